Source: an optimization exercise on an open RTL-to-GDS flow (aim: small area and a short achievable clock period). Production flows keep margins and buffers that such runs may drop.
RTL that was checked went through simulation tests only; none was proved equivalent to the original.
Order is by start time. A run may have started before the one above it ended, and the first run may already hold edits.
Some runs may be left out. An edit can pass the tests and still lose a function that they never use.
No functional check of the RTL was part of run 3.

## flow/design.v

```verilog
`timescale 1ns / 1ps
module Metastable_Remover(
    input signal_in,
    output signal_out,
    input clk
    );
    parameter BARLEN=4;  
    reg [BARLEN-1:0] barieer; 
    always @(posedge clk) begin
        barieer<={signal_in,barieer[BARLEN-1:1]};
    end
    assign signal_out=barieer[0];
endmodule
`timescale 1ns / 1ps
module Bounce_Remover(
    si,
    so,
    clk,
    rst
    );
    input  wire si;
    output reg so;
    input  wire clk;
    input  wire rst;
    parameter WAITBW=4;  
    reg si0;
    always @(posedge clk) si0<=rst ? 1'b0 : si;
    wire si_rise, si_fall;
    assign si_rise = (~si0)&si;
    assign si_fall  = si0&(~si);
    reg [WAITBW-1:0] waitcount;
    wire [WAITBW-1:0] all0;
    assign all0=0;
    always @(posedge clk) 
    if (rst) begin
        so<=0;
        waitcount<=0;
    end else if (waitcount>0) begin
        waitcount<=waitcount-1;
    end else if (si_rise) begin
        so<=1;
        waitcount<=~all0;
    end else if (si_fall) begin
        so<=0;
        waitcount<=~all0;
    end 
endmodule
`timescale 1ns / 1ps
module Period_Measurer(si, so, init, clk, rst);
   input  wire si;
   output reg  so;
   input  wire init;
   input  wire clk;
   input  wire rst;
   localparam [2:0] S_IDLE = 3'd0, S_ACC = 3'd1, S_LAST = 3'd2, S_PRE = 3'd3, S_RUN = 3'd4;
   localparam [25:0] DIVIDEND = 26'd50000000;
   reg si0;
   always @(posedge clk) si0 <= rst ? 1'b0 : si;
   wire rise = ~si0 & si;
   wire fall = si0 & ~si;
   reg [2:0]  st;
   reg [31:0] sh, sl;
   reg [15:0] k;
   reg [19:0] r, q;
   reg [5:0]  n;
   reg [2:0]  ds;    
   wire last_fall = (st == S_ACC) & fall & (k == 16'd4095);
   wire lo_half   = (ds == 3'd3);
   wire busy      = (ds == 3'd1) | lo_half;
   wire div1      = (n < 6'd22);
   wire addst     = (n == 6'd22);
   wire [19:0] dvs = div1 ? (lo_half ? sl[31:12] : sh[31:12]) : q;
   wire dbit = div1 ? DIVIDEND[5'd21 - n[4:0]] : DIVIDEND[6'd38 - n];
   wire [20:0] trial = {r, dbit};
   wire [21:0] diff  = {1'b0, trial} - {2'b0, dvs};
   wire qb = ~diff[21];
   wire [19:0] rn = qb ? diff[19:0] : trial[19:0];
   always @(posedge clk) begin
      if (st == S_IDLE) begin
         ds <= 3'd0;
      end else if (ds == 3'd0) begin
         if (last_fall) begin
            ds <= 3'd1;
            n  <= 6'd0;
            r  <= 20'd11;
         end
      end else if (ds == 3'd2) begin
         if (st == S_PRE || st == S_RUN) begin
            ds <= 3'd3;
            n  <= 6'd0;
            r  <= 20'd11;
         end
      end else if (busy) begin
         n <= n + 6'd1;
         if (n == 6'd38) ds <= ds + 3'd1;
         if (addst) begin
            q <= q + 20'd1000;
            r <= 20'd762;
         end else begin
            r <= rn;
            if (div1) q <= {q[18:0], qb};
         end
      end
   end
   wire div2step = busy & ~div1 & ~addst;
   always @(posedge clk) begin
      if (st == S_IDLE) begin
         sh <= {31'd0, rise};
         sl <= 32'd0;
      end else begin
         if (st == S_ACC && si)
            sh <= sh + 32'd1;
         else if (div2step && !lo_half)
            sh[15:0] <= {sh[14:0], qb};
         if ((st == S_ACC || st == S_LAST) && !si)
            sl <= sl + 32'd1;
         else if (div2step && lo_half)
            sl[15:0] <= {sl[14:0], qb};
      end
   end
   wire hit = so ? ((ds >= 3'd2) & (k == sh[15:0])) : ((ds == 3'd4) & (k == sl[15:0]));
   always @(posedge clk) begin
      if (init | rst) st <= S_IDLE;
      else case (st)
         S_IDLE: if (rise) st <= S_ACC;
         S_ACC:  if (last_fall) st <= S_LAST;
         S_LAST: if (rise) st <= S_PRE;
         S_PRE:  if (k == 16'd0) st <= S_RUN;
         default: ;
      endcase
      if (rst) so <= 1'b0;
      else if (st == S_PRE) so <= (k == 16'd0);
      else if (st == S_RUN) so <= so ^ hit;
      else so <= 1'b0;
      case (st)
         S_IDLE: k <= 16'd0;
         S_ACC:  if (rise) k <= k + 16'd1;
         S_LAST: if (rise) k <= 16'hFFF6;
         S_PRE:  k <= k + 16'd1;
         default: k <= hit ? 16'd1 : k + 16'd1;
      endcase
   end
endmodule
`timescale 1ns / 1ps
`timescale 1ns / 1ps
module lock3(
        input CLK,
        input rst,
        input c1,
        input c2,
        input c3,
        input init,
        output Bounce_Remover_outc1,
        output Bounce_Remover_outc2,
        output Bounce_Remover_outc3,
        output so1,
        output so2,
        output so3
    );
    wire Metastable_Remover_outc1;
    wire Metastable_Remover_outc2;
    wire Metastable_Remover_outc3;
    Metastable_Remover Metastable_Remover_Sensor1(.signal_in(c1), .signal_out(Metastable_Remover_outc1), .clk(CLK));
    Bounce_Remover Bounce_Remover_Sensor1(.si(Metastable_Remover_outc1), .so(Bounce_Remover_outc1), .clk(CLK), .rst(rst));
    Period_Measurer Period_Measurer1(.si(Bounce_Remover_outc1), .so(so1), .init(init), .clk(CLK), .rst(rst));
    Metastable_Remover Metastable_Remover_Sensor2(.signal_in(c2), .signal_out(Metastable_Remover_outc2), .clk(CLK));
    Bounce_Remover Bounce_Remover_Sensor2(.si(Metastable_Remover_outc2), .so(Bounce_Remover_outc2), .clk(CLK), .rst(rst));
    Period_Measurer Period_Measurer2(.si(Bounce_Remover_outc2), .so(so2), .init(init), .clk(CLK), .rst(rst));
    Metastable_Remover Metastable_Remover_Sensor3(.signal_in(c3), .signal_out(Metastable_Remover_outc3), .clk(CLK));
    Bounce_Remover Bounce_Remover_Sensor3(.si(Metastable_Remover_outc3), .so(Bounce_Remover_outc3), .clk(CLK), .rst(rst));
    Period_Measurer Period_Measurer3(.si(Bounce_Remover_outc3), .so(so3), .init(init), .clk(CLK), .rst(rst));
endmodule
```

## flow/run.sh

```bash
#!/bin/bash
# synth_recipe.tcl (not shown) runs the flow's synth.tcl, then flattens the netlist and writes it again
# the make line also repeats each setting of config.mk as NAME=value (left out here)
make -C /OpenROAD-flow-scripts/flow DESIGN_CONFIG=/design/flow/config.mk WORK_HOME=/design/flow/orfs CLKGATE_MAP_FILE= SYNTH_SCRIPT=/design/flow/synth_recipe.tcl finish
```

## flow/config.mk

```make
export PLATFORM = sky130hd
export DESIGN_NAME = lock3
export DESIGN_NICKNAME = lock3
export VERILOG_FILES = /design/flow/design.v
export SDC_FILE = /design/flow/constraint.sdc
export NUM_CORES = 8
export LEC_CHECK = 0
export CAP_MARGIN = 20
export CORE_MARGIN = 2
export CORE_UTILIZATION = 50
export PLACE_DENSITY = 0.6
export SLEW_MARGIN = 20
```

## flow/constraint.sdc

```tcl
create_clock -name core_clock -period 110.0 [get_ports {CLK}]
set_input_delay 22.0000 -clock core_clock [delete_from_list [all_inputs] [get_ports {CLK}]]
set_output_delay 22.0000 -clock core_clock [all_outputs]
set_load 0.01 [all_outputs]
```

==> results of run 1 <==
[routing by layer]
layer,wire [microns],global-route usage,share of wire,vias to the layer above
met5,0,0,0,-
met4,1760,0.0765,0.026,0
met3,2940,0.0307,0.044,118
met2,31900,0.396,0.47,521
met1,30700,0.305,0.46,11135
li1,-,-,-,11664
[logic make-up (layout without fill, tap and decap cells)]
kind of cell             count (synthesis)  count (layout)
multiplexers                           116             116
AO/OA/AOI/OAI                          744             744
AND/OR/NAND/NOR                       1311            1311
flip-flops                             432             432
XOR/XNOR                               290             290
buffers and inverters                  283             211
adder cells (fa/ha/maj)                114             114
[state kept, by name (all words and copies together), names as in the netlist, 16 cells and up]
name	flops
Period_Measurer1.sl	32
Period_Measurer3.sl	32
Period_Measurer1.sh	32
Period_Measurer1.q	20
Period_Measurer2.sl	32
Period_Measurer3.sh	32
Period_Measurer2.sh	32
Period_Measurer1.r	20
Period_Measurer1.k	16
Period_Measurer2.k	16
Period_Measurer3.q	20
Period_Measurer2.q	20
Period_Measurer2.r	20
Period_Measurer3.k	16
Period_Measurer3.r	20
[layout make-up]
type | instances | area, sq um | area share
Inverter | 79 | 297 | 0.00989
Tap cell | 748 | 936 | 0.0312
Clock inverter | 32 | 357 | 0.0119
Multi-Input combinational cell | 2575 | 16100 | 0.538
Sequential cell | 432 | 10500 | 0.351
Timing Repair Buffer | 37 | 325 | 0.0108
Clock buffer | 63 | 1400 | 0.0468
[cell usage after synthesis (11+ instances only)]
library cell  count
a211oi_1         52
a21o_1           21
a21oi_1         284
a311oi_1         13
a31o_2           15
a31oi_1          27
and2_1           24
and3_1           72
and4_1           15
buf_1            15
buf_2            26
clkbuf_1        157
dfxtp_1         243
edfxtp_1        189
ha_1            111
inv_1            78
mux2i_1         110
nand2_1         302
nand2b_1         18
nand3_1         168
nand4_1          61
nor2_1          401
nor2b_1          29
nor3_1           79
nor3b_1          11
nor4_1           38
o211ai_1         18
o21a_1           20
o21ai_0         171
o22ai_1          21
or3_1            35
xnor2_1         129
xor2_1          161
[worst paths after layout]
path / startpoint / depth (start not counted) / slack, ns / to
hold reg to reg: Metastable_Remover_Sensor1.barieer[3]$_DFF_P_ / 0 / 0.33 / Metastable_Remover_Sensor1.barieer[2]$_DFF_P_
setup / recovery: Bounce_Remover_Sensor2.so$_SDFFE_PP0P_ / 1 / 86.20 / Bounce_Remover_outc2
hold / removal: Metastable_Remover_Sensor1.barieer[3]$_DFF_P_ / 0 / 0.33 / Metastable_Remover_Sensor1.barieer[2]$_DFF_P_
setup reg to reg: Period_Measurer3.n[4]$_SDFFCE_PN0P_ / 15 / 104.95 / Period_Measurer3.r[0]$_SDFFCE_PN1P_
[stage by stage]
step	worst slack (ns)	instance area, sq um
after floorplan	87.25	27700
after global placement	86.76	28200
after detailed placement	86.73	28200
after CTS	86.15	30000
after global routing	86.10	30000
final	86.20	30000
[worst register-to-register path, stage by stage (launching register included)]
cell and delay (ns):
edfxtp_1 0.57, a21o_1 0.21, a31o_2 0.74, nand2_1 0.14
o21ai_0 0.15, o21ai_0 0.13, a32oi_1 0.30, ha_1 0.24
nor2b_1 0.07, o31a_1 0.30, o211ai_2 0.26, o2111ai_2 0.16
and3_4 0.22, a31oi_4 0.86, mux2_2 0.42, o21ai_0 0.13
==> metrics.yaml, run 1 <==
status:
  outcome: "complete, no violations"
yosys:
  synth_top_area_share: 0.205
  synth_top_family_by_area: "simple AND/OR/NAND/NOR gates"
  synth_area_leaders: "edfxtp_1 (20%), dfxtp_1 (18%), nor2_1 (5.4%), a21oi_1 (5.1%), xor2_1 (5.1%)"
  synth_cells: 3290
  synth_compound_area_frac: 0.165
  yosys.area.top_type: "edfxtp_1"
  ys_seq_area_frac: 0.380
  yosysWarnings: 3
  synthArstFlopShare: 0
  synth-adder-area-share: 0.0523
  synth-xor-area-share: 0.0916
  synth-edff-count: 189
  syn-num-nets: 3410
  synth-simple-area-share: 0.228
  ys_types: 93
  synth.cell_area_sq_um: 27700
  yosys_register_bits: 432
  muxShareOfSynthArea: 0.0422
  syn_avg_cell_area_sq_um: 8.42
  ys_dominant_reg_cell: "dfxtp_1"
routing:
  ant_nets: 0
  first_iter_violations: 1641
  drt-total-wl_microns: 67300
  drc_errors: 0
  wl_per_cell_microns: 17.0
  num_vias: 23438
  vias_per_cell: 5.91
  dr.pass1.iters: 7
timing:
  worstMarginPinSlew_ns: 1.07
  grt_setup_unrepaired: "false"
  fmax_mhz: 42.0
  max_slew_margin: 0.290
  hold_viol_final: 0
  report.final.slew_viol_count: 0
  skew_ns: 0.0255
  fin_crit_sh: 0.216
  whs_ns: 0.325
  fin_tns_setup_ns: 0
  period_minus_slack_ns: 23.80
  setup_viol: 0
place:
  dp.cells: 3870
  dp_hpwl_microns: 47200
  portBuffers: 11
  gp_congestion: 0.897
floorplanning:
  io_pins: 12
  start_util: 0.504
  fp.dieW_microns: 239
  die_h_microns: 239
  dieArea_sq_um: 57300
  row_count: 86
  coreArea_sq_um: 55000
clock_network:
  cts.path.max_buffers: 3
  clock_sinks: 432
  cts_tree: "yes"
  htree_levels: 2
  clk_latency_ns: 0.61
  cts-root-buf: "clkbuf_16"
  ctsHoldBuffers: 0
  numCtsBuffers: 51
  cts_setup_buffers: 0
  cts_resized: 0
  clk_pin_slew_ns: 0.06
critical_path:
  arrival_ns: 1.80
  cp_max_fo: 11
  cp_cell_sequence: "clkdlybuf4s50_1"
  slowest_stage: "clkdlybuf4s50_1"
  max_stage_delay_ns: 0.62
  cp.required_ns: 88.00
  endpoint_kind: "output port"
  worstSetupPathType: "register to output port"
  crit_buf_inv: 1
  startpoint_type: "register"
  critPathTopFamily: "buffers and inverters"
global_routing:
  grt_pass1_wl_microns: 111000
  grt_start_max_net_pins: 68
  overflow: 0
  antenna_found_initial: 0
  first_global_vias: 22223
  grt_usage: 0.233
layout:
  final_cell_mix: "nor2_1 (400), nand2_1 (302), a21oi_1 (282), dfxtp_1 (243), edfxtp_1 (189)"
  fin_util: 0.545
  layout.nets: 3296
  nFillCells: 5082
  diodes: 0
  stdcell_count: 3966
  drive_above_1_share: 0.0578
  final_common_cell: "nor2_1"
  synthToLayoutAreaGrowth_pct: 8.22
flow_run:
  cap_violations: 0
worst_hold_path:
  worstHoldPathType: "register to register"
Power of run 1 is not shown: the default activity estimate is doubtful for this run.
==> inputs of run 2 (changes only) <==
==> flow/design.v (replaced) <==
`timescale 1ns / 1ps
module Metastable_Remover(
    input signal_in,
    output signal_out,
    input clk
    );
    parameter BARLEN=4;  
    reg [BARLEN-1:0] barieer; 
    always @(posedge clk) begin
        barieer<={signal_in,barieer[BARLEN-1:1]};
    end
    assign signal_out=barieer[0];
endmodule
`timescale 1ns / 1ps
module Bounce_Remover(
    si,
    so,
    clk,
    rst
    );
    input  wire si;
    output reg so;
    input  wire clk;
    input  wire rst;
    parameter WAITBW=4;  
    reg si0;
    always @(posedge clk) si0<=rst ? 1'b0 : si;
    wire si_rise, si_fall;
    assign si_rise = (~si0)&si;
    assign si_fall  = si0&(~si);
    reg [WAITBW-1:0] waitcount;
    wire [WAITBW-1:0] all0;
    assign all0=0;
    always @(posedge clk) 
    if (rst) begin
        so<=0;
        waitcount<=0;
    end else if (waitcount>0) begin
        waitcount<=waitcount-1;
    end else if (si_rise) begin
        so<=1;
        waitcount<=~all0;
    end else if (si_fall) begin
        so<=0;
        waitcount<=~all0;
    end 
endmodule
`timescale 1ns / 1ps
module Period_Measurer(si, so, init, clk, rst, ph, pl, hrdy, lrdy, qb, hsh, lsh, hfin, lfin);
   input  wire si;
   output reg  so;
   input  wire init;
   input  wire clk;
   input  wire rst;
   output wire [19:0] ph, pl;
   output wire hrdy, lrdy;
   input  wire [1:0] qb;
   input  wire hsh, lsh, hfin, lfin;
   localparam [2:0] S_IDLE = 3'd0, S_ACC = 3'd1, S_LAST = 3'd2, S_PRE = 3'd3, S_RUN = 3'd4;
   reg si0;
   always @(posedge clk) si0 <= rst ? 1'b0 : si;
   wire rise = ~si0 & si;
   wire fall = si0 & ~si;
   reg [2:0]  st;
   reg [31:0] sh, sl;
   reg [15:0] k;
   reg hdone, ldone;
   wire last_fall = (st == S_ACC) & fall & (k == 16'd4095);
   wire locked = (st == S_PRE) | (st == S_RUN);
   assign ph = sh[31:12];
   assign pl = sl[31:12];
   assign hrdy = (locked | (st == S_LAST)) & ~hdone;
   assign lrdy = locked & ~ldone;
   always @(posedge clk) begin
      if (st == S_IDLE) begin
         hdone <= 1'b0;
         ldone <= 1'b0;
      end else begin
         if (hfin) hdone <= 1'b1;
         if (lfin) ldone <= 1'b1;
      end
   end
   always @(posedge clk) begin
      if (st == S_IDLE) begin
         sh <= {31'd0, rise};
         sl <= 32'd0;
      end else begin
         if (st == S_ACC && si)
            sh <= sh + 32'd1;
         else if (hsh)
            sh[15:0] <= {sh[13:0], qb};
         if ((st == S_ACC || st == S_LAST) && !si)
            sl <= sl + 32'd1;
         else if (lsh)
            sl[15:0] <= {sl[13:0], qb};
      end
   end
   wire hit = so ? (hdone & (k == sh[15:0])) : (ldone & (k == sl[15:0]));
   always @(posedge clk) begin
      if (init | rst) st <= S_IDLE;
      else case (st)
         S_IDLE: if (rise) st <= S_ACC;
         S_ACC:  if (last_fall) st <= S_LAST;
         S_LAST: if (rise) st <= S_PRE;
         S_PRE:  if (k == 16'd0) st <= S_RUN;
         default: ;
      endcase
      if (rst) so <= 1'b0;
      else if (st == S_PRE) so <= (k == 16'd0);
      else if (st == S_RUN) so <= so ^ hit;
      else so <= 1'b0;
      case (st)
         S_IDLE: k <= 16'd0;
         S_ACC:  if (rise) k <= k + 16'd1;
         S_LAST: if (rise) k <= 16'hFFF6;
         S_PRE:  k <= k + 16'd1;
         default: k <= hit ? 16'd1 : k + 16'd1;
      endcase
   end
endmodule
module Divider(clk, abort, ph1, pl1, ph2, pl2, ph3, pl3, hrdy, lrdy, qb, hsh, lsh, hfin, lfin);
   input  wire clk, abort;
   input  wire [19:0] ph1, pl1, ph2, pl2, ph3, pl3;
   input  wire [2:0] hrdy, lrdy;
   output wire [1:0] qb;
   output wire [2:0] hsh, lsh, hfin, lfin;
   localparam [25:0] DIVIDEND = 26'd50000000;
   reg busy;
   reg [1:0] ch;
   reg half;           
   reg [4:0] n;
   reg [19:0] r, q;
   wire [2:0] cur = busy ? (3'd1 << ch) : 3'd0;
   wire [2:0] hreq = hrdy & ~(half ? 3'd0 : cur);
   wire [2:0] lreq = lrdy & ~(half ? cur : 3'd0);
   wire last = busy & (n == 5'd18);
   wire div1 = (n < 5'd11);
   reg [19:0] p;
   always @(*) begin
      case ({half, ch})
         3'b000: p = ph1;
         3'b001: p = ph2;
         3'b010: p = ph3;
         3'b100: p = pl1;
         3'b101: p = pl2;
         default: p = pl3;
      endcase
   end
   wire [19:0] dvs = div1 ? p : q + 20'd1000;
   wire [5:0] bi = div1 ? (6'd21 - {n, 1'b0}) : (6'd37 - {n, 1'b0});
   wire b0 = DIVIDEND[bi];
   wire b1 = DIVIDEND[bi - 6'd1];
   wire [20:0] t0 = {r, b0};
   wire [21:0] d0 = {1'b0, t0} - {2'b0, dvs};
   wire q0 = ~d0[21];
   wire [19:0] r0 = q0 ? d0[19:0] : t0[19:0];
   wire [20:0] t1 = {r0, b1};
   wire [21:0] d1 = {1'b0, t1} - {2'b0, dvs};
   wire q1 = ~d1[21];
   wire [19:0] r1 = q1 ? d1[19:0] : t1[19:0];
   assign qb = {q0, q1};
   wire wr2 = busy & ~div1;
   assign hsh  = (wr2 & ~half) ? cur : 3'd0;
   assign lsh  = (wr2 &  half) ? cur : 3'd0;
   assign hfin = (last & ~half) ? cur : 3'd0;
   assign lfin = (last &  half) ? cur : 3'd0;
   wire start = ~busy | last;
   always @(posedge clk) begin
      if (abort) begin
         busy <= 1'b0;
      end else if (start && (hreq != 3'd0 || lreq != 3'd0)) begin
         busy <= 1'b1;
         n <= 5'd0;
         r <= 20'd11;
         if (hreq[0])      begin half <= 1'b0; ch <= 2'd0; end
         else if (hreq[1]) begin half <= 1'b0; ch <= 2'd1; end
         else if (hreq[2]) begin half <= 1'b0; ch <= 2'd2; end
         else if (lreq[0]) begin half <= 1'b1; ch <= 2'd0; end
         else if (lreq[1]) begin half <= 1'b1; ch <= 2'd1; end
         else              begin half <= 1'b1; ch <= 2'd2; end
      end else if (last) begin
         busy <= 1'b0;
      end else if (busy) begin
         n <= n + 5'd1;
         if (n == 5'd10) r <= 20'd762;
         else r <= r1;
         if (div1) q <= {q[17:0], q0, q1};
      end
   end
endmodule
`timescale 1ns / 1ps
`timescale 1ns / 1ps
module lock3(
        input CLK,
        input rst,
        input c1,
        input c2,
        input c3,
        input init,
        output Bounce_Remover_outc1,
        output Bounce_Remover_outc2,
        output Bounce_Remover_outc3,
        output so1,
        output so2,
        output so3
    );
    wire Metastable_Remover_outc1;
    wire Metastable_Remover_outc2;
    wire Metastable_Remover_outc3;
    wire [19:0] ph1, pl1, ph2, pl2, ph3, pl3;
    wire [2:0] hrdy, lrdy, hsh, lsh, hfin, lfin;
    wire [1:0] qb;
    Metastable_Remover Metastable_Remover_Sensor1(.signal_in(c1), .signal_out(Metastable_Remover_outc1), .clk(CLK));
    Bounce_Remover Bounce_Remover_Sensor1(.si(Metastable_Remover_outc1), .so(Bounce_Remover_outc1), .clk(CLK), .rst(rst));
    Period_Measurer Period_Measurer1(.si(Bounce_Remover_outc1), .so(so1), .init(init), .clk(CLK), .rst(rst),
        .ph(ph1), .pl(pl1), .hrdy(hrdy[0]), .lrdy(lrdy[0]), .qb(qb), .hsh(hsh[0]), .lsh(lsh[0]), .hfin(hfin[0]), .lfin(lfin[0]));
    Metastable_Remover Metastable_Remover_Sensor2(.signal_in(c2), .signal_out(Metastable_Remover_outc2), .clk(CLK));
    Bounce_Remover Bounce_Remover_Sensor2(.si(Metastable_Remover_outc2), .so(Bounce_Remover_outc2), .clk(CLK), .rst(rst));
    Period_Measurer Period_Measurer2(.si(Bounce_Remover_outc2), .so(so2), .init(init), .clk(CLK), .rst(rst),
        .ph(ph2), .pl(pl2), .hrdy(hrdy[1]), .lrdy(lrdy[1]), .qb(qb), .hsh(hsh[1]), .lsh(lsh[1]), .hfin(hfin[1]), .lfin(lfin[1]));
    Metastable_Remover Metastable_Remover_Sensor3(.signal_in(c3), .signal_out(Metastable_Remover_outc3), .clk(CLK));
    Bounce_Remover Bounce_Remover_Sensor3(.si(Metastable_Remover_outc3), .so(Bounce_Remover_outc3), .clk(CLK), .rst(rst));
    Period_Measurer Period_Measurer3(.si(Bounce_Remover_outc3), .so(so3), .init(init), .clk(CLK), .rst(rst),
        .ph(ph3), .pl(pl3), .hrdy(hrdy[2]), .lrdy(lrdy[2]), .qb(qb), .hsh(hsh[2]), .lsh(lsh[2]), .hfin(hfin[2]), .lfin(lfin[2]));
    Divider Divider0(.clk(CLK), .abort(init | rst),
        .ph1(ph1), .pl1(pl1), .ph2(ph2), .pl2(pl2), .ph3(ph3), .pl3(pl3),
        .hrdy(hrdy), .lrdy(lrdy), .qb(qb), .hsh(hsh), .lsh(lsh), .hfin(hfin), .lfin(lfin));
endmodule
==> run 2 against run 1 <==
Global-route usage is 3.8 points higher. Maximum frequency is 0.47% lower. Via count is 20% lower. Critical path type is now primary input to register. Highest routed layer unchanged.
==> metrics.yaml, run 2 <==
layout:
  final_common_cell: "nor2_1"
  final_cell_mix: "nor2_1 (306), dfxtp_1 (241), nand2_1 (230), a21oi_1 (197), o21ai_0 (163)"
  drive_above_1_share: 0.0652  # +0.00736
  synthToLayoutAreaGrowth_pct: 7.57
  nFillCells: 3933  # -23%
  layout.nets: 2560  # -22%
  diodes: 0  # unchanged
status:
  outcome: "complete, no violations"
place:
  gp_congestion: 0.915  # +1.9%
  dp_hpwl_microns: 43800  # -7.1%
  portBuffers: 11  # unchanged
floorplanning:
  start_util: 0.507  # +0.00333
  die_h_microns: 211  # -12%
  fp.dieW_microns: 211  # -12%
  dieArea_sq_um: 44300  # -23%
  row_count: 75  # -13%
  coreArea_sq_um: 42000  # -24%
  io_pins: 12  # unchanged
yosys:
  yosysWarnings: 4  # +1
  yosys.area.top_type: "dfxtp_1"
  ys_seq_area_frac: 0.366  # -0.0147
  synth.most_common_cell: "nor2_1"
  ys_dominant_reg_cell: "dfxtp_1"
  synth_compound_area_frac: 0.173  # +0.00778
  synth_top_area_share: 0.226  # +0.0214
  yosys_register_bits: 340  # -21%
  synth.cell_area_sq_um: 21300  # -23%
  synthArstFlopShare: 0  # unchanged
  synth-adder-area-share: 0.0406  # -0.0117
  synth_cells: 2576  # -22%
  syn_avg_cell_area_sq_um: 8.28  # -1.7%
  muxShareOfSynthArea: 0.0250  # -0.0172
  synth_area_leaders: "dfxtp_1 (23%), edfxtp_1 (14%), xnor2_1 (5.6%), nor2_1 (5.4%), xor2_1 (5.2%)"
  syn-num-nets: 2650  # -22%
  synth-edff-count: 99  # -48%
  synth-xor-area-share: 0.108  # +0.0168
  ys_types: 101  # +8.6%
  synth-simple-area-share: 0.245  # +0.0166
  ys_top_cells_by_count: "nor2_1 (307), dfxtp_1 (241), nand2_1 (230)"
  synth_top_family_by_area: "simple AND/OR/NAND/NOR gates"
worst_hold_path:
  worstHoldPathType: "register to register"
routing:
  drt-total-wl_microns: 60000  # -11%
  ant_nets: 0  # unchanged
  top_layer: "met4"
  vias_per_cell: 6.16  # +4.3%
  first_iter_violations: 1772  # +8.0%
  met2WireLength_microns: 26900  # -16%
  wl_met3_microns: 4270  # +45%
  dr.pass1.iters: 6  # -1
  drc_errors: 0  # unchanged
  drt-met1-wl_microns: 27500  # -10%
  num_vias: 18839  # -20%
  wl_per_cell_microns: 19.6  # +16%
global_routing:
  antenna_found_initial: 1  # +1
  overflow: 0  # unchanged
  grt_usage: 0.271  # +0.0383
  first_global_vias: 17682  # -20%
  grt_start_max_net_pins: 63  # -7.4%
  grt_pass1_wl_microns: 96800  # -13%
critical_path:
  startpoint_type: "primary input"
  cp_max_fo: 20  # +9
  endpoint_kind: "register"
  worstSetupPathType: "primary input to register"
  cp.required_ns: 110.25  # +22.25 ns
  arrival_ns: 24.16  # +22.36 ns
clock_network:
  htree_levels: 2  # unchanged
  numCtsBuffers: 41  # -20%
  ctsHoldBuffers: 0  # unchanged
  clk_pin_slew_ns: 0.06  # about the same
  cts.path.max_buffers: 3  # unchanged
  clk_latency_ns: 0.57  # -0.04 ns
  clock_sinks: 340  # -21%
  cts-root-buf: "clkbuf_16"
  cts_resized: 0  # unchanged
  cts_tree: "yes"
  cts_setup_buffers: 0  # unchanged
timing:
  max_slew_margin: 0.313  # +0.0234
  grt_setup_unrepaired: "false"
  fin_tns_setup_ns: 0  # unchanged
  fin_crit_sh: 0.217  # +0.00103
  hold_viol_final: 0  # unchanged
  setup_viol: 0  # unchanged
  fmax_mhz: 41.8  # -0.47%
  report.final.slew_viol_count: 0  # unchanged
  worstMarginPinSlew_ns: 1.03  # -0.0389 ns
  period_minus_slack_ns: 23.91  # +0.113 ns
  skew_ns: 0.0166  # -0.00893 ns
flow_run:
  cap_violations: 0  # unchanged
==> run 2: changes by cell type in the layout (fill, tap and decap cells not counted), moves of 23 or more <==
cell,before,now
edfxtp_1,189,99
a211oi_1,50,27
nand3_1,168,135
a21oi_1,282,197
nand2_1,302,230
ha_1,111,66
mux2i_1,110,15
inv_1,78,52
nor2_1,400,306
xor2_1,161,127
nor3_1,75,51
==> run 2: worst paths after layout <==
path	start	to	slack, ns	cells after the start
worst max-delay path	rst	Divider0.q[12]$_DFFE_PP_	86.09	5
worst max register to register	Divider0.ch[0]$_SDFFCE_PP0P_	Divider0.r[15]$_SDFFCE_PP0P_	101.55	24
worst min-delay path	Metastable_Remover_Sensor3.barieer[2]$_DFF_P_	Metastable_Remover_Sensor3.barieer[1]$_DFF_P_	0.33	0
worst min register to register	Metastable_Remover_Sensor3.barieer[2]$_DFF_P_	Metastable_Remover_Sensor3.barieer[1]$_DFF_P_	0.33	0
==> run 2: per-layer routing <==
layer / GRT usage / vias to the layer above
met5: 0 / -
met4: 0.0794 / 0
met3: 0.0408 / 98
met2: 0.426 / 663
met1: 0.386 / 8996
li1: - / 9082
==> run 2: area by class of cell <==
type | count | area [sq um] | area share
clock buffer | 60 | 1220 | 0.0532
clock inverter | 14 | 133 | 0.00578
inverter | 54 | 203 | 0.00883
multi-input combinational | 2016 | 12600 | 0.551
sequential | 340 | 7800 | 0.340
tap | 539 | 674 | 0.0294
timing repair buffer | 33 | 275 | 0.0120
==> run 2: cell families after synthesis <==
logic type / Yosys count
simple gates: 1051
xor+xnor: 264
buf+inv: 220
fa+ha+maj: 68
mux: 40
compound gates: 593
flops: 340
==> run 2: critical path: stages <==
cell	delay, ns
clkdlybuf4s50_1	0.76
buf_4	0.38
or2_2	0.48
nor3b_2	0.21
buf_4	0.30
==> run 2: through the flow <==
stage | std cells | utilization | hold WS, ns | cell area (sq um) | setup WS [ns]
after floorplan | 2576 | - | 0.310 | 21300 | 85.72
after global placement | 2982 | 0.514 | 0.312 | 21600 | 85.57
after detailed placement | 2982 | 0.514 | 0.312 | 21600 | 85.53
after CTS | 3056 | 0.546 | 0.329 | 22900 | 86.14
after global routing | 3056 | 0.546 | 0.342 | 22900 | 85.97
final | 3056 | 0.546 | 0.325 | 22900 | 86.09
Power of run 2 is not shown: the default activity estimate is doubtful for this run.
==> inputs of run 3 (changes only) <==
--- a/flow/design.v
+++ b/flow/design.v
@@ -65,14 +65,19 @@
    reg [31:0] sh, sl;
    reg [15:0] k;
    reg hdone, ldone;
-   wire last_fall = (st == S_ACC) & fall & (k == 16'd4095);
-   wire locked = (st == S_PRE) | (st == S_RUN);
+   wire idle = (st == S_IDLE);
+   wire acc  = (st == S_ACC);
+   wire lst  = (st == S_LAST);
+   wire pre  = (st == S_PRE);
+   wire run  = (st == S_RUN);
+   wire last_fall = acc & fall & (k[11:0] == 12'hFFF);
+   wire locked = pre | run;
    assign ph = sh[31:12];
    assign pl = sl[31:12];
-   assign hrdy = (locked | (st == S_LAST)) & ~hdone;
+   assign hrdy = (locked | lst) & ~hdone;
    assign lrdy = locked & ~ldone;
    always @(posedge clk) begin
-      if (st == S_IDLE) begin
+      if (idle) begin
          hdone <= 1'b0;
          ldone <= 1'b0;
       end else begin
@@ -80,42 +85,49 @@
          if (lfin) ldone <= 1'b1;
       end
    end
-   always @(posedge clk) begin
-      if (st == S_IDLE) begin
+   function [11:0] lfsr_next(input [11:0] s);
+      lfsr_next = {s[10:0], s[11] ^ s[5] ^ s[3] ^ s[0] ^ (s[10:0] == 11'd0)};
+   endfunction
+   wire hinc = acc & si;
+   wire linc = (acc | lst) & ~si;
+   wire hwrap = (sh[11:0] == 12'h800);
+   wire lwrap = (sl[11:0] == 12'h800);
+   always @(posedge clk) begin
+      if (idle) begin
          sh <= {31'd0, rise};
          sl <= 32'd0;
       end else begin
-         if (st == S_ACC && si)
-            sh <= sh + 32'd1;
-         else if (hsh)
+         if (hinc) begin
+            sh[11:0] <= lfsr_next(sh[11:0]);
+            if (hwrap) sh[31:12] <= sh[31:12] + 20'd1;
+         end else if (hsh)
             sh[15:0] <= {sh[13:0], qb};
-         if ((st == S_ACC || st == S_LAST) && !si)
-            sl <= sl + 32'd1;
-         else if (lsh)
+         if (linc) begin
+            sl[11:0] <= lfsr_next(sl[11:0]);
+            if (lwrap) sl[31:12] <= sl[31:12] + 20'd1;
+         end else if (lsh)
             sl[15:0] <= {sl[13:0], qb};
       end
    end
-   wire hit = so ? (hdone & (k == sh[15:0])) : (ldone & (k == sl[15:0]));
+   wire [15:0] dsel = so ? sh[15:0] : sl[15:0];
+   wire hit = (so ? hdone : ldone) & (k == dsel);
+   wire go = pre & k[3] & k[1];
    always @(posedge clk) begin
       if (init | rst) st <= S_IDLE;
       else case (st)
          S_IDLE: if (rise) st <= S_ACC;
          S_ACC:  if (last_fall) st <= S_LAST;
          S_LAST: if (rise) st <= S_PRE;
-         S_PRE:  if (k == 16'd0) st <= S_RUN;
+         S_PRE:  if (go) st <= S_RUN;
          default: ;
       endcase
       if (rst) so <= 1'b0;
-      else if (st == S_PRE) so <= (k == 16'd0);
-      else if (st == S_RUN) so <= so ^ hit;
+      else if (pre) so <= go;
+      else if (run) so <= so ^ hit;
       else so <= 1'b0;
-      case (st)
-         S_IDLE: k <= 16'd0;
-         S_ACC:  if (rise) k <= k + 16'd1;
-         S_LAST: if (rise) k <= 16'hFFF6;
-         S_PRE:  k <= k + 16'd1;
-         default: k <= hit ? 16'd1 : k + 16'd1;
-      endcase
+      if (idle) k <= 16'd0;
+      else if (go | (run & hit)) k <= 16'd1;
+      else if (((acc | lst) & rise) | locked) k <= k + 16'd1;
    end
 endmodule
 module Divider(clk, abort, ph1, pl1, ph2, pl2, ph3, pl3, hrdy, lrdy, qb, hsh, lsh, hfin, lfin);
@@ -124,32 +136,43 @@
    input  wire [2:0] hrdy, lrdy;
    output wire [1:0] qb;
    output wire [2:0] hsh, lsh, hfin, lfin;
-   localparam [25:0] DIVIDEND = 26'd50000000;
    reg busy;
    reg [1:0] ch;
    reg half;           
    reg [4:0] n;
    reg [19:0] r, q;
-   wire [2:0] cur = busy ? (3'd1 << ch) : 3'd0;
-   wire [2:0] hreq = hrdy & ~(half ? 3'd0 : cur);
-   wire [2:0] lreq = lrdy & ~(half ? cur : 3'd0);
+   wire [2:0] cur = busy ? {ch == 2'd2, ch == 2'd1, ch == 2'd0} : 3'd0;
+   wire [2:0] hcur = half ? 3'd0 : cur;
+   wire [2:0] lcur = half ? cur : 3'd0;
+   wire [2:0] hreq = hrdy & ~hcur;
+   wire [2:0] lreq = lrdy & ~lcur;
    wire last = busy & (n == 5'd18);
    wire div1 = (n < 5'd11);
-   reg [19:0] p;
+   wire [19:0] p = ({20{hcur[0]}} & ph1) | ({20{hcur[1]}} & ph2) | ({20{hcur[2]}} & ph3) |
+                   ({20{lcur[0]}} & pl1) | ({20{lcur[1]}} & pl2) | ({20{lcur[2]}} & pl3);
+   wire [19:0] dvs = div1 ? p : q + 20'd1000;
+   reg b0, b1;
    always @(*) begin
-      case ({half, ch})
-         3'b000: p = ph1;
-         3'b001: p = ph2;
-         3'b010: p = ph3;
-         3'b100: p = pl1;
-         3'b101: p = pl2;
-         default: p = pl3;
+      case (n)
+         5'd0:  {b0, b1} = 2'b11;
+         5'd1:  {b0, b1} = 2'b10;
+         5'd2:  {b0, b1} = 2'b10;
+         5'd3:  {b0, b1} = 2'b11;
+         5'd4:  {b0, b1} = 2'b11;
+         5'd5:  {b0, b1} = 2'b00;
+         5'd6:  {b0, b1} = 2'b00;
+         5'd7:  {b0, b1} = 2'b10;
+         5'd8:  {b0, b1} = 2'b00;
+         5'd9:  {b0, b1} = 2'b00;
+         5'd10: {b0, b1} = 2'b00;
+         5'd11: {b0, b1} = 2'b11;
+         5'd12: {b0, b1} = 2'b11;
+         5'd13: {b0, b1} = 2'b00;
+         5'd14: {b0, b1} = 2'b00;
+         5'd15: {b0, b1} = 2'b10;
+         default: {b0, b1} = 2'b00;
       endcase
    end
-   wire [19:0] dvs = div1 ? p : q + 20'd1000;
-   wire [5:0] bi = div1 ? (6'd21 - {n, 1'b0}) : (6'd37 - {n, 1'b0});
-   wire b0 = DIVIDEND[bi];
-   wire b1 = DIVIDEND[bi - 6'd1];
    wire [20:0] t0 = {r, b0};
    wire [21:0] d0 = {1'b0, t0} - {2'b0, dvs};
    wire q0 = ~d0[21];
@@ -159,33 +182,28 @@
    wire q1 = ~d1[21];
    wire [19:0] r1 = q1 ? d1[19:0] : t1[19:0];
    assign qb = {q0, q1};
-   wire wr2 = busy & ~div1;
-   assign hsh  = (wr2 & ~half) ? cur : 3'd0;
-   assign lsh  = (wr2 &  half) ? cur : 3'd0;
-   assign hfin = (last & ~half) ? cur : 3'd0;
-   assign lfin = (last &  half) ? cur : 3'd0;
-   wire start = ~busy | last;
-   always @(posedge clk) begin
-      if (abort) begin
-         busy <= 1'b0;
-      end else if (start && (hreq != 3'd0 || lreq != 3'd0)) begin
-         busy <= 1'b1;
-         n <= 5'd0;
-         r <= 20'd11;
+   wire wr2 = ~div1;
+   assign hsh  = wr2 ? hcur : 3'd0;
+   assign lsh  = wr2 ? lcur : 3'd0;
+   assign hfin = (n == 5'd18) ? hcur : 3'd0;
+   assign lfin = (n == 5'd18) ? lcur : 3'd0;
+   wire any = (hreq != 3'd0) | (lreq != 3'd0);
+   wire start = (~busy | last) & any;
+   always @(posedge clk) begin
+      if (abort) busy <= 1'b0;
+      else if (start) busy <= 1'b1;
+      else if (last) busy <= 1'b0;
+      if (start) begin
          if (hreq[0])      begin half <= 1'b0; ch <= 2'd0; end
          else if (hreq[1]) begin half <= 1'b0; ch <= 2'd1; end
          else if (hreq[2]) begin half <= 1'b0; ch <= 2'd2; end
          else if (lreq[0]) begin half <= 1'b1; ch <= 2'd0; end
          else if (lreq[1]) begin half <= 1'b1; ch <= 2'd1; end
          else              begin half <= 1'b1; ch <= 2'd2; end
-      end else if (last) begin
-         busy <= 1'b0;
-      end else if (busy) begin
-         n <= n + 5'd1;
-         if (n == 5'd10) r <= 20'd762;
-         else r <= r1;
-         if (div1) q <= {q[17:0], q0, q1};
       end
+      n <= start ? 5'd0 : n + 5'd1;
+      r <= start ? 20'd11 : (n == 5'd10) ? 20'd762 : r1;
+      if (busy & div1) q <= {q[17:0], q0, q1};
    end
 endmodule
 `timescale 1ns / 1ps
--- a/flow/config.mk
+++ b/flow/config.mk
@@ -7,6 +7,7 @@
 export LEC_CHECK = 0
 export CAP_MARGIN = 20
 export CORE_MARGIN = 2
-export CORE_UTILIZATION = 50
-export PLACE_DENSITY = 0.6
+export CORE_UTILIZATION = 70
+export CTS_BUF_LIST = sky130_fd_sc_hd__clkbuf_4 sky130_fd_sc_hd__clkbuf_8
+export PLACE_DENSITY = 0.8
 export SLEW_MARGIN = 20
==> run 3 against run 2 <==
Still clean. Sequential cell count grew 2. Non-clock buffer count is the same. Wire length shrank 20%. Critical path depth shrank 4. Global-route usage grew 6.0 points. Core utilization grew 23 points. Synthesized area shrank 9.3%.
==> metrics.yaml, run 3 <==
yosys:
  synth.most_common_cell: "nor2_1"
  ys_seq_area_frac: 0.367  # +0.00184
  synth_top_area_share: 0.327  # +0.101
  ys_top_cells_by_count: "nor2_1 (333), dfxtp_1 (316), nand2_1 (157)"
  ys_types: 71  # -30%
  synthArstFlopShare: 0  # unchanged
  synth_area_leaders: "dfxtp_1 (33%), mux2i_1 (6.7%), nor2_1 (6.5%), xor2_1 (6.0%), xnor2_1 (5.5%)"
  synth.cell_area_sq_um: 19300  # -9.3%
  yosys.area.top_type: "dfxtp_1"
  synth-edff-count: 26  # -74%
  syn-num-nets: 2360  # -11%
  yosys_register_bits: 342  # +0.59%
  syn_avg_cell_area_sq_um: 8.45  # +2.0%
  yosysWarnings: 4  # unchanged
  synth_cells: 2290  # -11%
  ys_dominant_reg_cell: "dfxtp_1"
clock_network:
  cts_tree: "yes"
  htree_levels: 2  # unchanged
  ctsHoldBuffers: 0  # unchanged
  clk_pin_slew_ns: 0.07  # about the same
  cts-root-buf: "clkbuf_8"
  numCtsBuffers: 56  # +37%
  cts_resized: 0  # unchanged
  clock_sinks: 342  # +0.59%
  clk_latency_ns: 0.60  # +0.03 ns
  cts_setup_buffers: 0  # unchanged
  cts.path.max_buffers: 3  # unchanged
routing:
  first_iter_violations: 1658  # -6.4%
  num_vias: 16749  # -11%
  vias_per_cell: 6.33  # +2.7%
  wl_per_cell_microns: 18.2  # -7.4%
  dr.pass1.iters: 6  # unchanged
  drc_errors: 0  # unchanged
  drt-total-wl_microns: 48100  # -20%
  ant_nets: 0  # unchanged
place:
  portBuffers: 11  # unchanged
  gp_congestion: 0.872  # -4.7%
  dp_hpwl_microns: 33600  # -23%
timing:
  max_slew_margin: 0.312  # -0.00109
  skew_ns: 0.0199  # +0.00339 ns
  fin_tns_setup_ns: 0  # unchanged
  period_minus_slack_ns: 24.33  # +0.418 ns
  worstMarginPinSlew_ns: 1.03  # +0.00403 ns
  fmax_mhz: 41.1  # -1.7%
  report.final.slew_viol_count: 0  # unchanged
  setup_viol: 0  # unchanged
  hold_viol_final: 0  # unchanged
  fin_crit_sh: 0.221  # +0.00380
  grt_setup_unrepaired: "false"
floorplanning:
  fp.dieW_microns: 170  # -19%
  start_util: 0.716  # +0.208
  dieArea_sq_um: 29000  # -35%
  die_h_microns: 170  # -19%
  coreArea_sq_um: 27000  # -36%
  row_count: 60  # -20%
  io_pins: 12  # unchanged
global_routing:
  antenna_found_initial: 0  # -1
  grt_start_max_net_pins: 68  # +7.9%
  overflow: 0  # unchanged
  first_global_vias: 15886  # -10%
  grt_usage: 0.331  # +0.0604
  grt_pass1_wl_microns: 79200  # -18%
critical_path:
  cp_max_fo: 20  # unchanged
  critPathTopFamily: "flip-flops"
  worstSetupPathType: "register to output port"
  max_stage_delay_ns: 1.00  # +0.24 ns
  slowest_stage: "dfxtp_1"
  arrival_ns: 2.33  # -21.83 ns
  endpoint_kind: "output port"
  crit_buf_inv: 1  # -2
  startpoint_type: "register"
  cp.required_ns: 88.00  # -22.25 ns
  cp_cell_sequence: "clkdlybuf4s50_1"
flow_run:
  cap_violations: 0  # unchanged
layout:
  final_cell_mix: "nor2_1 (332), dfxtp_1 (316), nand2_1 (157), xor2_1 (132), mux2i_1 (129)"
  synthToLayoutAreaGrowth_pct: 7.99
  diodes: 0  # unchanged
  layout.nets: 2329  # -9.0%
  nFillCells: 2002  # -49%
  drive_above_1_share: 0.0703  # +0.00516
  final_common_cell: "nor2_1"
worst_hold_path:
  worstHoldPathType: "register to register"
status:
  outcome: "complete, no violations"
## run 3: changes by cell type after synthesis, moves of 54 or more
| cell | delta |
|---|---|
| mux2i_1 | +114 |
| o21ai_0 | -99 |
| dfxtp_1 | +75 |
| edfxtp_1 | -73 |
| nand2_1 | -73 |
| a21oi_1 | -69 |
| a211oi_1 | +54 |
## run 3: per-stage QoR
stage / setup WS (ns) / std cells / util / area [sq um] / hold WS [ns]
after floorplan: 87.36 / 2290 / - / 19300 / 0.310
after detailed placement: 86.30 / 2542 / 0.726 / 19600 / 0.315
after global routing: 85.59 / 2645 / 0.773 / 20900 / 0.332
after global placement: 86.34 / 2542 / 0.726 / 19600 / 0.311
after CTS: 85.66 / 2645 / 0.773 / 20900 / 0.329
final: 85.67 / 2645 / 0.773 / 20900 / 0.327
## run 3: worst paths after layout
path,startpoint,endpoint,slack [ns],cells after the start
setup reg to reg,Divider0.ch[1]$_SDFFCE_PP0P_,Period_Measurer3.sh[0]$_DFFE_PP_,101.62,28
hold / removal,Metastable_Remover_Sensor1.barieer[1]$_DFF_P_,Metastable_Remover_Sensor1.barieer[0]$_DFF_P_,0.33,0
hold reg to reg,Metastable_Remover_Sensor1.barieer[1]$_DFF_P_,Metastable_Remover_Sensor1.barieer[0]$_DFF_P_,0.33,0
setup / recovery,Period_Measurer2.so$_SDFF_PP0_,so2,85.67,1
## run 3: cells by family after synthesis
kind of cell / count (synthesis) / share of synthesized area
DFF: 342 / 0.367
AOI/OAI and AO/OA: 470 / 0.159
and+or+nand+nor: 852 / 0.210
muxes: 136 / 0.0708
adders and majority gates: 69 / 0.0448
buffers and inverters: 168 / 0.0336
xor gates and xnor gates: 253 / 0.115
## run 3: routing by layer
layer / vias to the layer above / routed length [microns] / part of all wire / track usage
met1: 7933 / 21300 / 0.44 / 0.450
met3: 122 / 3070 / 0.064 / 0.0481
met2: 581 / 22100 / 0.46 / 0.536
li1: 8113 / - / - / -
met5: - / 0 / 0 / 0
met4: 0 / 1580 / 0.033 / 0.125
## run 3: final cells by class
| type | instances | area (sq um) | area share |
|---|---|---|---|
| clock buffer | 94 | 1190 | 0.0571 |
| clock inverter | 9 | 76.3 | 0.00365 |
| inverter | 46 | 173 | 0.00827 |
| multi-input combinational | 1780 | 11600 | 0.557 |
| sequential | 342 | 7110 | 0.340 |
| tap | 341 | 427 | 0.0204 |
| timing repair buffer | 33 | 275 | 0.0132 |
Power of run 3 is not shown: the default activity estimate is doubtful for this run.
==> inputs of run 4 (changes only) <==
--- a/flow/design.v
+++ b/flow/design.v
@@ -15,11 +15,13 @@
 module Bounce_Remover(
     si,
     so,
+    so_n,
     clk,
     rst
     );
     input  wire si;
     output reg so;
+    output reg so_n;  
     input  wire clk;
     input  wire rst;
     parameter WAITBW=4;  
@@ -31,19 +33,24 @@
     reg [WAITBW-1:0] waitcount;
     wire [WAITBW-1:0] all0;
     assign all0=0;
-    always @(posedge clk) 
-    if (rst) begin
-        so<=0;
-        waitcount<=0;
-    end else if (waitcount>0) begin
-        waitcount<=waitcount-1;
-    end else if (si_rise) begin
-        so<=1;
-        waitcount<=~all0;
-    end else if (si_fall) begin
-        so<=0;
-        waitcount<=~all0;
-    end 
+    reg so_next;
+    always @(*)
+    if (rst) so_next=1'b0;
+    else if (waitcount>0) so_next=~so_n;
+    else if (si_rise) so_next=1'b1;
+    else if (si_fall) so_next=1'b0;
+    else so_next=~so_n;
+    always @(posedge clk) begin
+        so<=so_next;
+        so_n<=~so_next;
+        if (rst) begin
+            waitcount<=0;
+        end else if (waitcount>0) begin
+            waitcount<=waitcount-1;
+        end else if (si_rise|si_fall) begin
+            waitcount<=~all0;
+        end
+    end
 endmodule
 `timescale 1ns / 1ps
 module Period_Measurer(si, so, init, clk, rst, ph, pl, hrdy, lrdy, qb, hsh, lsh, hfin, lfin);
@@ -88,30 +95,60 @@
    function [11:0] lfsr_next(input [11:0] s);
       lfsr_next = {s[10:0], s[11] ^ s[5] ^ s[3] ^ s[0] ^ (s[10:0] == 11'd0)};
    endfunction
+   function [19:0] inc20(input [19:0] a, input ci);
+      integer i;
+      reg c;
+      begin
+         c = ci;
+         for (i = 0; i < 20; i = i + 1) begin
+            inc20[i] = a[i] ^ c;
+            c = a[i] & c;
+         end
+      end
+   endfunction
+   function [15:0] inc16(input [15:0] a, input ci);
+      integer i;
+      reg c;
+      begin
+         c = ci;
+         for (i = 0; i < 16; i = i + 1) begin
+            inc16[i] = a[i] ^ c;
+            c = a[i] & c;
+         end
+      end
+   endfunction
    wire hinc = acc & si;
    wire linc = (acc | lst) & ~si;
    wire hwrap = (sh[11:0] == 12'h800);
    wire lwrap = (sl[11:0] == 12'h800);
+   wire [19:0] shu = inc20(sh[31:12], hinc & hwrap);
+   wire [19:0] slu = inc20(sl[31:12], linc & lwrap);
    always @(posedge clk) begin
       if (idle) begin
          sh <= {31'd0, rise};
          sl <= 32'd0;
       end else begin
-         if (hinc) begin
-            sh[11:0] <= lfsr_next(sh[11:0]);
-            if (hwrap) sh[31:12] <= sh[31:12] + 20'd1;
-         end else if (hsh)
-            sh[15:0] <= {sh[13:0], qb};
-         if (linc) begin
-            sl[11:0] <= lfsr_next(sl[11:0]);
-            if (lwrap) sl[31:12] <= sl[31:12] + 20'd1;
-         end else if (lsh)
-            sl[15:0] <= {sl[13:0], qb};
-      end
-   end
-   wire [15:0] dsel = so ? sh[15:0] : sl[15:0];
-   wire hit = (so ? hdone : ldone) & (k == dsel);
+         sh[31:16] <= shu[19:4];
+         sl[31:16] <= slu[19:4];
+         if (hinc) sh[11:0] <= lfsr_next(sh[11:0]);
+         if (hsh) sh[15:0] <= {sh[13:0], qb};
+         else sh[15:12] <= shu[3:0];
+         if (linc) sl[11:0] <= lfsr_next(sl[11:0]);
+         if (lsh) sl[15:0] <= {sl[13:0], qb};
+         else sl[15:12] <= slu[3:0];
+      end
+   end
+   reg so_n;
+   wire [15:0] dsel = so_n ? sl[15:0] : sh[15:0];
+   wire hit = (so_n ? ldone : hdone) & (k == dsel);
    wire go = pre & k[3] & k[1];
+   reg so_next;
+   always @(*) begin
+      if (rst) so_next = 1'b0;
+      else if (pre) so_next = go;
+      else if (run) so_next = so_n ~^ hit;
+      else so_next = 1'b0;
+   end
    always @(posedge clk) begin
       if (init | rst) st <= S_IDLE;
       else case (st)
@@ -121,13 +158,11 @@
          S_PRE:  if (go) st <= S_RUN;
          default: ;
       endcase
-      if (rst) so <= 1'b0;
-      else if (pre) so <= go;
-      else if (run) so <= so ^ hit;
-      else so <= 1'b0;
+      so <= so_next;
+      so_n <= ~so_next;
       if (idle) k <= 16'd0;
       else if (go | (run & hit)) k <= 16'd1;
-      else if (((acc | lst) & rise) | locked) k <= k + 16'd1;
+      else k <= inc16(k, ((acc | lst) & rise) | locked);
    end
 endmodule
 module Divider(clk, abort, ph1, pl1, ph2, pl2, ph3, pl3, hrdy, lrdy, qb, hsh, lsh, hfin, lfin);
@@ -150,7 +185,33 @@
    wire div1 = (n < 5'd11);
    wire [19:0] p = ({20{hcur[0]}} & ph1) | ({20{hcur[1]}} & ph2) | ({20{hcur[2]}} & ph3) |
                    ({20{lcur[0]}} & pl1) | ({20{lcur[1]}} & pl2) | ({20{lcur[2]}} & pl3);
-   wire [19:0] dvs = div1 ? p : q + 20'd1000;
+   function [21:0] sub21(input [20:0] a, input [19:0] b);
+      integer i;
+      reg c, bi;
+      begin
+         c = 1'b1;
+         for (i = 0; i < 21; i = i + 1) begin
+            bi = (i < 20) ? ~b[i] : 1'b1;
+            sub21[i] = a[i] ^ bi ^ c;
+            c = (a[i] & bi) | (a[i] & c) | (bi & c);
+         end
+         sub21[21] = c;
+      end
+   endfunction
+   function [19:0] add1000(input [19:0] a);
+      integer i;
+      reg c;
+      reg [19:0] k;
+      begin
+         k = 20'd1000;
+         c = 1'b0;
+         for (i = 0; i < 20; i = i + 1) begin
+            add1000[i] = a[i] ^ k[i] ^ c;
+            c = (a[i] & k[i]) | (a[i] & c) | (k[i] & c);
+         end
+      end
+   endfunction
+   wire [19:0] dvs = div1 ? p : add1000(q);
    reg b0, b1;
    always @(*) begin
       case (n)
@@ -174,12 +235,12 @@
       endcase
    end
    wire [20:0] t0 = {r, b0};
-   wire [21:0] d0 = {1'b0, t0} - {2'b0, dvs};
-   wire q0 = ~d0[21];
+   wire [21:0] d0 = sub21(t0, dvs);
+   wire q0 = d0[21];
    wire [19:0] r0 = q0 ? d0[19:0] : t0[19:0];
    wire [20:0] t1 = {r0, b1};
-   wire [21:0] d1 = {1'b0, t1} - {2'b0, dvs};
-   wire q1 = ~d1[21];
+   wire [21:0] d1 = sub21(t1, dvs);
+   wire q1 = d1[21];
    wire [19:0] r1 = q1 ? d1[19:0] : t1[19:0];
    assign qb = {q0, q1};
    wire wr2 = ~div1;
@@ -225,20 +286,21 @@
     wire Metastable_Remover_outc1;
     wire Metastable_Remover_outc2;
     wire Metastable_Remover_outc3;
+    wire debounced_n1, debounced_n2, debounced_n3;
     wire [19:0] ph1, pl1, ph2, pl2, ph3, pl3;
     wire [2:0] hrdy, lrdy, hsh, lsh, hfin, lfin;
     wire [1:0] qb;
     Metastable_Remover Metastable_Remover_Sensor1(.signal_in(c1), .signal_out(Metastable_Remover_outc1), .clk(CLK));
-    Bounce_Remover Bounce_Remover_Sensor1(.si(Metastable_Remover_outc1), .so(Bounce_Remover_outc1), .clk(CLK), .rst(rst));
-    Period_Measurer Period_Measurer1(.si(Bounce_Remover_outc1), .so(so1), .init(init), .clk(CLK), .rst(rst),
+    Bounce_Remover Bounce_Remover_Sensor1(.si(Metastable_Remover_outc1), .so(Bounce_Remover_outc1), .so_n(debounced_n1), .clk(CLK), .rst(rst));
+    Period_Measurer Period_Measurer1(.si(~debounced_n1), .so(so1), .init(init), .clk(CLK), .rst(rst),
         .ph(ph1), .pl(pl1), .hrdy(hrdy[0]), .lrdy(lrdy[0]), .qb(qb), .hsh(hsh[0]), .lsh(lsh[0]), .hfin(hfin[0]), .lfin(lfin[0]));
     Metastable_Remover Metastable_Remover_Sensor2(.signal_in(c2), .signal_out(Metastable_Remover_outc2), .clk(CLK));
-    Bounce_Remover Bounce_Remover_Sensor2(.si(Metastable_Remover_outc2), .so(Bounce_Remover_outc2), .clk(CLK), .rst(rst));
-    Period_Measurer Period_Measurer2(.si(Bounce_Remover_outc2), .so(so2), .init(init), .clk(CLK), .rst(rst),
+    Bounce_Remover Bounce_Remover_Sensor2(.si(Metastable_Remover_outc2), .so(Bounce_Remover_outc2), .so_n(debounced_n2), .clk(CLK), .rst(rst));
+    Period_Measurer Period_Measurer2(.si(~debounced_n2), .so(so2), .init(init), .clk(CLK), .rst(rst),
         .ph(ph2), .pl(pl2), .hrdy(hrdy[1]), .lrdy(lrdy[1]), .qb(qb), .hsh(hsh[1]), .lsh(lsh[1]), .hfin(hfin[1]), .lfin(lfin[1]));
     Metastable_Remover Metastable_Remover_Sensor3(.signal_in(c3), .signal_out(Metastable_Remover_outc3), .clk(CLK));
-    Bounce_Remover Bounce_Remover_Sensor3(.si(Metastable_Remover_outc3), .so(Bounce_Remover_outc3), .clk(CLK), .rst(rst));
-    Period_Measurer Period_Measurer3(.si(Bounce_Remover_outc3), .so(so3), .init(init), .clk(CLK), .rst(rst),
+    Bounce_Remover Bounce_Remover_Sensor3(.si(Metastable_Remover_outc3), .so(Bounce_Remover_outc3), .so_n(debounced_n3), .clk(CLK), .rst(rst));
+    Period_Measurer Period_Measurer3(.si(~debounced_n3), .so(so3), .init(init), .clk(CLK), .rst(rst),
         .ph(ph3), .pl(pl3), .hrdy(hrdy[2]), .lrdy(lrdy[2]), .qb(qb), .hsh(hsh[2]), .lsh(lsh[2]), .hfin(hfin[2]), .lfin(lfin[2]));
     Divider Divider0(.clk(CLK), .abort(init | rst),
         .ph1(ph1), .pl1(pl1), .ph2(ph2), .pl2(pl2), .ph3(ph3), .pl3(pl3),
==> flow/flow/run.sh (new file) <==
#!/bin/bash
# Standard layout (standard.sh), with a faster port buffer and a
# clock tree of large buffers without dummy loads. Output goes to flow_make.log.
set -euo pipefail
bash standard.sh \
  "BUFFER_PORTS_ARGS=-buffer_cell sky130_fd_sc_hd__buf_2" \
  "CTS_ARGS=-sink_clustering_enable -repair_clock_nets -dont_use_dummy_load -sink_clustering_size 30 -sink_clustering_max_diameter 100 -buf_list sky130_fd_sc_hd__clkbuf_16" \
  finish > flow_make.log 2>&1
==> flow/standard.sh (new file) <==
#!/bin/bash
# synth_recipe.tcl (not shown) runs the flow's synth.tcl, then flattens the netlist and writes it again
# the make line also repeats each setting of config.mk as NAME=value (left out here)
make -C /OpenROAD-flow-scripts/flow DESIGN_CONFIG=/design/flow/config.mk WORK_HOME=/design/flow/orfs CLKGATE_MAP_FILE= SYNTH_SCRIPT=/design/flow/synth_recipe.tcl "${@:-finish}"
--- a/flow/config.mk
+++ b/flow/config.mk
@@ -8,6 +8,5 @@
 export CAP_MARGIN = 20
 export CORE_MARGIN = 2
 export CORE_UTILIZATION = 70
-export CTS_BUF_LIST = sky130_fd_sc_hd__clkbuf_4 sky130_fd_sc_hd__clkbuf_8
 export PLACE_DENSITY = 0.8
 export SLEW_MARGIN = 20
removed: flow/run.sh
==> run 4 against run 3 <==
Clock-buffer cell count fell by 79. Wire length fell by 23%. First-iteration DRC count fell by 44%. Global-route usage fell by 5.3 points. Synthesized cell count fell by 21%. Highest routed layer unchanged.
==> metrics.yaml, run 4 <==
clock_network:
  cts.path.max_buffers: 3  # unchanged
  clk_pin_slew_ns: 0.12  # +0.05 ns
  cts-root-buf: "clkbuf_16"
  ctsHoldBuffers: 0  # unchanged
  numCtsBuffers: 15  # -73%
  clock_sinks: 348  # +1.8%
  clk_latency_ns: 0.51  # -0.09 ns
  cts_tree: "yes"
  htree_levels: 1  # -1
  cts_resized: 0  # unchanged
  cts_setup_buffers: 0  # unchanged
yosys:
  ys_dominant_reg_cell: "dfxtp_1"
  syn_avg_cell_area_sq_um: 10.0  # +19%
  yosysWarnings: 4  # unchanged
  syn-num-nets: 2043  # -13%
  ys_seq_area_frac: 0.398  # +0.0309
  ys_types: 65  # -8.5%
  yosys.area.top_type: "dfxtp_1"
  synth_cells: 1810  # -21%
  yosys_register_bits: 348  # +1.8%
  synth_area_leaders: "dfxtp_1 (36%), ha_1 (13%), mux2i_1 (7.8%), edfxtp_1 (4.3%), fa_1 (4.1%)"
  ys_top_cells_by_count: "dfxtp_1 (322), nor2_1 (197), ha_1 (190)"
  synth.most_common_cell: "dfxtp_1"
  synthArstFlopShare: 0  # unchanged
  synth-edff-count: 26  # unchanged
  synth_top_area_share: 0.355  # +0.0282
  synth.cell_area_sq_um: 18100  # -6.2%
floorplanning:
  die_h_microns: 165  # -3.1%
  coreArea_sq_um: 25300  # -6.3%
  start_util: 0.716  # about the same
  io_pins: 12  # unchanged
  dieArea_sq_um: 27200  # -6.1%
  fp.dieW_microns: 165  # -3.1%
  row_count: 58  # -3.3%
place:
  portBuffers: 11  # unchanged
  dp_hpwl_microns: 26300  # -22%
  gp_congestion: 0.824  # -5.4%
  placedInstanceArea_sq_um: 18300  # -6.7%
critical_path:
  endpoint_kind: "output port"
  cp_cell_sequence: "buf_2"
  cp_max_fo: 1  # -95%
  worstSetupPathType: "register to output port"
  startpoint_type: "register"
  max_stage_delay_ns: 0.33  # -0.67 ns
  slowest_stage: "dfxtp_1"
  crit_buf_inv: 1  # unchanged
  critPathTopFamily: "flip-flops"
  r2r_cells: 56  # +100%
  arrival_ns: 0.96  # -1.37 ns
  cp.required_ns: 88.00  # about the same
  crit_cells: 1  # unchanged
  reg2reg_slack_ns: 89.82  # -11.80 ns
routing:
  first_iter_violations: 924  # -44%
  ant_nets: 0  # unchanged
  drc_errors: 0  # unchanged
  wl_per_cell_microns: 17.7  # -2.6%
  num_vias: 12555  # -25%
  drt-total-wl_microns: 36800  # -23%
  vias_per_cell: 6.04  # -4.6%
  dr.pass1.iters: 5  # -1
worst_hold_path:
  worstHoldPathType: "register to register"
  hold_depth: 0  # unchanged
timing:
  skew_ns: 0.0215  # +0.00150 ns
  fin_crit_sh: 0.209  # -0.0125
  fmax_mhz: 43.6  # +6.0%
  period_minus_slack_ns: 22.96  # -1.37 ns
  grt_setup_unrepaired: "false"
  hold_viol_final: 0  # unchanged
  max_slew_margin: 0.272  # -0.0395
  whs_ns: 0.328  # +0.00150 ns
  report.final.slew_viol_count: 0  # unchanged
  fin_tns_setup_ns: 0  # unchanged
  setup_viol: 0  # unchanged
  worstMarginPinSlew_ns: 1.09  # +0.0592 ns
global_routing:
  overflow: 0  # unchanged
  grt_usage: 0.279  # -0.0528
  grt_pass1_wl_microns: 61600  # -22%
  antenna_found_initial: 0  # unchanged
  grt_start_max_net_pins: 49  # -28%
  first_global_vias: 12418  # -22%
layout:
  multi_input_area_sq_um: 10300  # -12%
  synthToLayoutAreaGrowth_pct: 3.02
  drive_above_1_share: 0.0475  # -0.0228
  diodes: 0  # unchanged
  layout.nets: 1983  # -15%
  final_common_cell: "dfxtp_1"
  fin_area_sq_um: 18700  # -11%
  final_cell_mix: "dfxtp_1 (322), nor2_1 (196), ha_1 (190), mux2i_1 (141), and2_1 (117)"
  nFillCells: 1857  # -7.2%
  seqCellArea_sq_um: 7230  # +1.7%
status:
  outcome: "complete, no violations"
flow_run:
  cap_violations: 0  # unchanged
==> run 4: layout make-up <==
class	instances	share of cell area
flip-flops and latches	348	0.387
multi-input cells	1299	0.550
clock buffers	15	0.0201
repair buffers	26	0.00897
inverters	60	0.0120
well taps	330	0.0221
==> run 4: logic make-up after synthesis <==
kind of cell	after synthesis	synth area share
AO/OA/AOI/OAI	283	0.110
flip-flops	348	0.398
multiplexers	147	0.0815
XOR/XNOR	90	0.0434
AND/OR/NAND/NOR	550	0.156
adder cells (fa/ha/maj)	229	0.173
buffers and inverters	163	0.0382
==> run 4: path summary, 6_finish.rpt <==
kind / end / from
worst max-delay path: so3 / Period_Measurer3.so$_DFF_P_
worst min-delay path: Metastable_Remover_Sensor2.barieer[1]$_DFF_P_ / Metastable_Remover_Sensor2.barieer[2]$_DFF_P_
worst max register to register: Period_Measurer1.sh[0]$_DFFE_PP_ / Divider0.ch[1]$_SDFFCE_PP0P_
worst min register to register: Metastable_Remover_Sensor2.barieer[1]$_DFF_P_ / Metastable_Remover_Sensor2.barieer[2]$_DFF_P_
==> run 4: through the flow <==
stage	cells	utilization	setup WS, ns
2_1_floorplan	1810	-	86.99
3_3_place_gp	2063	0.723	86.77
3_5_place_dp	2063	0.723	86.76
4_1_cts	2078	0.737	87.03
5_1_grt	2078	0.738	86.99
6_report	2078	0.738	87.04
==> run 4: per-layer routing <==
metal / vias to the layer above / global-route usage / share of wire
met5: - / 0 / 0
met4: 0 / 0.0731 / 0.024
met3: 59 / 0.0254 / 0.037
met2: 253 / 0.484 / 0.48
met1: 5995 / 0.374 / 0.46
li1: 6248 / - / -
Power of run 4 is not shown: the default activity estimate is doubtful for this run.
==> inputs of run 5 (changes only) <==
==> flow/run.sh (new file) <==
#!/bin/bash
# synth_recipe.tcl (not shown) runs the flow's synth.tcl, then flattens the netlist and writes it again
# the make line also repeats each setting of config.mk as NAME=value (left out here)
make -C /OpenROAD-flow-scripts/flow DESIGN_CONFIG=/design/flow/config.mk WORK_HOME=/design/flow/orfs CLKGATE_MAP_FILE= SYNTH_SCRIPT=/design/flow/synth_recipe.tcl finish
--- a/flow/config.mk
+++ b/flow/config.mk
@@ -8,5 +8,8 @@
 export CAP_MARGIN = 20
 export CORE_MARGIN = 2
 export CORE_UTILIZATION = 70
+export CTS_BUF_LIST = sky130_fd_sc_hd__clkbuf_16
+export CTS_CLUSTER_DIAMETER = 100
+export CTS_CLUSTER_SIZE = 30
 export PLACE_DENSITY = 0.8
 export SLEW_MARGIN = 20
removed: flow/flow/run.sh
removed: flow/standard.sh
==> run 5 against run 4 <==
Maximum frequency fell by 1.9%. Largest cell class unchanged. Via count up 1.2%. Clock-buffer cell count stayed put. Hold slack got worse by 0.0083 ns. Clock skew grew 0.0029 ns. Die area did not move. Core utilization grew 0.42 points. Register-to-register slack improved by 0.02 ns. Synthesized area unchanged.
==> metrics.yaml, run 5 <==
layout:
  final_common_cell: "dfxtp_1"
  final_cell_mix: "dfxtp_1 (322), nor2_1 (196), ha_1 (190), mux2i_1 (141), and2_1 (117)"
  synthToLayoutAreaGrowth_pct: 3.61
  diodes: 0  # unchanged
  drive_above_1_share: 0.0426  # -0.00484
  layout.nets: 1984  # +0.050%
  nFillCells: 1853  # -0.22%
  fin_area_sq_um: 18800  # +0.57%
global_routing:
  top_usage_layer: "met2"
  first_global_vias: 12854  # +3.5%
  antenna_found_initial: 0  # unchanged
  overflow: 0  # unchanged
  grt_usage: 0.288  # +0.00969
  met3_usage: 0.0294  # +0.00402
  use_met2: 0.500  # +0.0165
  grt_pass1_wl_microns: 63800  # +3.5%
  grt_start_max_net_pins: 49  # unchanged
  use_met1: 0.388  # +0.0140
timing:
  report.final.slew_viol_count: 0  # unchanged
  worstMarginPinSlew_ns: 1.09  # -0.00337 ns
  max_slew_margin: 0.275  # +0.00225
  fin_crit_sh: 0.213  # +0.00407
  fmax_mhz: 42.7  # -1.9%
  grt_setup_unrepaired: "false"
  skew_ns: 0.0243  # +0.00287 ns
  hold_viol_final: 0  # unchanged
  fin_tns_setup_ns: 0  # unchanged
  period_minus_slack_ns: 23.41  # +0.448 ns
  setup_viol: 0  # unchanged
critical_path:
  slowest_stage: "clkdlybuf4s50_1"
  startpoint_type: "register"
  max_stage_delay_ns: 0.54  # +0.21 ns
  cp_max_fo: 1  # unchanged
  endpoint_kind: "output port"
  critPathTopFamily: "buffers and inverters"
  arrival_ns: 1.41  # +0.45 ns
  worstSetupPathType: "register to output port"
  cp.required_ns: 88.00  # about the same
  cp_cell_sequence: "clkdlybuf4s50_1"
  crit_buf_inv: 1  # unchanged
routing:
  vias_per_cell: 6.08  # +0.65%
  drt-total-wl_microns: 38300  # +4.0%
  ant_nets: 0  # unchanged
  first_iter_violations: 870  # -5.8%
  num_vias: 12703  # +1.2%
  dr.pass1.iters: 5  # unchanged
  wl_per_cell_microns: 18.3  # +3.5%
  drc_errors: 0  # unchanged
yosys:
  yosys.area.top_type: "dfxtp_1"
  synth_cells: 1810  # unchanged
  synth.cell_area_sq_um: 18100  # unchanged
  yosys_register_bits: 348  # unchanged
  syn-num-nets: 2043  # unchanged
  ys_top_cells_by_count: "dfxtp_1 (322), nor2_1 (197), ha_1 (190)"
  ys_dominant_reg_cell: "dfxtp_1"
  yosysWarnings: 4  # unchanged
  synth_area_leaders: "dfxtp_1 (36%), ha_1 (13%), mux2i_1 (7.8%), edfxtp_1 (4.3%), fa_1 (4.1%)"
  synth_top_area_share: 0.355  # unchanged
  ys_seq_area_frac: 0.398  # unchanged
  synthArstFlopShare: 0  # unchanged
  syn_avg_cell_area_sq_um: 10.0  # unchanged
  synth.most_common_cell: "dfxtp_1"
  ys_types: 65  # unchanged
  synth-edff-count: 26  # unchanged
place:
  gp_congestion: 0.842  # +2.1%
  placedInstanceArea_sq_um: 18400  # +0.38%
  dp_hpwl_microns: 27300  # +3.8%
  portBuffers: 11  # unchanged
clock_network:
  ctsHoldBuffers: 0  # unchanged
  cts-root-buf: "clkbuf_16"
  cts_tree: "yes"
  cts_resized: 0  # unchanged
  clk_pin_slew_ns: 0.12  # about the same
  numCtsBuffers: 15  # unchanged
  clk_latency_ns: 0.52  # about the same
  htree_levels: 1  # unchanged
  clock_sinks: 348  # unchanged
  cts_setup_buffers: 0  # unchanged
  cts.path.max_buffers: 3  # unchanged
floorplanning:
  coreArea_sq_um: 25300  # unchanged
  dieArea_sq_um: 27200  # unchanged
  fp.dieW_microns: 165  # unchanged
  io_pins: 12  # unchanged
  row_count: 58  # unchanged
  start_util: 0.716  # unchanged
  die_h_microns: 165  # unchanged
status:
  outcome: "complete, no violations"
worst_hold_path:
  worstHoldPathType: "register to register"
flow_run:
  cap_violations: 0  # unchanged
run 5: final cells by class:
type	instances	area [sq um]	share of cell area
clock inverter	10	50.0	0.00266
multi-input combinational	1299	10300	0.547
clock buffer	15	375	0.0200
tap	330	413	0.0220
timing repair buffer	27	230	0.0122
sequential	348	7230	0.384
inverter	60	225	0.0120
run 5: metal layers:
metal / vias to the layer above / routed length, microns
li1: 6265 / -
met3: 53 / 1570
met1: 6135 / 17200
met5: - / 0
met2: 250 / 18700
met4: 0 / 752
run 5: path summary, 6_finish.rpt:
check / startpoint / cells after the start / slack [ns] / endpoint
hold reg to reg: Metastable_Remover_Sensor2.barieer[1]$_DFF_P_ / 0 / 0.32 / Metastable_Remover_Sensor2.barieer[0]$_DFF_P_
hold / removal: Metastable_Remover_Sensor2.barieer[1]$_DFF_P_ / 0 / 0.32 / Metastable_Remover_Sensor2.barieer[0]$_DFF_P_
setup reg to reg: Divider0.ch[0]$_SDFFCE_PP0P_ / 57 / 89.84 / Period_Measurer1.sh[0]$_DFFE_PP_
setup / recovery: Bounce_Remover_Sensor2.so$_DFF_P_ / 1 / 86.59 / Bounce_Remover_outc2
run 5: logic make-up after synthesis:
kind of cell | synth area share
compound gates | 0.110
mux | 0.0815
xor+xnor | 0.0434
simple gates | 0.156
flops | 0.398
buf+inv | 0.0382
fa+ha+maj | 0.173
run 5: per-stage QoR:
step	setup slack, ns	util	std cells	hold WS, ns
finish	86.59	0.742	2089	0.320
global route	86.56	0.742	2089	0.353
CTS	86.57	0.742	2089	0.328
detailed placement	86.46	0.725	2064	0.312
global placement	86.52	0.725	2064	0.310
floorplan	86.99	-	1810	0.310
Power of run 5 is not shown: the default activity estimate is doubtful for this run.

## port drivers added, routing unchanged
How much do the figures lean on ideal ports? The routed layouts below were timed once more, with nothing changed but the port constraints.
Step 1 sets driving cells, clkbuf_16 on the clock port and buf_2 on the other inputs (assumed; they add their load-dependent delay and slew).
Step 2 adds t to the input delays and takes it off the output delays; t is the mean of the earliest and latest rising clock arrival at the registers after step 1. Input paths then give back, and output paths get back, about the clock's delay inside the block.
a / b / c = no drivers / after step 1 / after step 2; a / b = the first two.
run | t (ns) | setup slack, ns | worst hold slack (ns) | worst setup path after step 2 | slew at the worst register clock pin (ns)
run 1 | 0.655 | 86.199 / 86.139 / 86.735 | 0.325 / 0.325 / 0.325 | input to register | 0.07 / 0.07
run 2 | 0.621 | 86.086 / 86.120 / 85.499 | 0.325 / 0.325 / 0.325 | input to register | 0.06 / 0.06
run 3 | 0.643 | 85.667 / 85.619 / 86.261 | 0.327 / 0.327 / 0.327 | register to output | 0.07 / 0.07
run 4 | 0.550 | 87.040 / 86.988 / 86.739 | 0.328 / 0.328 / 0.328 | input to register | 0.12 / 0.12
run 5 | 0.557 | 86.593 / 86.545 / 86.463 | 0.320 / 0.320 / 0.320 | input to register | 0.12 / 0.12
After both steps every run listed still meets setup and hold. For run 2, which loses most, drivers alone change the setup slack by +0.034 ns; drivers and shift together by -0.587 ns.
